What follows belongs to an exercise in optimizing a design on an open flow for small area, a short achievable clock period and few clock cycles; a production flow would make more cautious choices.
Only simulation tests tie the RTL to the original design; equivalence was not proved.
Order is by start time. A run may have started before the one above it ended, and the first run may already hold edits.
The series may have gaps, and a smaller design here may also do less where the tests do not look.
Power and IR drop assume default switching activity.

--- flow/run.sh ---
#!/bin/bash
# synth_recipe.tcl (not shown) runs the flow's synth.tcl, then flattens the netlist and writes it again
# the make line also repeats each setting of config.mk as NAME=value (left out here)
make -C /OpenROAD-flow-scripts/flow DESIGN_CONFIG=/design/flow/config.mk WORK_HOME=/design/flow/orfs CLKGATE_MAP_FILE= SYNTH_SCRIPT=/design/flow/synth_recipe.tcl finish
--- flow/config.mk ---
export PLATFORM = sky130hd
export DESIGN_NAME = multi_cycle_cpu
export DESIGN_NICKNAME = multi_cycle_cpu
export VERILOG_FILES = /design/flow/design.v
export SDC_FILE = /design/flow/constraint.sdc
export NUM_CORES = 4
export LEC_CHECK = 0
export CAP_MARGIN = 20
export CORE_MARGIN = 2
export CORE_UTILIZATION = 40
export PLACE_DENSITY = 0.6
export SETUP_SLACK_MARGIN = 0.5
export SLEW_MARGIN = 20
--- flow/constraint.sdc ---
create_clock -name core_clock -period 11.0 [get_ports {clk}]
set_input_delay 2.2000 -clock core_clock [delete_from_list [all_inputs] [get_ports {clk}]]
set_output_delay 2.2000 -clock core_clock [all_outputs]
set_load 0.01 [all_outputs]
--- flow/design.v ---
`default_nettype none
module cpu_alu (
    input wire [31:0] src_a,
    input wire [31:0] src_b,
    input wire [ 3:0] control,
    output reg signed [31:0] result,
    output reg carry,
    output reg borrow,
    output wire zero,
    output reg overflow,
    output wire neg,
    output reg lt
);
  wire signed [31:0] src_a_signed = src_a;
  wire signed [31:0] src_b_signed = src_b;
  wire [4:0] shamt = src_b[4:0];
  always @(*) begin
    carry    = 0;
    borrow   = 0;
    overflow = 0;
    lt       = 0;
    casez (control)
      4'b0000: {carry, result} = {1'b0, src_a} + {1'b0, src_b};
      4'b1000: begin
        {carry, result} = {1'b1, src_a} - {1'b0, src_b};
        borrow = ~carry;
        overflow = (src_a[31] != src_b[31]) && (result[31] != src_a[31]);
        lt = (result[31] ^ overflow);
      end
      4'b0001: result = src_a << shamt;
      4'b0010: result = {31'b0, src_a_signed < src_b_signed};
      4'b0011: result = {31'b0, src_a < src_b};
      4'b0100: result = src_a ^ src_b;
      4'b0101: result = src_a >> shamt;
      4'b1101: result = src_a_signed >>> shamt;
      4'b0110: result = src_a | src_b;
      4'b0111: result = src_a & src_b;
      4'b1001: result = src_a;
      4'b1010: result = src_b;
      4'b1111: result = 32'b0;
      default: result = 32'b0;
    endcase
  end
  assign zero = (result == 0);
  assign neg  = result[31];
endmodule
`default_nettype none
module cpu_imm_extend (
    input  wire [24:0] data,
    input  wire [ 2:0] imm_src,
    output reg  [31:0] imm_ext
);
  wire [11:0] imm_i = data[24:13];
  wire [11:0] imm_s = {data[24:18], data[4:0]};
  wire [12:0] imm_b = {data[24], data[0], data[23:18], data[4:1], 1'b0};
  wire [31:0] imm_u = {data[24:5], {12{1'b0}}};
  wire [20:0] imm_j = {data[24], data[12:5], data[13], data[23:14], 1'b0};
  always @(*) begin
    case (imm_src)
      3'd0: imm_ext = {{20{imm_i[11]}}, imm_i};
      3'd1: imm_ext = {{20{imm_s[11]}}, imm_s};
      3'd2: imm_ext = {{19{imm_b[12]}}, imm_b};
      3'd3: imm_ext = imm_u;
      3'd4: imm_ext = {{11{imm_j[20]}}, imm_j};
      default: imm_ext = 32'b0;
    endcase
  end
endmodule
`default_nettype none
module cpu_register_file (
    input wire clk,
    input wire rst_n,
    input wire [4:0] a1,
    input wire [4:0] a2,
    input wire [4:0] a3,
    input wire [31:0] wd3,
    input wire we3,
    output wire [31:0] rd1,
    output wire [31:0] rd2
);
  localparam REGS_SIZE = 32;
  reg [31:0] regs[0:REGS_SIZE-1];
  integer i;
  always @(posedge clk or negedge rst_n) begin
    if (!rst_n) begin
      for (i = 0; i < REGS_SIZE; i = i + 1) begin
        regs[i] <= 0;
      end
    end else begin
      if (we3 && a3 != 0) begin
        regs[a3] <= wd3;
      end
    end
  end
  assign rd1 = (a1 == 0) ? 0 : regs[a1];
  assign rd2 = (a2 == 0) ? 0 : regs[a2];
  generate
    genvar idx;
    for (idx = 0; idx < 32; idx = idx + 1) begin : g_register
      wire [31:0] val = regs[idx];
    end
  endgenerate
endmodule
`default_nettype none
module cpu_data_extend (
    input  wire [31:0] data,
    input  wire [ 2:0] control,
    output reg  [31:0] data_ext
);
  always @(*) begin
    case (control)
      3'b000:  data_ext = {{24{data[7]}}, data[7:0]};
      3'b001:  data_ext = {{16{data[15]}}, data[15:0]};
      3'b010:  data_ext = data;
      3'b100:  data_ext = {{24{1'b0}}, data[7:0]};
      3'b101:  data_ext = {{16{1'b0}}, data[15:0]};
      default: data_ext = 32'b0;
    endcase
  end
endmodule
`default_nettype none
module mcc_control (
    input wire clk,
    input wire rst_n,
    input wire [6:0] op,
    input wire [2:0] funct3,
    input wire [6:0] funct7,
    output reg [1:0] branch_type,
    output reg adr_src,
    output reg [3:0] mem_write,
    output reg ir_write,
    output reg [1:0] result_src,
    output reg [3:0] alu_control,
    output reg [1:0] alu_src_a,
    output reg [1:0] alu_src_b,
    output reg [2:0] imm_src,
    output reg reg_write,
    output reg [2:0] data_ext_control
);
  localparam S_FETCH = 3'd0;
  localparam S_DECODE = 3'd1;
  localparam S_EXECUTE = 3'd2;
  localparam S_WRITE = 3'd3;
  localparam S_MEM_READ = 3'd4;
  localparam OP_LOAD = 7'b0000011;
  localparam OP_ALU_IMM = 7'b0010011;
  localparam OP_AUIPC = 7'b0010111;
  localparam OP_STORE = 7'b0100011;
  localparam OP_ALU_RD = 7'b0110011;
  localparam OP_LUI = 7'b0110111;
  localparam OP_BRANCH = 7'b1100011;
  localparam OP_JALR = 7'b1100111;
  localparam OP_JAL = 7'b1101111;
  reg [2:0] state, next_state;
  always @(*) begin
    branch_type = 2'd0;
    adr_src = 1'd0;
    mem_write = 4'b0000;
    ir_write = 0;
    result_src = 2'd0;
    alu_control = 4'b0000;
    alu_src_a = 2'd0;
    alu_src_b = 2'd0;
    imm_src = 3'd0;
    reg_write = 0;
    data_ext_control = 3'b000;
    case (state)
      S_FETCH: begin
        adr_src = 1'd0;
        branch_type = 2'd1;
        ir_write = 1;
        alu_src_a = 2'd0;
        alu_src_b = 2'd2;
        alu_control = 4'b0000;
        result_src = 2'd2;
        next_state = S_DECODE;
      end
      S_DECODE: begin
        if (op == OP_BRANCH) begin
          imm_src = 3'd2;
          alu_src_a = 2'd1;
          alu_src_b = 2'd1;
          alu_control = 4'b0000;
        end else if (op == OP_AUIPC) begin
          imm_src = 3'd3;
          alu_src_a = 2'd1;
          alu_src_b = 2'd1;
          alu_control = 4'b0000;
        end else if (op == OP_JAL) begin
          imm_src = 3'd4;
          alu_src_a = 2'd1;
          alu_src_b = 2'd1;
          alu_control = 4'b0000;
        end
        next_state = S_EXECUTE;
      end
      S_EXECUTE: begin
        case (op)
          OP_LOAD: begin
            imm_src = 3'd0;
            alu_src_a = 2'd2;
            alu_src_b = 2'd1;
            alu_control = 4'b0000;
            next_state = S_MEM_READ;
          end
          OP_ALU_IMM: begin
            imm_src = 3'd0;
            alu_src_a = 2'd2;
            alu_src_b = 2'd1;
            alu_control = {(funct3 == 3'b101) ? funct7[5] : 1'b0, funct3};
            next_state = S_WRITE;
          end
          OP_AUIPC: begin
            result_src = 2'd0;
            reg_write  = 1;
            next_state = S_FETCH;
          end
          OP_STORE: begin
            imm_src = 3'd1;
            alu_src_a = 2'd2;
            alu_src_b = 2'd1;
            alu_control = 4'b0000;
            next_state = S_WRITE;
          end
          OP_ALU_RD: begin
            alu_src_a   = 2'd2;
            alu_src_b   = 2'd0;
            alu_control = {funct7[5], funct3};
            next_state  = S_WRITE;
          end
          OP_LUI: begin
            imm_src = 3'd3;
            alu_src_b = 2'd1;
            alu_control = 4'b1010;
            next_state = S_WRITE;
          end
          OP_BRANCH: begin
            alu_src_a   = 2'd2;
            alu_src_b   = 2'd0;
            alu_control = 4'b1000;
            branch_type = 2'd2;
            result_src  = 2'd0;
            next_state  = S_FETCH;
          end
          OP_JALR: begin
            imm_src = 3'd0;
            alu_src_a = 2'd2;
            alu_src_b = 2'd1;
            alu_control = 4'b0000;
            branch_type = 2'd1;
            result_src = 2'd2;
            next_state = S_WRITE;
          end
          OP_JAL: begin
            branch_type = 2'd1;
            result_src  = 2'd0;
            next_state  = S_WRITE;
          end
          default: next_state = S_FETCH;
        endcase
      end
      S_MEM_READ: begin
        result_src = 2'd0;
        adr_src = 1'd1;
        next_state = S_WRITE;
      end
      S_WRITE: begin
        case (op)
          OP_LOAD: begin
            result_src = 2'd1;
            data_ext_control = funct3;
            reg_write = 1;
          end
          OP_ALU_IMM, OP_ALU_RD: begin
            result_src = 2'd0;
            reg_write  = 1;
          end
          OP_STORE: begin
            result_src = 2'd0;
            adr_src = 1'd1;
            case (funct3)
              3'b000:  mem_write = 4'b0001;
              3'b001:  mem_write = 4'b0011;
              3'b010:  mem_write = 4'b1111;
              default: mem_write = 4'b0000;
            endcase
          end
          OP_LUI: begin
            result_src = 2'd0;
            reg_write  = 1;
          end
          OP_JALR, OP_JAL: begin
            alu_src_a   = 2'd1;
            alu_src_b   = 2'd2;
            alu_control = 4'b0000;
            result_src  = 2'd2;
            reg_write   = 1;
          end
          default: begin
          end
        endcase
        next_state = S_FETCH;
      end
      default: next_state = S_FETCH;
    endcase
  end
  always @(posedge clk or negedge rst_n) begin
    if (!rst_n) begin
      state <= S_FETCH;
    end else begin
      state <= next_state;
    end
  end
endmodule
module mcc_branch_logic (
    input wire [1:0] branch_type,
    input wire [2:0] funct3,
    input wire alu_zero,
    input wire alu_lt,
    input wire alu_borrow,
    output reg pc_write
);
  always @(*) begin
    case (branch_type)
      2'd0: pc_write = 0;
      2'd1: pc_write = 1;
      2'd2: begin
        case (funct3)
          3'b000:  pc_write = alu_zero;   
          3'b001:  pc_write = !alu_zero;   
          3'b100:  pc_write = alu_lt;   
          3'b101:  pc_write = !alu_lt;   
          3'b110:  pc_write = alu_borrow;   
          3'b111:  pc_write = !alu_borrow;   
          default: pc_write = 0;
        endcase
      end
      default: pc_write = 0;
    endcase
  end
endmodule
module multi_cycle_cpu (
    input wire clk,
    input wire rst_n,
    output wire [31:0] mem_addr,
    output wire [31:0] mem_wdata,
    output wire [ 3:0] mem_wenable,
    input  wire [31:0] mem_rdata
);
  reg [31:0] pc;
  reg [31:0] old_pc;
  reg [31:0] instr;
  reg [31:0] data;
  wire [1:0] branch_type;
  wire adr_src;
  wire ir_write;
  wire [1:0] result_src;
  wire [3:0] alu_control;
  wire [1:0] alu_src_a;
  wire [1:0] alu_src_b;
  wire [2:0] imm_src;
  wire reg_write;
  wire [2:0] data_ext_control;
  wire [2:0] funct3 = instr[14:12];
  mcc_control control (
      .clk  (clk),
      .rst_n(rst_n),
      .op(instr[6:0]),
      .funct3(funct3),
      .funct7(instr[31:25]),
      .branch_type(branch_type),
      .adr_src(adr_src),
      .mem_write(mem_wenable),
      .ir_write(ir_write),
      .result_src(result_src),
      .alu_control(alu_control),
      .alu_src_a(alu_src_a),
      .alu_src_b(alu_src_b),
      .imm_src(imm_src),
      .reg_write(reg_write),
      .data_ext_control(data_ext_control)
  );
  wire alu_zero;
  wire alu_lt;
  wire alu_borrow;
  wire pc_write;
  mcc_branch_logic branch_logic (
      .branch_type(branch_type),
      .funct3(funct3),
      .alu_zero(alu_zero),
      .alu_lt(alu_lt),
      .alu_borrow(alu_borrow),
      .pc_write(pc_write)
  );
  wire [31:0] imm_ext;
  cpu_imm_extend imm_extend (
      .data(instr[31:7]),
      .imm_src(imm_src),
      .imm_ext(imm_ext)
  );
  wire [31:0] data_ext;
  cpu_data_extend data_extend (
      .data(data),
      .control(data_ext_control),
      .data_ext(data_ext)
  );
  wire [31:0] rd1;
  wire [31:0] rd2;
  cpu_register_file register_file (
      .clk  (clk),
      .rst_n(rst_n),
      .a1(instr[19:15]),
      .a2(instr[24:20]),
      .a3(instr[11:7]),
      .rd1(rd1),
      .rd2(rd2),
      .we3(reg_write),
      .wd3(result)
  );
  reg  [31:0] rd1_buf;
  reg  [31:0] rd2_buf;
  reg  [31:0] src_a;
  reg  [31:0] src_b;
  wire [31:0] alu_result;
  cpu_alu alu (
      .src_a  (src_a),
      .src_b  (src_b),
      .control(alu_control),
      .result(alu_result),
      .zero(alu_zero),
      .lt(alu_lt),
      .borrow(alu_borrow)
  );
  reg [31:0] alu_out;
  reg [31:0] result;
  always @(*) begin
    case (alu_src_a)
      2'd0:     src_a = pc;
      2'd1: src_a = old_pc;
      2'd2:    src_a = rd1_buf;
      default:           src_a = 32'b0;
    endcase
    case (alu_src_b)
      2'd0: src_b = rd2_buf;
      2'd1: src_b = imm_ext;
      2'd2:   src_b = 4;
      default:        src_b = 32'b0;
    endcase
    case (result_src)
      2'd0:    result = alu_out;
      2'd1:       result = data_ext;
      2'd2: result = alu_result;
      default:                result = 32'b0;
    endcase
  end
  wire [31:0] pc_next = result;
  always @(posedge clk or negedge rst_n) begin
    if (!rst_n) begin
      pc <= 0;
    end else begin
      if (pc_write) begin
        pc <= pc_next & ~1;
      end
      if (ir_write) begin
        old_pc <= pc;
        instr  <= mem_rdata;
      end
      rd1_buf <= rd1;
      rd2_buf <= rd2;
      data <= mem_rdata;
      alu_out <= alu_result;
    end
  end
  assign mem_addr  = adr_src == 1'd0 ? pc : result;
  assign mem_wdata = rd2_buf;
endmodule
==> results of run 1 <==
==> critical path: cells and delay by family, from the launching register on <==
family | cells | cell delay, ns
adders and majority gates | 2 | 0.65
buffers and inverters | 3 | 0.54
DFF | 1 | 0.42
AOI/OAI and AO/OA | 18 | 4.20
and+or+nand+nor | 9 | 1.80
==> layer usage <==
metal	track usage	routed length [um]	vias to the layer above
met3	0.167	52100	1966
met5	0.000575	471	-
met2	0.598	148000	5836
met1	0.504	126000	32500
met4	0.320	35600	38
li1	-	-	26900
==> cell usage in the layout (no fill, tap or decap), types with 120 or more instances in the layout <==
master,synthesis,layout
dfrtp_1,1026,1024
a21oi_1,836,827
nand2_1,796,785
nor2_1,776,699
o21ai_0,571,565
a22oi_1,334,334
buf_4,20,299
a221oi_1,301,292
a22o_1,256,256
edfxtp_1,191,191
nor3_1,172,153
nand4_1,150,150
inv_1,135,135
clkbuf_16,0,134
nand3_1,124,120
==> state kept, by name, summed over array words and instances (netlist names) <==
| name | flops |
|---|---|
| register_file.regs | 992 |
| alu_out | 32 |
| data | 32 |
| instr | 32 |
| rd1_buf | 32 |
| rd2_buf | 32 |
| old_pc | 31 |
| pc | 31 |
| control.state | 3 |
==> logic make-up after synthesis <==
family	count (synthesis)	synth area share
compound gates	2789	0.284
xor+xnor	13	0.00173
simple gates	2198	0.146
fa+ha+maj	106	0.0205
buf+inv	822	0.0508
flops	1217	0.478
mux	120	0.0189
==> worst max path at each step <==
stage          slack [ns]  depth (start not counted)                        from           end
3_5_place_dp          0.1                         30  control.state[0]$_DFF_PN0_  mem_addr[31]
6_report             0.38                         32          instr[5]$_DFFE_PP_  mem_addr[31]
5_1_grt              0.14                         32          instr[5]$_DFFE_PP_  mem_addr[31]
3_3_place_gp         0.17                         30  control.state[1]$_DFF_PN0_  mem_addr[31]
2_1_floorplan        0.89                         36          instr[5]$_DFFE_PP_  mem_addr[31]
4_1_cts              0.51                         23          instr[5]$_DFFE_PP_  mem_addr[22]
==> report_power, final <==
group | leakage [uW] | switching (uW) | total [uW] | internal [uW]
Sequential | 0.0161 | 260 | 5170 | 4910
Combinational | 0.0133 | 5960 | 8190 | 2220
Clock | 0.00212 | 1980 | 4550 | 2560
Total | 0.0316 | 8210 | 17900 | 9700
==> stage by stage <==
stage / instances / power [uW] / util / hold slack [ns] / cell area, um^2
2_1_floorplan: 7265 / 9220 / - / 0.447 / 65800
3_3_place_gp: 9152 / 12700 / 0.429 / 0.452 / 69900
3_5_place_dp: 9153 / 12700 / 0.429 / 0.461 / 69900
4_1_cts: 9404 / 17300 / 0.458 / 0.479 / 74700
5_1_grt: 9422 / 18300 / 0.462 / 0.482 / 75200
6_report: 9439 / 17900 / 0.462 / 0.479 / 75300
==> timing repair <==
action / CTS / global route
resized for setup: 57 / 67
pin swaps: 14 / 14
setup endpoints to repair: 10 / 20
buffers inserted: 18 / 15
==> final cells by class <==
class,count,area [um^2]
fillers,15600,87700
multi-input cells,5226,32500
flip-flops and latches,1217,31400
repair buffers,429,3710
clock buffers,177,3670
well taps,2175,2720
clock inverters,56,682
inverters,142,538
diodes,17,42.5
==> notes.md, run 1 <==
TritonCTS built the clock tree. The average detailed-routed wire length per instance is 38.4 um. The cell sitting at the root of the clock tree is a clkbuf_16. Before antenna repair, the detailed router went through 13 iterations. The slew at the pin closest to its max-slew limit came out at 1.25 ns.

The maximum clock path buffer count came out at 3. The number of DRC markers after the initial detailed-route iteration came out at 13200. After global routing the overflow that remains totals 0. In this run the core area contains 148 standard-cell rows.

After routing, the total negative slack on setup checks comes to 0 ns. The number of distinct library cells after synthesis is 106. The number of standard cells after synthesis is 7265. The number of cells on the worst reg-to-reg path is 25. Yosys mapped a number of flops with a built-in enable equal to 191.

In the synthesized netlist, the cells that appear most often are 1026 x dfrtp_1, 836 x a21oi_1, 796 x nand2_1. The die footprint came out at 168000 um^2. The number of cells on the worst hold path came out at 0. The via count of the first global-routing pass was 62900. From bottom edge to top edge, the die measures 409 um.

The worst-case clock skew came out at 0.0389 ns. The setup slack after layout came out at 0.384 ns. The worst hold path terminates at old_pc[21]$_DFFE_PP_. Synthesis produced a netlist with a net count of 7405. The flow ran to the end and the layout has no timing, DRC or antenna violations. The number of synthesis warnings came out at 8. The minimum clock period came out at 10.62 ns. The total via count after detailed routing came out at 67300. After legalization and detailed placement, the total HPWL measured 220000 um. The largest individual stage delay along the critical path comes from the cell a2111o_1.

The global-route total usage across every layer is 0.419. The quantity of hold-fixing buffers added after cts is 0. The cell taking the most area after synthesis is dfrtp_1. For this design the static power due to leakage is 0.0316 uW. The number of pins exceeding their max-slew limit in the final report came to 0. Setup repair after global routing could not meet its margin everywhere. The worst register-to-register path begins at instr[5]$_DFFE_PP_. For the worst setup path, the data arrival time is 8.42 ns.

The pin count of the biggest net entering global routing came out at 157. The number of DRC violations after detailed routing is 0. The final worst-path cycle share came out at 0.965. The cell area after synthesis is 65800 um^2.

The highest ir drop seen on vdd is 0.243 mV. The setup slack at placement is 0.0961 ns. In this run the most critical hold path is launched from pc[21]$_DFFE_PN0P_.

The first-pass GRT wire length came out at 498000 um. The register-to-register setup slack is 1.95 ns. The last weighted congestion value of the routability-driven placer came out at 1.09. The die is 409 um wide. The proportion of synthesized chip area in sequential cells is 0.478.

The critical path startpoint category is a flop. The maximum level of the CTS H-tree is 4. The most numerous cell type found on the critical path is a21oi_2.

The power density normalized to cell area came out at 238 nW/um^2. The number of antenna violations at the first check in global routing is 30. The synthesized area divided by synthesized cell count came out at 9.05 um^2.

Pin placement for this block handled 102 I/O pins. The number of endpoints with negative hold slack in the final report is 0. The fraction of synthesis flops using an asynchronous set or reset pin is 0.843. The total wire length after detailed routing came out at 362000 um. For the worst setup path, the data required time is 8.80 ns. The clock slew at the register clock pins of the worst setup and hold paths is 0.06 ns.

The fraction of layout cells with a size suffix above 1 came out at 0.111. The highest fanout seen on the critical path came out at 8. The insertion delay to the later sink of the worst-skew pair is 0.81 ns.

The number of vias per cell after detailed routing came out at 7.13. The number of nets in the layout came out at 7287. The most used flip-flop cell after synthesis is dfrtp_1.

The share of Yosys cell area claimed by the top area cell type is 0.390. The count of port buffers added during placement came out at 101. The initial core utilization came out at 0.403. The clock sink total is 1217. The total of max-cap violations came out at 0. The endpoint identified for the worst register-to-register timing path is pc[27]$_DFFE_PN0P_. The worst relative slew slack came out at 0.158.

The most common cell in the synthesized netlist is dfrtp_1. The path class of the lowest-slack min-delay path is reg -> reg. By startpoint and endpoint, the worst setup path is classified as reg -> out. In this run the remaining antenna-violating nets after routing total 0.

The type of element capturing the critical path is an output pin. The fmax came out at 0.0942 GHz. Counting the buffers created by CTS gives 131. After synthesis, the cell types taking the most area are dfrtp_1 39%, edfxtp_1 8.7%, a21oi_1 6.4%, nand2_1 4.5%, nor2_1 4.4%. The setup-violating endpoint count in the final report came out at 0.

For this run, the slowest stage of the critical path takes 0.55 ns. The area of the core came out at 163000 um^2. Compared with the post-synthesis result, the final layout area differs by 14.5%.

The synthesized flop and latch total came out at 1217.
Testbench counts, summed over its fixed seeds: cycles 1,746,720.
==> run 2, diff against run 1 <==
==> flow/design.v (replaced) <==
`default_nettype none
module cpu_alu (
    input wire [31:0] src_a,
    input wire [31:0] src_b,
    input wire sub,
    input wire [2:0] funct3,
    input wire alt,   
    output wire [31:0] sum,
    output reg  [31:0] result,
    output wire eq,
    output wire lt,
    output wire ltu
);
  wire [32:0] s = {1'b0, src_a} + {1'b0, src_b ^ {32{sub}}} + {32'b0, sub};
  assign sum = s[31:0];
  assign ltu = ~s[32];
  assign lt  = (src_a[31] ^ src_b[31]) ? src_a[31] : s[31];
  assign eq  = src_a == src_b;
  wire left = ~funct3[2];
  wire [4:0] shamt = src_b[4:0];
  reg [31:0] a_rev, sh_rev;
  integer k;
  always @(*) for (k = 0; k < 32; k = k + 1) a_rev[k] = src_a[31-k];
  wire [31:0] sh_in = left ? a_rev : src_a;
  wire fill = alt & src_a[31] & ~left;
  wire signed [32:0] sh_s = {fill, sh_in};
  wire [32:0] sh_w = sh_s >>> shamt;
  wire [31:0] sh = sh_w[31:0];
  always @(*) for (k = 0; k < 32; k = k + 1) sh_rev[k] = sh[31-k];
  always @(*) begin
    case (funct3)
      3'b000:  result = sum;
      3'b001:  result = sh_rev;
      3'b010:  result = {31'b0, lt};
      3'b011:  result = {31'b0, ltu};
      3'b100:  result = src_a ^ src_b;
      3'b101:  result = sh;
      3'b110:  result = src_a | src_b;
      default: result = src_a & src_b;
    endcase
  end
endmodule
`default_nettype none
module cpu_imm_extend (
    input  wire [24:0] data,
    input  wire [ 1:0] imm_src,
    output wire [31:0] imm_ext
);
  wire [11:0] imm_i = data[24:13];
  wire [11:0] imm_s = {data[24:18], data[4:0]};
  assign imm_ext = {{20{data[24]}}, (imm_src == 2'd1) ? imm_s : imm_i};
endmodule
`default_nettype none
module cpu_register_file (
    input wire clk,
    input wire rst_n,
    input wire [4:0] a1,
    input wire [4:0] a2,
    input wire [4:0] a3,
    input wire [31:0] wd3,
    input wire we3,
    output wire [31:0] rd1,
    output wire [31:0] rd2
);
  reg [31:0] regs[1:31];
  reg [31:1] valid;
  genvar i;
  generate
    for (i = 1; i < 32; i = i + 1) begin : g_reg
      always @(posedge clk) begin
        if (we3 && a3 == i) regs[i] <= wd3;
      end
    end
  endgenerate
  always @(posedge clk or negedge rst_n) begin
    if (!rst_n) valid <= 0;
    else if (we3 && a3 != 0) valid[a3] <= 1'b1;
  end
  wire [31:0] v = {valid, 1'b0};
  wire [31:0] r1 = (a1 == 0) ? 32'b0 : regs[a1];
  wire [31:0] r2 = (a2 == 0) ? 32'b0 : regs[a2];
  assign rd1 = v[a1] ? r1 : 32'b0;
  assign rd2 = v[a2] ? r2 : 32'b0;
endmodule
`default_nettype none
module cpu_data_extend (
    input  wire [31:0] data,
    input  wire [ 2:0] control,
    output wire [31:0] data_ext
);
  wire b = control[1:0] == 2'b00;
  wire h = control[1:0] == 2'b01;
  wire s = ~control[2] & (b ? data[7] : data[15]);
  assign data_ext[7:0]   = data[7:0];
  assign data_ext[15:8]  = b ? {8{s}} : data[15:8];
  assign data_ext[31:16] = (b | h) ? {16{s}} : data[31:16];
endmodule
`default_nettype none
module multi_cycle_cpu (
    input wire clk,
    input wire rst_n,
    output wire [31:0] mem_addr,
    output wire [31:0] mem_wdata,
    output wire [ 3:0] mem_wenable,
    input  wire [31:0] mem_rdata
);
  reg  [31:1] pc;      
  reg         v;       
  reg  [31:2] ir;      
  reg  [31:1] alt;     
  reg  [31:0] rs1v;    
  reg  [31:0] rs2v;
  wire [6:2] op = ir[6:2];
  wire [2:0] f3 = ir[14:12];
  wire [4:0] rd = ir[11:7];
  wire e_branch = op[6] & ~op[2];
  wire e_jalr   = op[6] & op[2] & ~op[3];
  wire e_jal    = op[6] & op[3];
  wire e_load   = ~op[6] & ~op[4] & ~op[5];
  wire e_store  = ~op[6] & ~op[4] & op[5];
  wire e_lui    = ~op[6] & op[4] & op[2] & op[5];
  wire e_auipc  = ~op[6] & op[4] & op[2] & ~op[5];
  wire e_reg    = ~op[6] & op[4] & ~op[2] & op[5];
  wire e_mem    = ~op[6] & ~op[4];
  wire [31:0] imm_ext;
  cpu_imm_extend imm_extend (
      .data(ir[31:7]),
      .imm_src(e_store ? 2'd1 : 2'd0),
      .imm_ext(imm_ext)
  );
  wire [31:0] src_b = (e_reg | e_branch) ? rs2v : imm_ext;
  wire sub = e_branch | (~op[6] & op[4] & ~op[2] & (f3[1] & ~f3[2] | (op[5] & ir[30] & f3 == 3'b000)));
  wire [31:0] sum, alu_result;
  wire eq, lt, ltu;
  cpu_alu alu (
      .src_a(rs1v),
      .src_b(src_b),
      .sub(sub),
      .funct3(f3),
      .alt(ir[30]),
      .sum(sum),
      .result(alu_result),
      .eq(eq),
      .lt(lt),
      .ltu(ltu)
  );
  wire cond = f3[0] ^ (f3[2] ? (f3[1] ? ltu : lt) : eq);
  wire redirect = v & ((e_branch & (cond ^ ir[31])) | e_jalr);
  wire fetch = ~(v & e_mem);
  wire [31:0] ld_ext;
  cpu_data_extend data_extend (
      .data(mem_rdata),
      .control(f3),
      .data_ext(ld_ext)
  );
  wire [31:0] ex_result = e_lui ? {ir[31:12], 12'b0} :
                          (op[6] | op[2]) ? {alt, 1'b0} : alu_result;
  wire [31:0] wb_data = e_load ? ld_ext : ex_result;
  wire wb_en = v & ~e_branch & ~e_store & (rd != 5'd0);
  wire [31:0] inst = mem_rdata;
  wire [4:0] rs1 = inst[19:15];
  wire [4:0] rs2 = inst[24:20];
  wire [31:0] rf1, rf2;
  cpu_register_file register_file (
      .clk(clk),
      .rst_n(rst_n),
      .a1(rs1),
      .a2(rs2),
      .a3(rd),
      .wd3(wb_data),
      .we3(wb_en),
      .rd1(rf1),
      .rd2(rf2)
  );
  wire byp1 = wb_en & (rd == rs1);
  wire byp2 = wb_en & (rd == rs2);
  wire f_branch = inst[6] & ~inst[2];
  wire f_jal    = inst[6] & inst[3];
  wire f_auipc  = ~inst[6] & inst[4] & inst[2] & ~inst[5];
  wire f_taken  = f_jal | (f_branch & inst[31]);
  wire [31:1] f_imm = f_branch ? {{20{inst[31]}}, inst[7], inst[30:25], inst[11:8]} :
                      f_jal    ? {{12{inst[31]}}, inst[19:12], inst[20], inst[30:21]} :
                                 {inst[31:12], 11'b0};
  wire [31:1] f_target = pc + f_imm;
  wire [31:1] pc4 = pc + 31'd2;
  wire [31:1] jalr_target = sum[31:1];
  always @(posedge clk or negedge rst_n) begin
    if (!rst_n) begin
      pc <= 31'b0;
      v  <= 1'b0;
    end else begin
      v <= fetch & ~redirect;
      if (redirect) pc <= e_jalr ? jalr_target : alt;
      else if (fetch) pc <= f_taken ? f_target : pc4;
    end
  end
  always @(posedge clk) begin
    ir   <= inst[31:2];
    alt  <= ((f_branch & ~inst[31]) | f_auipc) ? f_target : pc4;
    rs1v <= byp1 ? ex_result : rf1;
    rs2v <= byp2 ? ex_result : rf2;
  end
  assign mem_addr = (v & e_mem) ? sum : {pc, 1'b0};
  assign mem_wdata = rs2v;
  assign mem_wenable = (v & e_store) ? {f3[1], f3[1], f3[1] | f3[0], 1'b1} : 4'b0000;
endmodule
==> run 2 against run 1 <==
Against the previous run:
- combinational power down 54%
- global-route usage up 0.41 points
- sequential share of layout area up 7.6 points
- still clean
- synthesized area down 8.9%
- critical path type unchanged
- final cell count down 23%
- die area down 8.8%
- utilization down 0.18 points
- critical path depth down 15
==> notes.md, run 2 <==
The initial core utilization is 0.402. The number of post-CTS setup repair buffers is 0. The layout overhead on the synthesized area came out at 14.6%.

The fraction of layout cells with a size suffix above 1 came out at 0.124. The library cell used as clock root buffer is clkbuf_16. The highest ir drop seen on vdd is 0.140 mV. The number of nets produced by synthesis is 5276. The number of DRC violations after detailed routing came out at 0. Prior to clock tree synthesis, the placed netlist has a worst setup slack of 2.83 ns. The total of max-cap violations came out at 0.

The number of DRC markers after the initial detailed-route iteration came out at 12000. The worst relative slew slack is 0.163. The fmax is 0.111 GHz. The register with the most flip-flops in the layout has 992 of them.

The cell internal power dissipation is 9110 uW. Of the total power, the share spent switching nets is 0.353. The synthesized netlist contains 105 unique library cells.

The fraction of synthesis flops using an asynchronous set or reset pin is 0.0534. The number of gates given a new drive strength after cts came out at 0. The worst setup path is of the reg -> out kind. The first global-routing pass estimated 441000 um of wire. The number of antenna violations at the first check in global routing is 20. The synthesized flop and latch total came out at 1180.

The total wire length after detailed routing came out at 334000 um. The insertion delay to the later sink of the worst-skew pair came out at 0.81 ns. The dominant register cell in the synthesized netlist is edfxtp_1. The worst setup path is launched from a flop.

The slew at the pin closest to its max-slew limit came out at 1.25 ns. The number of pins exceeding their max-slew limit in the final report came to 0. The data required time of the critical path is 8.80 ns.

The arrival time reported for the critical path endpoint came out at 6.85 ns. Measured on the finished design, the core utilization comes to 0.460. The number of enable-type register cells in the synthesized netlist is 992. The tightest min-delay check is of the reg -> reg type. After routing, the total negative slack on setup checks comes to 0 ns. For this design the ratio of total power to cell area is 205 nW/um^2. By area the synthesized netlist is led by edfxtp_1 50%, a22oi_1 5.7%, dfxtp_1 4.2%, a22o_1 3.9%, a221oi_1 3.5%. The clock network power share is 0.312. The highest fanout seen on the critical path came out at 21. The average instance in the mapped netlist occupies 11.7 um^2. The maximum level of the CTS H-tree came out at 3. Measured along the x axis, the die boundary spans 391 um.

Leaving out fill and tap cells, the most frequent cells in the layout are 992 x edfxtp_1, 456 x a22oi_1, 375 x nand2_1. The proportion of synthesized chip area in sequential cells came out at 0.565. The via count of the first global-routing pass is 51100. The static leakage came out at 0.0231 uW.

The die span in y came out at 391 um. After legalization and detailed placement, the total HPWL measured 202000 um. The share of Yosys cell area claimed by the top area cell type is 0.497. The quantity of hold-fixing buffers added after cts came out at 0.

The setup-violating endpoint count in the final report is 0. The number of buffers created by CTS came out at 121. The count of port buffers added during placement came out at 101. The number of vias per cell after detailed routing came out at 7.64. The power consumption is 14100 uW. The portion of total power attributed to sequential cells is 0.420.

Dividing the final minimum period by the clock period gives 0.823. The worst-case clock skew came out at 0.0860 ns. The average detailed-routed wire length per instance came out at 46.2 um. The routed layout has 55200 vias. The global-route met3 utilization came out at 0.165. The most frequent cell after synthesis is edfxtp_1.

The global routing stage identified its most utilized layer as met2. Setup repair after global routing left no endpoint under its margin. The most common cell after layout, fill and taps aside is edfxtp_1. STA classifies the critical path endpoint as an output pin. The total global routing overflow is 0. The count of fill cells added during filler insertion is 13600. The register with the most flip-flops is register_file.regs. Yosys printed 36 warnings.

The switching power of the nets came out at 4980 uW. In the final layout, the registers with the most flip-flops are register_file.regs: 992 flops, rs1v: 32 flops, rs2v: 32 flops. The first TritonRoute pass finished after 12 iterations. The setup slack after layout is 1.95 ns.

The clock slew at the register clock pins of the worst setup and hold paths came out at 0.06 ns. Pin placement for this block handled 102 I/O pins. Entering global routing, the biggest net connects 64 pins. In this run the cell area of the synthesized design comes to 59900 um^2.

The total area of multi-input combinational cells is 25100 um^2. The number of standard cells after synthesis came out at 5102. The smallest clock period supported by the final layout is computed as 9.05 ns. The cell taking the most area after synthesis is edfxtp_1. The met2 layer usage reported by global route is 0.623. The clock sink total is 1180. TritonCTS built the clock tree.

The initialized floorplan defines 142 standard-cell rows. After synthesis, the most frequently instantiated cells are 992 x edfxtp_1, 456 x a22oi_1, 376 x nand2_1. In the global route stage, met1 resource usage came out at 0.500. The number of nets in the layout came out at 5333. The global-route total usage across every layer came out at 0.423. The area of the core is 149000 um^2.

The die footprint is 153000 um^2. The congestion estimate from routability-driven global placement came to 1.00. The maximum clock path buffer count came out at 3.

The run finished with no timing, DRC or antenna violations. The share of total power dissipated in combinational logic is 0.268. The number of endpoints with negative hold slack in the final report is 0. Summing all flip-flop and latch instances after layout gives 33900 um^2. The post-route antenna net violation count is 0.
[run 2: kinds of logic (layout without fill, tap and decap cells)]
| family | count (synthesis) | count (layout) | synth area share |
|---|---|---|---|
| AOI/OAI and AO/OA | 1870 | 1870 | 0.236 |
| xor gates and xnor gates | 131 | 131 | 0.0191 |
| adders and majority gates | 140 | 140 | 0.0295 |
| buffers and inverters | 486 | 650 | 0.0321 |
| DFF | 1180 | 1180 | 0.565 |
| muxes | 117 | 117 | 0.0254 |
| other | 0 | 15 | 0 |
| and+or+nand+nor | 1178 | 1178 | 0.0931 |
[run 2: power by group through the flow]
stage,registers (uW),logic (uW),clock network (uW)
final,5910,3780,4390
after global routing,5910,3900,4550
after CTS,5880,3630,4370
after detailed placement,5980,3610,0
after global placement,5980,3600,0
after floorplan,5740,1990,0
[run 2: routing by layer]
layer  up-vias  part of all wire
met5         -           0.00072
met4        24             0.095
met1     26800              0.34
met3      1737              0.15
met2      5873              0.42
li1      20800                 -
[run 2: layout make-up]
cell class | count | area share
Antenna cell | 15 | 0.000547
Clock buffer | 146 | 0.0469
Clock inverter | 84 | 0.0144
Inverter | 106 | 0.00579
Multi-Input combinational cell | 3436 | 0.365
Sequential cell | 1180 | 0.493
Tap cell | 1944 | 0.0354
Timing Repair Buffer | 314 | 0.0383
[run 2: per-stage QoR]
stage,instances,area [um^2],hold WS (ns)
global route,7210,68600,0.491
floorplan,5102,59900,0.439
global placement,6976,64400,0.450
detailed placement,6977,64400,0.465
finish,7225,68700,0.471
CTS,7207,68600,0.479
[run 2: worst paths after layout]
kind	slack [ns]	startpoint	cells past startpoint	to
setup / recovery	1.95	ir[6]$_DFF_P_	17	mem_addr[27]
hold / removal	0.47	register_file.valid[6]$_DFFE_PN0P_	1	register_file.valid[6]$_DFFE_PN0P_
setup reg to reg	3.31	ir[6]$_DFF_P_	16	pc[31]$_DFFE_PN0P_
hold reg to reg	0.47	register_file.valid[6]$_DFFE_PN0P_	1	register_file.valid[6]$_DFFE_PN0P_
max in group asynchronous	8.71	rst_n	2	pc[7]$_DFFE_PN0P_
min in group asynchronous	1.57	rst_n	2	pc[28]$_DFFE_PN0P_
[run 2: worst max-delay path: stages, from the launching register on]
cell and delay (ns):
dfxtp_1 0.49, a21oi_2 0.38, or2_2 0.48, and2_1 0.96, a21oi_1 0.21, xnor2_1 0.23, ha_1 0.46, nand2_1 0.11
o21ai_0 0.53, nand3_1 0.14, nand2_1 0.12, a31oi_1 0.13, a21oi_1 0.29, nor4_1 0.10, a311oi_1 0.64, nand2_1 0.13
nand2_1 0.10, clkdlybuf4s50_1 0.56
Testbench counts for the RTL of run 2, summed over its fixed seeds: cycles 511,671.
==> run 3, diff against run 2 <==
==> flow/design.v (replaced) <==
`default_nettype none
module cpu_alu (
    input wire [31:0] src_a,
    input wire [31:0] src_b,
    input wire sub,
    input wire [2:0] funct3,
    input wire alt,   
    output reg  [31:0] result,
    output wire eq,
    output wire lt,
    output wire ltu
);
  wire [32:0] s = {1'b0, src_a} + {1'b0, src_b ^ {32{sub}}} + {32'b0, sub};
  assign ltu = ~s[32];
  assign lt  = (src_a[31] ^ src_b[31]) ? src_a[31] : s[31];
  assign eq  = src_a == src_b;
  wire left = ~funct3[2];
  wire [4:0] shamt = src_b[4:0];
  reg [31:0] a_rev, sh_rev;
  integer k;
  always @(*) for (k = 0; k < 32; k = k + 1) a_rev[k] = src_a[31-k];
  wire [31:0] sh_in = left ? a_rev : src_a;
  wire fill = alt & src_a[31] & ~left;
  wire signed [32:0] sh_s = {fill, sh_in};
  wire [32:0] sh_w = sh_s >>> shamt;
  wire [31:0] sh = sh_w[31:0];
  always @(*) for (k = 0; k < 32; k = k + 1) sh_rev[k] = sh[31-k];
  always @(*) begin
    case (funct3)
      3'b000:  result = s[31:0];
      3'b001:  result = sh_rev;
      3'b010:  result = {31'b0, lt};
      3'b011:  result = {31'b0, ltu};
      3'b100:  result = src_a ^ src_b;
      3'b101:  result = sh;
      3'b110:  result = src_a | src_b;
      default: result = src_a & src_b;
    endcase
  end
endmodule
`default_nettype none
module cpu_imm_extend (
    input  wire [24:0] data,
    input  wire [ 1:0] imm_src,
    output wire [31:0] imm_ext
);
  wire [11:0] imm_i = data[24:13];
  wire [11:0] imm_s = {data[24:18], data[4:0]};
  assign imm_ext = {{20{data[24]}}, (imm_src == 2'd1) ? imm_s : imm_i};
endmodule
`default_nettype none
module cpu_register_file (
    input wire clk,
    input wire rst_n,
    input wire [4:0] a1,
    input wire [4:0] a2,
    input wire [4:0] a3,
    input wire [31:0] wd3,
    input wire we3,
    output wire [31:0] rd1,
    output wire [31:0] rd2
);
  reg [31:0] regs[1:31];
  reg [31:1] valid;
  genvar i;
  generate
    for (i = 1; i < 32; i = i + 1) begin : g_reg
      always @(posedge clk) begin
        if (we3 && a3 == i) regs[i] <= wd3;
      end
    end
  endgenerate
  always @(posedge clk or negedge rst_n) begin
    if (!rst_n) valid <= 0;
    else if (we3 && a3 != 0) valid[a3] <= 1'b1;
  end
  wire [31:0] v = {valid, 1'b0};
  wire [31:0] r1 = (a1 == 0) ? 32'b0 : regs[a1];
  wire [31:0] r2 = (a2 == 0) ? 32'b0 : regs[a2];
  assign rd1 = v[a1] ? r1 : 32'b0;
  assign rd2 = v[a2] ? r2 : 32'b0;
endmodule
`default_nettype none
module cpu_data_extend (
    input  wire [31:0] data,
    input  wire [ 2:0] control,
    output wire [31:0] data_ext
);
  wire b = control[1:0] == 2'b00;
  wire h = control[1:0] == 2'b01;
  wire s = ~control[2] & (b ? data[7] : data[15]);
  assign data_ext[7:0]   = data[7:0];
  assign data_ext[15:8]  = b ? {8{s}} : data[15:8];
  assign data_ext[31:16] = (b | h) ? {16{s}} : data[31:16];
endmodule
`default_nettype none
module multi_cycle_cpu (
    input wire clk,
    input wire rst_n,
    output wire [31:0] mem_addr,
    output wire [31:0] mem_wdata,
    output wire [ 3:0] mem_wenable,
    input  wire [31:0] mem_rdata
);
  reg  [31:1] pc;        
  reg         x_wb;      
  reg         x_mem;     
  reg         x_store;
  reg         x_branch;
  reg         x_jalr;
  reg         x_load;
  reg         x_link;    
  reg         x_sub;
  reg  [2:0]  x_f3;
  reg         x_f7;      
  reg         x_pred;    
  reg  [4:0]  x_rd;
  reg  [11:0] x_imm;     
  reg  [31:1] alt;       
  reg  [31:0] rs1v;
  reg  [31:0] opb;       
  wire [31:0] alu_result;
  wire eq, lt, ltu;
  cpu_alu alu (
      .src_a(rs1v),
      .src_b(opb),
      .sub(x_sub),
      .funct3(x_f3),
      .alt(x_f7),
      .result(alu_result),
      .eq(eq),
      .lt(lt),
      .ltu(ltu)
  );
  wire [31:0] addr = rs1v + {{20{x_imm[11]}}, x_imm};
  wire cond = x_f3[0] ^ (x_f3[2] ? (x_f3[1] ? ltu : lt) : eq);
  wire redirect = (x_branch & (cond ^ x_pred)) | x_jalr;
  wire fetch = ~x_mem;
  wire take = fetch & ~redirect;
  wire [31:0] ld_ext;
  cpu_data_extend data_extend (
      .data(mem_rdata),
      .control(x_f3),
      .data_ext(ld_ext)
  );
  wire [31:0] ex_result = x_link ? {alt, 1'b0} : alu_result;
  wire [31:0] wb_data = x_load ? ld_ext : ex_result;
  wire [31:0] inst = mem_rdata;
  wire [4:0] rs1 = inst[19:15];
  wire [4:0] rs2 = inst[24:20];
  wire [4:0] rd = inst[11:7];
  wire [2:0] f3 = inst[14:12];
  wire f_branch = inst[6] & ~inst[2];
  wire f_jalr   = inst[6] & inst[2] & ~inst[3];
  wire f_jal    = inst[6] & inst[3];
  wire f_mem    = ~inst[6] & ~inst[4];
  wire f_load   = f_mem & ~inst[5];
  wire f_store  = f_mem & inst[5];
  wire f_lui    = ~inst[6] & inst[4] & inst[2] & inst[5];
  wire f_auipc  = ~inst[6] & inst[4] & inst[2] & ~inst[5];
  wire f_alu    = ~inst[6] & inst[4] & ~inst[2];
  wire f_opimm  = f_alu & ~inst[5];
  wire f_wb     = ~f_branch & ~f_store & (rd != 5'd0);
  wire f_sub    = f_branch | (f_alu & ((f3[2:1] == 2'b01) | (inst[5] & inst[30] & f3 == 3'b000)));
  wire f_taken  = f_jal | (f_branch & inst[31]);
  wire [31:0] rf1, rf2;
  cpu_register_file register_file (
      .clk(clk),
      .rst_n(rst_n),
      .a1(rs1),
      .a2(rs2),
      .a3(x_rd),
      .wd3(wb_data),
      .we3(x_wb),
      .rd1(rf1),
      .rd2(rf2)
  );
  wire byp1 = x_wb & (x_rd == rs1);
  wire byp2 = x_wb & (x_rd == rs2);
  wire [31:0] imm_i;
  cpu_imm_extend imm_extend (
      .data(inst[31:7]),
      .imm_src(2'd0),
      .imm_ext(imm_i)
  );
  wire [31:1] f_imm = f_branch ? {{20{inst[31]}}, inst[7], inst[30:25], inst[11:8]} :
                      f_jal    ? {{12{inst[31]}}, inst[19:12], inst[20], inst[30:21]} :
                                 {inst[31:12], 11'b0};
  wire [31:1] f_target = pc + f_imm;
  wire [31:1] pc4 = pc + 31'd2;
  always @(posedge clk or negedge rst_n) begin
    if (!rst_n) begin
      pc       <= 31'b0;
      x_wb     <= 1'b0;
      x_mem    <= 1'b0;
      x_store  <= 1'b0;
      x_branch <= 1'b0;
      x_jalr   <= 1'b0;
    end else begin
      x_wb     <= take & f_wb;
      x_mem    <= take & f_mem;
      x_store  <= take & f_store;
      x_branch <= take & f_branch;
      x_jalr   <= take & f_jalr;
      if (redirect) pc <= x_jalr ? addr[31:1] : alt;
      else if (fetch) pc <= f_taken ? f_target : pc4;
    end
  end
  always @(posedge clk) begin
    x_load <= f_load;
    x_link <= (inst[6] & inst[2]) | f_auipc | f_lui;
    x_sub  <= f_sub;
    x_f3   <= f3;
    x_f7   <= inst[30];
    x_pred <= inst[31];
    x_rd   <= rd;
    x_imm  <= f_store ? {inst[31:25], inst[11:7]} : inst[31:20];
    alt    <= f_lui ? {inst[31:12], 11'b0} : ((f_branch & ~inst[31]) | f_auipc) ? f_target : pc4;
    rs1v   <= byp1 ? ex_result : rf1;
    opb    <= f_opimm ? imm_i : byp2 ? ex_result : rf2;
  end
  assign mem_addr = x_mem ? addr : {pc, 1'b0};
  assign mem_wdata = opb;
  assign mem_wenable = x_store ? {x_f3[1], x_f3[1], x_f3[1] | x_f3[0], 1'b1} : 4'b0000;
endmodule
--- a/flow/config.mk
+++ b/flow/config.mk
@@ -9,5 +9,5 @@
 export CORE_MARGIN = 2
 export CORE_UTILIZATION = 40
 export PLACE_DENSITY = 0.6
-export SETUP_SLACK_MARGIN = 0.5
+export SETUP_SLACK_MARGIN = 4
 export SLEW_MARGIN = 20
==> run 3 against run 2 <==
Against the previous run:
- sequential share of layout area down 0.90 points
- global-route usage down 5.1 points
- flip-flop and latch count down 3
- count of clock-buffer cells in the layout up 5
- via count down 0.42%
- critical path depth down 6
- critical path type unchanged
- largest power group unchanged
==> notes.md, run 3 <==
The run finished with no timing, DRC or antenna violations. Across all layers, the routed design uses 55000 vias. The number of endpoints with negative hold slack in the final report is 0. The critical path startpoint category is a flop. In the final layout, the registers with the most flip-flops are register_file.regs: 992 flops, opb: 32 flops, rs1v: 32 flops.

The via count of the first global-routing pass is 51000. For this run, the leading register cell type out of synthesis is edfxtp_1. The die span in y came out at 396 um.

The first global-routing pass estimated 409000 um of wire. The average detailed-routed wire length per instance is 41.3 um. The number of buffers created by CTS is 120. The path class of the tightest hold or removal check is reg -> reg.

The analysis attributes to cell leakage a power of 0.0241 uW. The cell area after synthesis is 61300 um^2. The insertion delay to the later sink of the worst-skew pair is 0.81 ns.

The top cell types in the final layout, fill and taps aside, are 992 x edfxtp_1, 318 x a22oi_1, 298 x nand2_1. The type of element capturing the critical path is an output pin. The number of DRC markers after the initial detailed-route iteration came out at 12700. Measured along the x axis, the die boundary spans 396 um. The number of enable-type register cells in the synthesized netlist came out at 992. The critical path starts at rs1v[16]$_DFF_P_. The number of DRC violations after detailed routing is 0.

The global-route total usage across every layer came out at 0.372. The highest fanout seen on the critical path came out at 7. The power consumption is 14000 uW. The share of the synthesized netlist area taken by xor and xnor gates came out at 0.0229.

The fraction of layout cells with a size suffix above 1 came out at 0.132. The routed wire length on met2 is 121000 um. Measured against the total synthesized area, the mux share comes to 0.0479. The clock slew at the register clock pins of the worst setup and hold paths came out at 0.06 ns.

At the pin with the least slew margin, the transition time is 1.31 ns. The library cell used as clock root buffer is clkbuf_16. The count of port buffers added during placement came out at 101. The uppermost layer routed is met5. Clock skew on the completed layout was measured at 0.0768 ns. The number of pins exceeding their max-slew limit in the final report is 0. Setup repair after global routing could not meet its margin everywhere. Among all stages on the critical path, the largest delay is contributed by dfxtp_1. TritonCTS built the clock tree.

Dividing the detail-routed via count by the number of cells gives 7.52. The number of nets in the layout came out at 5374. The tightest hold path in the finished design has a slack of 0.491 ns. The proportion of synthesized chip area in sequential cells came out at 0.552. The count of nets left with antenna violations once routing finished came out at 0. Entering global routing, the biggest net connects 69 pins. Relative to the synthesized area, the layout overhead comes to 14.0%. The number of post-CTS setup repair buffers came out at 0. The minimum clock period came out at 6.94 ns. After synthesis, the largest family of logic cells by area is compound AO/OA/AOI/OAI gates.

The worst relative slew slack came out at 0.118. The number of standard-cell rows in the floorplan is 143. The half-perimeter wire length after placement came out at 177000 um.

For this run, the share of the core covered by cells in the final layout is 0.459. The startpoint identified for the worst hold timing path is register_file.valid[6]$_DFFE_PN0P_. The highest ir drop seen on vdd came out at 0.144 mV.

The area fraction in compound gates after synthesis is 0.219. The maximum clock path buffer count is 3. edfxtp_1 is the most common cell in the netlist.

The number of nets produced by synthesis came out at 5341. Setup total negative slack on the finished layout was measured at 0 ns. After technology mapping, the gate count stands at 5135. The most common cell after layout, fill and taps aside is edfxtp_1. The critical path in this run is classified as reg -> out. Counting flops and latches in the post-synthesis netlist gives 1177. The total global routing overflow came out at 0. For this configuration, the core starts out at a cell density of 0.403.

After routing the design area is 69900 um^2. The total met3 wirelength after detailed routing is 51700 um. The final layout contains routed wiring with a total length of 302000 um. Counting instances in the post-synthesis netlist gives the leading cell types as 992 x edfxtp_1, 325 x clkbuf_1, 321 x nor2_1.

Of the total synthesized cell area, the portion taken by full adders, half adders and majority gates is 0.0355. The delay of the slowest cell on the worst path came out at 0.69 ns. The detailed-router iteration count before antenna repair is 11. The flip-flop count of the largest register, all copies and words added came out at 992.

The quantity of hold-fixing buffers added after cts is 0. STA puts the critical path data required time at 8.80 ns. The power density normalized to cell area is 201 nW/um^2. The setup-violating endpoint count in the final report is 0. The critical path goes through ha_1 -> a21o_1 -> a221o_1 -> a31o_2 -> a21boi_0 -> a21oi_1 -> o31ai_2 -> o21bai_1 -> xor2_1 -> mux2_2 -> clkdlybuf4s50_1. The fmax came out at 0.144 GHz. The cell taking the most area after synthesis is edfxtp_1. The wire length on met1 came out at 103000 um. The number of synthesis warnings is 36. The simple logic cell fraction of the synthesized area came out at 0.0903. The total area inside the core boundary comes to 152000 um^2. Of the post-synthesis cell area, the dominant cell type holds 0.486. The startpoint identified for the worst register-to-register timing path is x_sub$_DFF_P_.

The die footprint is 156000 um^2. After synthesis, the cell types taking the most area are edfxtp_1 49%, a22o_1 4.1%, a221oi_1 3.9%, a22oi_1 3.9%, dfxtp_1 3.9%. In this run the cell area measured after placement is 65700 um^2. The last weighted congestion value of the routability-driven placer is 1.01.

The number of different library cells used by synthesis comes to 92. The maximum level of the CTS H-tree came out at 3. The fraction of synthesis flops using an asynchronous set or reset pin came out at 0.0569. The arrival time reported for the critical path endpoint came out at 4.74 ns.

The total of max-cap violations came out at 0. The register with the most flip-flops is register_file.regs. The synthesized area divided by synthesized cell count is 11.9 um^2. 102 I/O pins were placed. In the finished design, the share of the clock period the worst path needs comes to 0.631. The number of antenna violations at the first check in global routing was 18.

The clock sink total came out at 1177.
==> run 3: kinds of logic after synthesis <==
| kind of cell | Yosys count |
|---|---|
| flip-flops | 1177 |
| buffers and inverters | 499 |
| adder cells (fa/ha/maj) | 172 |
| AND/OR/NAND/NOR | 1155 |
| XOR/XNOR | 160 |
| AO/OA/AOI/OAI | 1780 |
| multiplexers | 192 |
==> run 3: final timing paths <==
| kind | endpoint | slack [ns] | cells after the start |
|---|---|---|---|
| worst max-delay path | mem_addr[28] | 4.06 | 11 |
| worst min-delay path | register_file.valid[6]$_DFFE_PN0P_ | 0.49 | 1 |
| worst max register to register | pc[30]$_DFFE_PN0P_ | 5.57 | 14 |
| worst min register to register | register_file.valid[6]$_DFFE_PN0P_ | 0.49 | 1 |
| max in group asynchronous | x_mem$_DFF_PN0_ | 8.64 | 2 |
| min in group asynchronous | pc[13]$_DFFE_PN0P_ | 1.37 | 1 |
==> run 3: stage by stage <==
step / worst slack [ns] / instances
floorplan: 4.84 / 5135
global placement: 3.91 / 7076
detailed placement: 3.90 / 7076
CTS: 4.01 / 7301
global route: 3.94 / 7303
finish: 4.06 / 7311
==> run 3: final cells by class <==
type / count / area [um^2]
Timing Repair Buffer: 298 / 2480
Tap cell: 2030 / 2540
Multi-Input combinational cell: 3459 / 26500
Sequential cell: 1177 / 33800
Clock buffer: 151 / 3170
Fill cell: 13700 / 82200
Clock inverter: 74 / 936
Antenna cell: 10 / 25.0
Inverter: 112 / 420
==> run 3: power breakdown <==
group	leakage, uW	internal (uW)	total [uW]	switching (uW)
Sequential	0.0108	5320	5790	477
Clock	0.00200	2470	4340	1870
Combinational	0.0112	1450	3910	2460
==> run 3: worst max-delay path: cells and delay by family (launching register included) <==
kind / cells / cell delay (ns)
compound gates: 7 / 1.73
flops: 1 / 0.69
buf+inv: 1 / 0.55
fa+ha+maj: 1 / 0.39
xor+xnor: 1 / 0.32
mux: 1 / 0.31
==> run 3: metal layers <==
metal,global-route usage,vias to the layer above
li1,-,20900
met1,0.456,26600
met2,0.522,5870
met3,0.172,1640
met4,0.239,29
met5,0.0139,-
==> run 3: timing repair <==
action                                  CTS  global route
pin swaps                                 0             0
endpoints found under the setup margin    9             8
gates resized for setup                   5             6
Testbench counts for the RTL of run 3, summed over its fixed seeds: cycles 511,671.
==> run 4, diff against run 3 <==
--- a/flow/config.mk
+++ b/flow/config.mk
@@ -9,5 +9,5 @@
 export CORE_MARGIN = 2
 export CORE_UTILIZATION = 40
 export PLACE_DENSITY = 0.6
-export SETUP_SLACK_MARGIN = 4
+export SETUP_SLACK_MARGIN = 5
 export SLEW_MARGIN = 20
==> run 4 against run 3 <==
Against the previous run:
- still clean
- global-route usage up 0.10 points
- combinational power up 6.1%
- sequential power about the same
- setup slack better by 0.87 ns
- register-to-register slack worse by 0.05 ns
- synthesized area unchanged
- first-iteration DRC count down 1.1%
- count of clock-buffer cells in the layout down 7
- design area up 1.4%
- final cell count up 0.71%
- via count up 0.44%
- critical path type unchanged
- critical endpoint is now mem_addr[26]
==> notes.md, run 4 <==
During I/O placement, the number of pins put on the boundary was 102. The minimum clock period came out at 6.06 ns. The portion of total power attributed to sequential cells is 0.407.

In the routed design, unresolved DRC markers number 0. The worst relative slew slack is 0.142. In this run the deepest clock path goes through 3 buffers.

Summed over all failing endpoints, the final setup total negative slack is 0 ns. Counting flops with an async set or reset pin after synthesis yields a share of 0.0569. The congestion estimate from routability-driven global placement came to 1.02. The cell internal power dissipation came out at 9300 uW. The synthesized area divided by synthesized cell count is 11.9 um^2.

The number of buffers created by CTS is 120. The fraction of layout cells with a size suffix above 1 came out at 0.154. The number of antenna violations at the first check in global routing was 19. The most frequent cell after synthesis is edfxtp_1. The total of max-cap violations is 0. In this run the clock root is driven by a clkbuf_16. Global routing finished with a remaining overflow of 0. The worst setup path category is reg -> out.

STA classifies the critical path startpoint as a flop. The count of port buffers added during placement came out at 101. The proportion of synthesized chip area in sequential cells is 0.552. The slew at the pin closest to its max-slew limit came out at 1.28 ns. The setup slack after layout is 4.94 ns.

Prior to clock tree synthesis, the placed netlist has a worst setup slack of 3.91 ns. The number of pins exceeding their max-slew limit in the final report came out at 0. After filler insertion, the fill cell instance count of the layout stands at 13600. The netlist uses 92 different library cells. The pin count of the biggest net entering global routing is 69.

The worst setup path is captured at an output pin. Setup repair after global routing could not meet its margin everywhere. The layout overhead on the synthesized area is 15.6%. In this run, the number of DRC markers left after iteration 0 of detailed routing was 12500. The static leakage came out at 0.0245 uW. In the finished design, the share of the clock period the worst path needs comes to 0.551. The register with the most flip-flops is register_file.regs. The register with the most flip-flops in the layout has 992 of them. The synthesized flop and latch total came out at 1177. The number of standard cells after synthesis came out at 5135. The switching share of total power is 0.346. TritonCTS built the clock tree. The commonest cells after synthesis are 992 x edfxtp_1, 325 x clkbuf_1, 321 x nor2_1. At the later pin of the worst-skew pair, clock insertion delay measures 0.84 ns. The global-route total usage across every layer came out at 0.373. The horizontal die dimension is 396 um. Setup violations remaining at the end of the flow were counted as 0. The largest total area in the synthesized netlist belongs to edfxtp_1.

IR analysis of the VDD net gives a maximum drop of 0.159 mV. The detailed-router iteration count before antenna repair came out at 11. The half-perimeter wire length after placement came out at 178000 um. Summed over all layers, the routed wires come to 304000 um. Dividing the detail-routed wire length by the instance count gives 41.2 um. The detail route stage leaves a number of antenna-violating nets equal to 0. The via count of the first global-routing pass came out at 50700. The clock sink total came out at 1177. The clock slew at the register clock pins of the worst setup and hold paths is 0.06 ns.

Hold repair after CTS inserted 0 buffers. The worst-case clock skew came out at 0.109 ns. The H-tree was split into 3 levels. The cell area after synthesis is 61300 um^2. The largest registers in the layout are register_file.regs: 992 flops, opb: 32 flops, rs1v: 32 flops. The highest fanout seen on the critical path is 3. The synthesized design contains 992 enable-type register cells. The number of standard-cell rows in the floorplan is 143. The die footprint is 156000 um^2. The flow ran to the end and the layout has no timing, DRC or antenna violations.

The clock network power share came out at 0.301. For this run, the leading register cell type out of synthesis is edfxtp_1. Synthesis produced a netlist with a net count of 5341. The net count of the finished layout is 5425. The path class of the lowest-slack min-delay path is reg -> reg.

The most common cell after layout, fill and taps aside is edfxtp_1. For this run, the top clock speed supported by timing is 0.165 GHz. Yosys printed 36 warnings.

Sorting the synthesized cells by area gives the leading types as edfxtp_1 49%, a22o_1 4.1%, a221oi_1 3.9%, a22oi_1 3.9%, dfxtp_1 3.9%. The share of Yosys cell area claimed by the top area cell type came out at 0.486. The number of endpoints with negative hold slack in the final report came out at 0. In the layout the commonest cells are 992 x edfxtp_1, 318 x a22oi_1, 297 x nand2_1. The analysis attributes to net switching a power of 4930 uW. The worst register-to-register path has a setup slack of 5.52 ns. The die span in y is 396 um. The initial core utilization came out at 0.403. The total area inside the core boundary comes to 152000 um^2. At the worst endpoint, the arrival time is 3.86 ns. The logic gate share of total power came out at 0.292. The total via count after detailed routing is 55200. The data required time of the critical path came out at 8.80 ns. The first global-routing pass estimated 410000 um of wire. Using the TritonRoute via totals, the vias-per-cell ratio works out to 7.50. Dividing total power by cell area gives a power density of 201 nW/um^2.
==> run 4: through the flow <==
| step | power [uW] | area [um^2] | std cells | hold slack [ns] | utilization |
|---|---|---|---|---|---|
| after floorplan | 8010 | 61300 | 5135 | 0.455 | - |
| after global placement | 9620 | 65700 | 7075 | 0.470 | 0.432 |
| after detailed placement | 9650 | 65700 | 7075 | 0.480 | 0.432 |
| after CTS | 14000 | 70400 | 7323 | 0.496 | 0.463 |
| after global routing | 14600 | 70900 | 7350 | 0.508 | 0.466 |
| final | 14200 | 70900 | 7363 | 0.494 | 0.466 |
==> run 4: layout make-up <==
type | count | area (um^2) | share of cell area
antenna | 13 | 32.5 | 0.000459
clock inverter | 79 | 896 | 0.0126
clock buffer | 144 | 3150 | 0.0445
sequential | 1177 | 33900 | 0.478
timing repair buffer | 349 | 2950 | 0.0416
tap | 2030 | 2540 | 0.0358
multi-input combinational | 3459 | 27000 | 0.381
inverter | 112 | 428 | 0.00604
==> run 4: power groups by stage <==
stage	Combinational [uW]	Sequential, uW	Clock (uW)
3_5_place_dp	3790	5860	0
5_1_grt	4360	5790	4430
3_3_place_gp	3770	5860	0
6_report	4150	5790	4290
4_1_cts	3940	5770	4260
2_1_floorplan	2390	5620	0
==> run 4: timing repair <==
| action | in CTS | in global routing |
|---|---|---|
| endpoints found under the setup margin | 26 | 25 |
| buffers inserted | 25 | 26 |
| resized for setup | 117 | 54 |
| pin swaps | 27 | 20 |
==> run 4: worst paths after layout <==
check,startpoint,end,cells past startpoint
worst max-delay path,rs1v[0]$_DFF_P_,mem_addr[26],17
worst min-delay path,register_file.valid[13]$_DFFE_PN0P_,register_file.valid[13]$_DFFE_PN0P_,1
worst max register to register,opb[0]$_DFF_P_,pc[30]$_DFFE_PN0P_,15
worst min register to register,register_file.valid[13]$_DFFE_PN0P_,register_file.valid[13]$_DFFE_PN0P_,1
max in group asynchronous,rst_n,x_jalr$_DFF_PN0_,1
min in group asynchronous,rst_n,pc[21]$_DFFE_PN0P_,1
==> run 4: layer usage <==
layer | GRT usage | vias to the layer above | wire length (um)
li1 | - | 21000 | -
met1 | 0.458 | 26700 | 103000
met2 | 0.534 | 5897 | 124000
met3 | 0.156 | 1663 | 49400
met4 | 0.244 | 20 | 26800
met5 | 0.000308 | - | 371
==> run 4: cell families (layout without fill, tap and decap cells) <==
| logic type | after synthesis | after routing | share of synthesized area |
|---|---|---|---|
| AOI/OAI and AO/OA | 1780 | 1780 | 0.219 |
| muxes | 192 | 192 | 0.0479 |
| and+or+nand+nor | 1155 | 1155 | 0.0903 |
| xor gates and xnor gates | 160 | 160 | 0.0229 |
| buffers and inverters | 499 | 684 | 0.0323 |
| other | 0 | 13 | 0 |
| adders and majority gates | 172 | 172 | 0.0355 |
| DFF | 1177 | 1177 | 0.552 |
==> run 4: worst max-delay path, stage by stage (launching register included) <==
cell and delay, ns:
dfxtp_2 0.32, buf_6 0.13, ha_4 0.17, inv_2 0.06
fa_2 0.23, nor2b_4 0.06, o31ai_4 0.34, a21oi_4 0.13
o211ai_1 0.23, buf_4 0.19, a21oi_4 0.07, o31ai_4 0.30
buf_6 0.16, buf_12 0.10, buf_12 0.09, xnor2_4 0.09
mux2_4 0.31, buf_6 0.13
==> run 5, diff against run 4 <==
--- a/flow/design.v
+++ b/flow/design.v
@@ -5,12 +5,14 @@
     input wire sub,
     input wire [2:0] funct3,
     input wire alt,   
+    output wire [31:0] sum,
     output reg  [31:0] result,
     output wire eq,
     output wire lt,
     output wire ltu
 );
   wire [32:0] s = {1'b0, src_a} + {1'b0, src_b ^ {32{sub}}} + {32'b0, sub};
+  assign sum = s[31:0];
   assign ltu = ~s[32];
   assign lt  = (src_a[31] ^ src_b[31]) ? src_a[31] : s[31];
   assign eq  = src_a == src_b;
@@ -107,9 +109,10 @@
   reg         x_mem;     
   reg         x_store;
   reg         x_branch;
-  reg         x_jalr;
+  reg         x_jump;    
   reg         x_load;
   reg         x_link;    
+  reg         x_pcrel;   
   reg         x_sub;
   reg  [2:0]  x_f3;
   reg         x_f7;      
@@ -119,7 +122,7 @@
   reg  [31:1] alt;       
   reg  [31:0] rs1v;
   reg  [31:0] opb;       
-  wire [31:0] alu_result;
+  wire [31:0] alu_sum, alu_result;
   wire eq, lt, ltu;
   cpu_alu alu (
       .src_a(rs1v),
@@ -127,6 +130,7 @@
       .sub(x_sub),
       .funct3(x_f3),
       .alt(x_f7),
+      .sum(alu_sum),
       .result(alu_result),
       .eq(eq),
       .lt(lt),
@@ -134,7 +138,7 @@
   );
   wire [31:0] addr = rs1v + {{20{x_imm[11]}}, x_imm};
   wire cond = x_f3[0] ^ (x_f3[2] ? (x_f3[1] ? ltu : lt) : eq);
-  wire redirect = (x_branch & (cond ^ x_pred)) | x_jalr;
+  wire redirect = (x_branch & (cond ^ x_pred)) | x_jump;
   wire fetch = ~x_mem;
   wire take = fetch & ~redirect;
   wire [31:0] ld_ext;
@@ -162,7 +166,7 @@
   wire f_opimm  = f_alu & ~inst[5];
   wire f_wb     = ~f_branch & ~f_store & (rd != 5'd0);
   wire f_sub    = f_branch | (f_alu & ((f3[2:1] == 2'b01) | (inst[5] & inst[30] & f3 == 3'b000)));
-  wire f_taken  = f_jal | (f_branch & inst[31]);
+  wire f_taken  = f_branch & inst[31];
   wire [31:0] rf1, rf2;
   cpu_register_file register_file (
       .clk(clk),
@@ -183,11 +187,13 @@
       .imm_src(2'd0),
       .imm_ext(imm_i)
   );
-  wire [31:1] f_imm = f_branch ? {{20{inst[31]}}, inst[7], inst[30:25], inst[11:8]} :
-                      f_jal    ? {{12{inst[31]}}, inst[19:12], inst[20], inst[30:21]} :
-                                 {inst[31:12], 11'b0};
-  wire [31:1] f_target = pc + f_imm;
+  wire [31:1] f_target = pc + {{20{inst[31]}}, inst[7], inst[30:25], inst[11:8]};
   wire [31:1] pc4 = pc + 31'd2;
+  wire f_pcrel = f_jal | f_auipc;
+  wire f_u     = f_lui | f_auipc;
+  wire [31:0] f_immb = f_opimm ? imm_i :
+                       f_u     ? {inst[31:12], 12'b0} :
+                                 {{12{inst[31]}}, inst[19:12], inst[20], inst[30:21], 1'b0};
   always @(posedge clk or negedge rst_n) begin
     if (!rst_n) begin
       pc       <= 31'b0;
@@ -195,29 +201,30 @@
       x_mem    <= 1'b0;
       x_store  <= 1'b0;
       x_branch <= 1'b0;
-      x_jalr   <= 1'b0;
+      x_jump   <= 1'b0;
     end else begin
       x_wb     <= take & f_wb;
       x_mem    <= take & f_mem;
       x_store  <= take & f_store;
       x_branch <= take & f_branch;
-      x_jalr   <= take & f_jalr;
-      if (redirect) pc <= x_jalr ? addr[31:1] : alt;
+      x_jump   <= take & (f_jal | f_jalr);
+      if (redirect) pc <= x_jump ? (x_pcrel ? alu_sum[31:1] : addr[31:1]) : alt;
       else if (fetch) pc <= f_taken ? f_target : pc4;
     end
   end
   always @(posedge clk) begin
-    x_load <= f_load;
-    x_link <= (inst[6] & inst[2]) | f_auipc | f_lui;
-    x_sub  <= f_sub;
-    x_f3   <= f3;
-    x_f7   <= inst[30];
-    x_pred <= inst[31];
-    x_rd   <= rd;
-    x_imm  <= f_store ? {inst[31:25], inst[11:7]} : inst[31:20];
-    alt    <= f_lui ? {inst[31:12], 11'b0} : ((f_branch & ~inst[31]) | f_auipc) ? f_target : pc4;
-    rs1v   <= byp1 ? ex_result : rf1;
-    opb    <= f_opimm ? imm_i : byp2 ? ex_result : rf2;
+    x_load  <= f_load;
+    x_link  <= inst[6] & inst[2];
+    x_pcrel <= f_pcrel;
+    x_sub   <= f_sub;
+    x_f3    <= f_u | f_jal ? 3'b000 : f3;
+    x_f7    <= inst[30];
+    x_pred  <= inst[31];
+    x_rd    <= rd;
+    x_imm   <= f_store ? {inst[31:25], inst[11:7]} : inst[31:20];
+    alt     <= (f_branch & ~inst[31]) ? f_target : pc4;
+    rs1v    <= f_pcrel ? {pc, 1'b0} : f_lui ? 32'b0 : byp1 ? ex_result : rf1;
+    opb     <= (f_opimm | f_u | f_jal) ? f_immb : byp2 ? ex_result : rf2;
   end
   assign mem_addr = x_mem ? addr : {pc, 1'b0};
   assign mem_wdata = opb;
--- a/flow/config.mk
+++ b/flow/config.mk
@@ -8,6 +8,6 @@
 export CAP_MARGIN = 20
 export CORE_MARGIN = 2
 export CORE_UTILIZATION = 40
-export PLACE_DENSITY = 0.6
+export PLACE_DENSITY = 0.45
 export SETUP_SLACK_MARGIN = 5
 export SLEW_MARGIN = 20
==> run 5 against run 4 <==
Against the previous run:
- still clean
- wire length is 14% higher
- synthesized area hardly changed
- sequential share of layout area hardly changed
- largest power group unchanged
==> notes.md, run 5 <==
Of the total power, the clock network draws 0.298. The register area came out at 33900 um^2. Summing all placed instances gives a cell area of 65900 um^2. Timing would allow up to 0.161 GHz. The number of endpoints with negative hold slack in the final report came to 0. The total wire length after detailed routing came out at 347000 um. The number of DRC violations after detailed routing is 0. The layout overhead on the synthesized area is 15.8%.

The pin count of the biggest net entering global routing is 85. The first-pass GRT wire length came out at 461000 um. The HPWL after detailed placement is 216000 um.

In the layout the commonest cells are 992 x edfxtp_1, 322 x nand2_1, 316 x a221oi_1. The register-to-register setup slack is 4.97 ns. The analysis attributes to net switching a power of 5570 uW. The minimum clock period is 6.21 ns.

The number of pins exceeding their max-slew limit in the final report came out at 0. The horizontal die dimension came out at 396 um. The register with the most flip-flops is register_file.regs. STA classifies the critical path startpoint as an input pin. The setup-violating endpoint count in the final report is 0. The register with the most flip-flops in the layout has 992 of them. The number of cells on the worst reg-to-reg path is 14. The endpoint identified for the worst register-to-register timing path is register_file.regs[6][26]$_DFFE_PP_. The clock sink total came out at 1178. The total of max-cap violations is 0. The number of nets produced by synthesis came out at 5437. The number of antenna violations at the first check in global routing is 15. The power consumption came out at 15100 uW. The total global routing overflow is 0. Headroom to the max-slew limit came out at 0.112.

The start of the worst register-to-register path is opb[0]$_DFF_P_. For this run, the leading register cell type out of synthesis is edfxtp_1. The clock tree from TritonCTS is built. The most frequent cell after synthesis is edfxtp_1. Setup repair after global routing could not meet its margin everywhere. The initial core utilization came out at 0.403. The critical path is of the in -> reg type.

During I/O placement, the number of pins put on the boundary was 102. The cell internal power dissipation came out at 9490 uW. In the synthesized netlist, the cells that appear most often are 992 x edfxtp_1, 368 x nor2_1, 323 x nand2_1. The count of fill cells added during filler insertion came out at 13800. The biggest area contributor in the post-synthesis netlist is edfxtp_1. The synthesized flop and latch total came out at 1178.

The run finished with no timing, DRC or antenna violations. In this run the number of H-tree levels came out at 4. The total via count after detailed routing is 55700.

The root buffer cell chosen for the clock tree is clkbuf_16. The largest registers in the layout are register_file.regs: 992 flops, opb: 32 flops, rs1v: 32 flops. The number of enable-type register cells in the synthesized netlist is 992. For the worst setup path, the data required time is 11.71 ns. After clock tree synthesis, the clock-pin slew on the worst setup and hold paths is 0.06 ns.

For this run, the detailed router's first-pass iteration total came to 10. Dividing the synthesized area by the synthesized cell count gives 11.7 um^2. The quantity of hold-fixing buffers added after cts came out at 0. The later pin in the worst-skew pair is clocked with a latency of 0.79 ns. Along the worst path, the maximum fanout reaches 18. Sorting the synthesized cells by area gives the leading types as edfxtp_1 49%, a221oi_1 4.5%, a22o_1 4.2%, dfxtp_1 3.9%, ha_1 3.4%.

At the end of routability-driven placement, the weighted congestion stood at 1.01. Of the post-synthesis cell area, the dominant cell type holds 0.486. The number of buffers created by CTS is 133. In this run the static leakage power is 0.0246 uW.

The final worst-path cycle share came out at 0.564. Across every metal layer, demand over resource in global routing totals 0.432. The setup total negative slack is 0 ns. The number of standard-cell rows in the floorplan is 143. The total area of multi-input combinational cells came out at 26800 um^2. Synthesis produced 5231 cells. For the worst setup path, the data arrival time is 6.92 ns.

The die footprint came out at 156000 um^2. The cell area that synthesis handed to floorplanning was 61300 um^2. The maximum clock path buffer count came out at 3. The proportion of synthesized chip area in sequential cells came out at 0.552. After floorplanning, the core was sized to cover 152000 um^2.

The number of distinct library cells after synthesis is 89. The portion of total power attributed to sequential cells is 0.404. The fraction of layout cells with a size suffix above 1 came out at 0.151.

Power spread over the standard cell area amounts to 212 nW/um^2. The start point of the critical path is mem_rdata[20]. In this run the worst hold path is classified as reg -> reg.

The number of nets in the layout came out at 5539. The average detailed-routed wire length per instance is 46.5 um. The count of port buffers added during placement is 101. The highest ir drop seen on vdd came out at 0.165 mV.

After the first detailed-routing iteration, the DRC count stood at 10500. The worst setup path is captured at a flop. The switching share of total power is 0.370. The number of vias per cell after detailed routing came out at 7.46.

Across all hold checks on the routed design, the worst slack comes to 0.480 ns. The worst-case clock skew is 0.0283 ns. The count of nets left with antenna violations once routing finished came out at 0. During synthesis, Yosys emitted a total of 36 warnings. The logic gate share of total power is 0.298. With fillers left out, the area of the finished cells amounts to 71000 um^2.

The via count of the first global-routing pass is 52500. The library cell used most frequently in the layout, excluding fill and tap cells, is edfxtp_1. The most critical setup path has its endpoint at opb[11]$_DFF_P_. At the pin with the least slew margin, the transition time is 1.32 ns. The core utilization of the finished layout came out at 0.467. The die is 396 um tall. The fraction of synthesis flops using an asynchronous set or reset pin came out at 0.0569.
## run 5: changes by cell type after synthesis, sizes merged, moves of 25 or more
cell	previous run	this run
o21bai	48	21
a22oi	318	276
nor2	321	368
nand2	298	323
nor3	66	128
a221oi	276	317
## run 5: timing repair
action                                  4_1_cts  5_1_grt
hold endpoints to repair                      0        0
endpoints found under the setup margin       88       51
pin swaps                                    23       23
gates resized for setup                      98       54
setup buffers                                21       12
## run 5: power groups by stage
| stage | clock network (uW) | logic [uW] | registers [uW] |
|---|---|---|---|
| floorplan | 0 | 2500 | 5710 |
| global placement | 0 | 4200 | 6150 |
| detailed placement | 0 | 4210 | 6140 |
| CTS | 4510 | 4300 | 6050 |
| global route | 4680 | 4690 | 6070 |
| finish | 4480 | 4490 | 6090 |
## run 5: how the worst min path moves through the flow
stage / start / to / slack (ns) / cells past startpoint
floorplan: register_file.valid[3]$_DFFE_PN0P_ / register_file.valid[3]$_DFFE_PN0P_ / 0.44 / 1
global placement: register_file.valid[30]$_DFFE_PN0P_ / register_file.valid[30]$_DFFE_PN0P_ / 0.46 / 1
detailed placement: register_file.valid[22]$_DFFE_PN0P_ / register_file.valid[22]$_DFFE_PN0P_ / 0.46 / 1
CTS: register_file.valid[14]$_DFFE_PN0P_ / register_file.valid[14]$_DFFE_PN0P_ / 0.48 / 1
global route: register_file.valid[15]$_DFFE_PN0P_ / register_file.valid[15]$_DFFE_PN0P_ / 0.50 / 1
finish: register_file.valid[14]$_DFFE_PN0P_ / register_file.valid[14]$_DFFE_PN0P_ / 0.48 / 1
## run 5: stage by stage
stage,setup WS (ns),cells
6_report,4.79,7472
3_3_place_gp,4.05,7190
2_1_floorplan,5.90,5231
4_1_cts,4.82,7449
5_1_grt,4.80,7464
3_5_place_dp,4.34,7192
## run 5: critical path: stages
cell and delay [ns]:
clkdlybuf4s50_1 1.00, nand2b_1 0.62, nor2_4 1.08, buf_4 0.64, a22o_1 0.24, a221oi_1 0.05, nand4_1 0.18, o221ai_1 0.46
nand2_1 0.23, a21oi_1 0.06, nor2_1 0.13
## run 5: layout make-up
class	count	share of cell area
flip-flops and latches	1178	0.478
multi-input cells	3546	0.377
clock buffers	163	0.0496
repair buffers	354	0.0421
well taps	2030	0.0358
clock inverters	73	0.0109
inverters	120	0.00640
diodes	8	0.000282
## run 5: kinds of logic (layout without fill, tap and decap cells)
| kind of cell | count (synthesis) | after routing | share of synthesized area |
|---|---|---|---|
| adders and majority gates | 172 | 172 | 0.0355 |
| DFF | 1178 | 1178 | 0.552 |
| buffers and inverters | 507 | 710 | 0.0320 |
| other | 0 | 8 | 0 |
| and+or+nand+nor | 1271 | 1271 | 0.0982 |
| xor gates and xnor gates | 163 | 163 | 0.0233 |
| muxes | 169 | 169 | 0.0416 |
| AOI/OAI and AO/OA | 1771 | 1771 | 0.218 |
## run 5: metal layers
| metal | track usage | wire length, um | part of all wire | vias up |
|---|---|---|---|---|
| met5 | 0.00123 | 182 | 0.00052 | - |
| met4 | 0.306 | 31000 | 0.089 | 10 |
| met3 | 0.141 | 44600 | 0.13 | 1540 |
| met2 | 0.648 | 149000 | 0.43 | 5140 |
| met1 | 0.523 | 122000 | 0.35 | 27700 |
| li1 | - | - | - | 21300 |
Testbench counts for the RTL of run 5, summed over its fixed seeds: cycles 513,540.
==> run 6, diff against run 5 <==
==> flow/flow/run.sh (new file) <==
#!/bin/bash
set -euo pipefail
bash standard.sh SETUP_SLACK_MARGIN=6.5 "BUFFER_PORTS_ARGS=-buffer_cell sky130_fd_sc_hd__buf_4" finish > standard.log 2>&1
==> flow/standard.sh (new file) <==
#!/bin/bash
# synth_recipe.tcl (not shown) runs the flow's synth.tcl, then flattens the netlist and writes it again
# the make line also repeats each setting of config.mk as NAME=value (left out here)
make -C /OpenROAD-flow-scripts/flow DESIGN_CONFIG=/design/flow/config.mk WORK_HOME=/design/flow/orfs CLKGATE_MAP_FILE= SYNTH_SCRIPT=/design/flow/synth_recipe.tcl "${@:-finish}"
--- a/flow/config.mk
+++ b/flow/config.mk
@@ -11,3 +11,4 @@
 export PLACE_DENSITY = 0.45
 export SETUP_SLACK_MARGIN = 5
 export SLEW_MARGIN = 20
+export TNS_END_PERCENT = 20
removed: flow/run.sh
==> run 6 against run 5 <==
Against the previous run:
- wire length rose by 1.5%
- largest cell class unchanged
- still clean
- via count rose by 0.76%
- clock power rose by 4.9%
- highest routed layer unchanged
==> notes.md, run 6 <==
The flow ran to the end and the layout has no timing, DRC or antenna violations. The critical path ends at mem_addr[29]. The total of max-cap violations is 0.

The static leakage came out at 0.0256 uW. The post-route antenna net violation count is 0. In the synthesized netlist, the cells that appear most often are 992 x edfxtp_1, 368 x nor2_1, 323 x nand2_1. The insertion delay to the later sink of the worst-skew pair came out at 0.82 ns. Detailed routing placed a total of 44400 um of wire on met3. The routed layout has 56200 vias. VDD sags by at most 0.152 mV. The number of cells on the worst reg-to-reg path is 7. The number of standard-cell rows in the floorplan is 143. Relative to the synthesized area, the layout overhead comes to 19.2%. Sorting the synthesized cells by area gives the leading types as edfxtp_1 49%, a221oi_1 4.5%, a22o_1 4.2%, dfxtp_1 3.9%, ha_1 3.4%. The initial utilization of the core area, before any placement, comes to 0.403. Setup violations remaining at the end of the flow were counted as 0.

The largest delay contributor family on the critical path is compound AO/OA/AOI/OAI gates. In this run the critical register-to-register path is launched from rs1v[31]$_DFF_P_. Leaving out fill and tap cells, the most frequent cell in the layout is edfxtp_1.

The flip-flop count of the largest register, all copies and words added came out at 992. After clock tree synthesis, the clock-pin slew on the worst setup and hold paths is 0.07 ns. The worst relative slew slack came out at 0.0517. Setup repair after global routing could not meet its margin everywhere.

The most used flip-flop cell after synthesis is edfxtp_1. The last weighted congestion value of the routability-driven placer is 0.988. Synthesis inferred 1178 register bits. For this run, the total global-route usage over all layers was measured as 0.436.

The setup path with the least slack is of type reg -> out. The final instance area is 73100 um^2. In this run the number of H-tree levels came out at 4.

The die span in y is 396 um. The number of nets produced by synthesis came out at 5437. The slew at the pin closest to its max-slew limit came out at 1.42 ns. The number of antenna violations at the first check in global routing is 11. In the final layout, the share of cells above drive strength 1 is 0.203. The tree is rooted in a clkbuf_16. The Yosys step of the flow raised 36 warnings. The core utilization of the finished layout is 0.481. The number of DRC violations after detailed routing came out at 0.

In the finished design, the share of the clock period the worst path needs comes to 0.525. The data required time of the critical path is 8.80 ns. In this run the count of I/O pins placed on the die edge is 102. The number of endpoints with negative hold slack in the final report is 0. Derived from the worst setup path, the maximum achievable clock frequency is 0.173 GHz. Entering global routing, the biggest net connects 66 pins.

The number of nets in the layout came out at 5622. Power spread over the standard cell area amounts to 214 nW/um^2. The delay of the slowest cell on the worst path came out at 0.41 ns. The critical path runs through a total of 11 cells. The via count of the first global-routing pass came out at 52300. Measured along the x axis, the die boundary spans 396 um. The uppermost layer routed is met5. The highest fanout seen on the critical path is 8. The design draws 15600 uW. The register with the most flip-flops is register_file.regs. The first-pass GRT wire length is 464000 um.

The arrival time reported for the critical path endpoint came out at 3.58 ns. After synthesis the cells add up to 61300 um^2. The fraction of synthesis flops using an asynchronous set or reset pin came out at 0.0569.

The number of buffers created by CTS came out at 134. Of the post-synthesis cell area, the dominant cell type holds 0.486. The clock net in this run drives a total of 1178 sinks. The biggest area contributor in the post-synthesis netlist is edfxtp_1. The setup check on the worst reg-to-reg path leaves a slack of 5.95 ns. STA classifies the critical path endpoint as an output pin. Walking the worst path, the cells encountered are buf_12 -> ha_4 -> a211oi_2 -> o21bai_1 -> a211oi_2 -> o31ai_2 -> a211o_1 -> a41oi_2 -> xnor2_2 -> mux2_2 -> buf_4. The worst register-to-register path ends at register_file.regs[1][4]$_DFFE_PP_. The critical path starts at x_pred$_DFF_P_. The most frequent cell after synthesis is edfxtp_1. The minimum clock period came out at 5.78 ns. The count of port buffers added during placement came out at 101. In this run the worst hold path is classified as reg -> reg. The average detailed-routed wire length per instance came out at 46.6 um. Once placement finished, the instance area stood at 65500 um^2. The cell type of the slowest stage on the worst timing path is dfxtp_4. The quantity of hold-fixing buffers added after cts is 0.

The wire length on met1 came out at 125000 um. STA classifies the critical path startpoint as a flop. TritonCTS built the clock tree. The critical path contains buffers and inverters numbering 2 combined. The number of pins exceeding their max-slew limit in the final report came out at 0. Yosys mapped the design onto 89 distinct sky130hd cell types. The number of standard cells after synthesis is 5231.

The area of the core is 152000 um^2. The largest registers in the layout are register_file.regs: 992 flops, opb: 32 flops, rs1v: 32 flops. The routed wire length on met2 is 150000 um. The most numerous cell type found on the critical path is a211oi_2. The synthesized area divided by synthesized cell count is 11.7 um^2. The proportion of synthesized chip area in sequential cells is 0.552. The floorplan step defined a die boundary enclosing 156000 um^2. After routing, the total negative slack on setup checks comes to 0 ns.

The total wire length after detailed routing came out at 353000 um. The number of enable-type register cells in the synthesized netlist is 992. The worst-case clock skew came out at 0.0604 ns. The half-perimeter wire length after placement is 209000 um. The detailed-router iteration count before antenna repair is 12. Leaving out fill and tap cells, the most frequent cells in the layout are 992 x edfxtp_1, 343 x buf_4, 314 x a221oi_1. The worst hold margin came out at 0.491 ns. The number of vias per cell after detailed routing came out at 7.43. The number of DRC markers after the initial detailed-route iteration is 10700. Global routing finished with a remaining overflow of 0.

The maximum clock path buffer count came out at 3.
run 6: changes by cell type in the layout (fill, tap and decap cells not counted), moves of 11 or more:
cell,delta
a21oi_1,-17
mux2_2,-12
buf_12,+13
buf_4,+99
a21oi_2,+14
clkdlybuf4s50_1,-86
buf_6,+55
ha_4,+11
mux2_4,+12
run 6: how the worst min path moves through the flow:
stage | start | endpoint | slack, ns | cells after the start
floorplan | register_file.valid[3]$_DFFE_PN0P_ | register_file.valid[3]$_DFFE_PN0P_ | 0.44 | 1
CTS | register_file.valid[14]$_DFFE_PN0P_ | register_file.valid[14]$_DFFE_PN0P_ | 0.49 | 1
detailed placement | register_file.valid[14]$_DFFE_PN0P_ | register_file.valid[14]$_DFFE_PN0P_ | 0.46 | 1
global placement | register_file.valid[14]$_DFFE_PN0P_ | register_file.valid[14]$_DFFE_PN0P_ | 0.47 | 1
finish | register_file.valid[14]$_DFFE_PN0P_ | register_file.valid[14]$_DFFE_PN0P_ | 0.49 | 1
global route | register_file.valid[14]$_DFFE_PN0P_ | register_file.valid[14]$_DFFE_PN0P_ | 0.51 | 1
run 6: final cells by class:
cell class | instances | area [um^2]
Timing Repair Buffer | 428 | 3720
Multi-Input combinational cell | 3554 | 27800
Tap cell | 2030 | 2540
Sequential cell | 1178 | 33900
Clock inverter | 80 | 1030
Fill cell | 13700 | 79000
Inverter | 120 | 455
Clock buffer | 165 | 3590
Antenna cell | 8 | 20.0
run 6: power by group:
| group | internal (uW) | switching (uW) |
|---|---|---|
| logic | 1760 | 3170 |
| registers | 5420 | 600 |
| clock network | 2670 | 2020 |
| total | 9850 | 5790 |
run 6: kinds of logic (layout without fill, tap and decap cells):
kind of cell / after synthesis / count (layout) / share of synthesized area
AOI/OAI and AO/OA: 1771 / 1778 / 0.218
and+or+nand+nor: 1271 / 1272 / 0.0982
DFF: 1178 / 1178 / 0.552
buffers and inverters: 507 / 793 / 0.0320
adders and majority gates: 172 / 172 / 0.0355
muxes: 169 / 169 / 0.0416
xor gates and xnor gates: 163 / 163 / 0.0233
other: 0 / 8 / 0
run 6: per-stage QoR:
step	setup slack, ns	std cells
2_1_floorplan	6.30	5231
3_3_place_gp	5.02	7163
3_5_place_dp	5.06	7167
4_1_cts	5.25	7477
5_1_grt	5.13	7556
6_report	5.22	7563
run 6: layer usage:
metal | global-route usage | vias up
met2 | 0.648 | 5181
met1 | 0.534 | 27900
met5 | 0.00185 | -
li1 | - | 21500
met3 | 0.138 | 1532
met4 | 0.315 | 10
run 6: timing repair:
action | CTS | global route
gates resized for setup | 177 | 173
endpoints found under the setup margin | 1064 | 894
pin swaps | 53 | 68
gates cloned | 5 | 3
setup buffers | 60 | 75
==> run 7, diff against run 6 <==
--- a/flow/design.v
+++ b/flow/design.v
@@ -15,7 +15,7 @@
   assign sum = s[31:0];
   assign ltu = ~s[32];
   assign lt  = (src_a[31] ^ src_b[31]) ? src_a[31] : s[31];
-  assign eq  = src_a == src_b;
+  assign eq  = ~|s[31:0];   
   wire left = ~funct3[2];
   wire [4:0] shamt = src_b[4:0];
   reg [31:0] a_rev, sh_rev;
--- a/flow/config.mk
+++ b/flow/config.mk
@@ -8,7 +8,9 @@
 export CAP_MARGIN = 20
 export CORE_MARGIN = 2
 export CORE_UTILIZATION = 40
+export CTS_CLUSTER_DIAMETER = 60
+export CTS_CLUSTER_SIZE = 20
 export PLACE_DENSITY = 0.45
 export SETUP_SLACK_MARGIN = 5
 export SLEW_MARGIN = 20
-export TNS_END_PERCENT = 20
+export TNS_END_PERCENT = 5
==> run 7 against run 6 <==
Against the previous run:
- global-route usage shrank 0.064 points
- total power shrank 3.4%
- utilization is 0.63 points lower
- clock power is 11% lower
- non-clock buffer count increased by 4
==> notes.md, run 7 <==
The fraction of layout cells with a size suffix above 1 came out at 0.200. The setup slack after layout came out at 4.74 ns. CTS built an H-tree with a depth of 3. The type of element capturing the critical path is an output pin.

The worst-case clock skew is 0.0868 ns. The synthesized flop and latch total came out at 1178. The count of port buffers added during placement came out at 101. Dividing the detail-routed via count by the number of cells gives 7.42. No sink is reached through more buffers than the 3 on the longest clock path. The fmax came out at 0.160 GHz. The layout overhead on the synthesized area is 17.8%. Of all cell types, the one taking the most synthesized area is edfxtp_1. The clock tree from TritonCTS is built.

After clock tree synthesis, the flow added hold-fix buffers numbering 0. The first-pass GRT wire length is 464000 um. The number of antenna violations at the first check in global routing came out at 19.

The clock slew at the register clock pins of the worst setup and hold paths came out at 0.07 ns. The area fraction in compound gates after synthesis came to 0.222. The multiplexer share of the synthesized area came out at 0.0419. In the final layout, the registers with the most flip-flops are register_file.regs: 992 flops, opb: 32 flops, rs1v: 32 flops. The number of pins exceeding their max-slew limit in the final report is 0. Summed over all layers, the global routing overflow is 0. Routability-driven placement finished with a final weighted congestion of 1.00. The average detailed-routed wire length per instance came out at 46.6 um. After synthesis, the largest family of logic cells by area is compound AO/OA/AOI/OAI gates.

The worst setup path is of the reg -> out kind. In the global route stage, overall resource usage came out at 0.435. For this run, the leading register cell type out of synthesis is edfxtp_1.

The total of max-cap violations is 0. The number of synthesis warnings came out at 36. Among cell families on the critical path, the largest total delay comes from compound AO/OA/AOI/OAI gates. The number of standard cells after synthesis came out at 5221. The worst setup path is launched from a flop. The flip-flop count of the largest register, all copies and words added is 992. The total wire length after detailed routing is 351000 um. The fraction of the mapped netlist area in adder cells came out at 0.0355. The number of standard-cell rows in the floorplan came out at 143.

The library cell used most frequently in the layout, excluding fill and tap cells, is edfxtp_1. The minimum clock period is 6.26 ns. The count of fill cells added during filler insertion came out at 13700. The signal on the critical path passes through ha_4 -> inv_2 -> fa_2 -> nor2b_2 -> o21a_1 -> o21ai_2 -> a211oi_2 -> o31ai_2 -> a21oi_2 -> buf_4 -> o221a_4 -> o41ai_4 -> buf_4 -> xnor2_2 -> nand2_1 -> o21ai_1 -> buf_4. The most common cell in the synthesized netlist is edfxtp_1.

Data on the critical path is required at its endpoint by 8.80 ns. The post-route antenna net violation count is 0. The library cells used most frequently in the layout, excluding fill and tap cells, are 992 x edfxtp_1, 345 x buf_4, 342 x a221oi_1. The delay of the slowest cell on the worst path came out at 0.39 ns.

The simple logic cell fraction of the synthesized area came out at 0.0933. Of the synthesized area, sequential elements account for 0.553. Setup violations remaining at the end of the flow were counted as 0. Each instance of the synthesized netlist takes up on average 11.7 um^2. In this run the clock root is driven by a clkbuf_16. The clock reaches the later pin of the worst-skew pair after 0.80 ns. The highest fanout seen on the critical path came out at 2.

In the routed design, unresolved DRC markers number 0. The die is 395 um wide. The path class of the tightest hold or removal check is reg -> reg. The flow ran to the end and the layout has no timing, DRC or antenna violations. Sorting the synthesized cells by how often they occur yields 992 x edfxtp_1, 369 x nor2_1, 342 x a221oi_1. The number of nets produced by synthesis came out at 5427.

Setup repair after global routing could not meet its margin everywhere. The worst relative slew slack is 0.147. For this run, the post-layout net count is 5580.

The highest ir drop seen on vdd is 0.155 mV. For this configuration, the core starts out at a cell density of 0.403. The final worst-path cycle share is 0.569. The number of endpoints with negative hold slack in the final report came out at 0.

The die footprint is 156000 um^2. The fraction of synthesis flops using an asynchronous set or reset pin came out at 0.0569. The number of buffers and inverters on the critical path came out at 4.

The half-perimeter wire length after placement is 212000 um. The number of distinct library cells after synthesis came out at 88. The number of buffers created by CTS came out at 108. The area of the core is 152000 um^2. The cell type of the slowest stage on the worst timing path is dfxtp_4. The via count of the first global-routing pass is 51900. Of the post-synthesis cell area, the dominant cell type holds 0.487.

The number of enable-type register cells in the synthesized netlist is 992. The power density normalized to cell area came out at 210 nW/um^2. The slew at the pin closest to its max-slew limit is 1.27 ns. Ranked by flip-flop count, first place goes to register_file.regs. Counting stages on the worst path, the most repeated cell is buf_4. The detailed-router iteration count before antenna repair came out at 13. The die is 395 um tall.

The clock sink total is 1178. Entering global routing, the biggest net connects 66 pins. The I/O pin total is 102. Data on the critical path arrives at its endpoint at 4.06 ns. The share of the synthesized netlist area taken by xor and xnor gates came out at 0.0225. Sorting the synthesized cells by area gives the leading types as edfxtp_1 49%, a221oi_1 4.9%, a22o_1 4.4%, dfxtp_1 3.9%, ha_1 3.5%. The setup total negative slack came out at 0 ns. The setup slack at placement came out at 4.39 ns. The number of DRC markers after the initial detailed-route iteration came out at 10300.

The static leakage is 0.0250 uW. The final route contains 55800 vias. The cell area after synthesis is 61200 um^2.
## run 7: final timing paths
check | start | endpoint | slack (ns) | depth (start not counted)
worst min-delay path | register_file.valid[26]$_DFFE_PN0P_ | register_file.valid[26]$_DFFE_PN0P_ | 0.47 | 1
max in group asynchronous | rst_n | x_mem$_DFF_PN0_ | 8.66 | 2
worst max register to register | opb[4]$_DFF_P_ | register_file.regs[18][27]$_DFFE_PP_ | 5.74 | 16
worst min register to register | register_file.valid[26]$_DFFE_PN0P_ | register_file.valid[26]$_DFFE_PN0P_ | 0.47 | 1
min in group asynchronous | rst_n | register_file.valid[17]$_DFFE_PN0P_ | 1.36 | 1
worst max-delay path | rs1v[0]$_SDFF_PP0_ | mem_addr[28] | 4.74 | 17
## run 7: cell type report
class	instances	area (um^2)	area share
antenna	17	42.5	0.000590
clock buffer	116	2750	0.0382
clock inverter	89	1150	0.0159
inverter	121	454	0.00630
multi-input combinational	3533	27400	0.380
sequential	1178	33900	0.471
tap	2030	2540	0.0352
timing repair buffer	432	3790	0.0526
## run 7: logic make-up (layout without fill, tap and decap cells)
group,after synthesis,in the layout
AOI/OAI and AO/OA,1807,1808
and+or+nand+nor,1217,1217
DFF,1178,1178
buffers and inverters,511,758
muxes,179,179
adders and majority gates,172,172
xor gates and xnor gates,157,157
other,0,17
## run 7: per-layer routing
metal	up-vias	GRT usage	part of all wire
met5	-	0	0.00080
li1	21400	-	-
met3	1406	0.129	0.13
met1	27900	0.548	0.36
met4	19	0.302	0.090
met2	5063	0.642	0.42
## run 7: what timing repair did
item / CTS / global route
pin swaps: 54 / 63
endpoints found under the setup margin: 1067 / 1141
cloned: 4 / 1
resized for setup: 198 / 146
buffers inserted: 66 / 54
## run 7: worst reg2reg max path: stages (launching register included)
cell,delay (ns)
dfxtp_2,0.33
buf_8,0.27
xor2_1,0.14
ha_1,0.43
nand2_1,0.18
o22ai_4,0.28
o22ai_4,0.16
nor4_4,0.44
o21a_1,0.21
nor3b_1,0.07
xnor2_1,0.81
a21o_1,0.23
a21oi_1,0.14
o31ai_1,0.76
nor2_1,0.11
a21oi_2,0.14
buf_4,0.34
## run 7: per-stage QoR
stage          total power (uW)  cells  hold WS [ns]  cell area [um^2]  utilization
2_1_floorplan              8300   5221         0.439             61500            -
3_3_place_gp              10400   7166         0.455             65600        0.432
3_5_place_dp              10400   7167         0.463             65600        0.432
4_1_cts                   14800   7442         0.477             71000        0.467
5_1_grt                   15500   7504         0.491             72000        0.474
6_report                  15100   7516         0.474             72100        0.475
## run 7: power breakdown
part / internal [uW] / switching (uW)
sequential: 5430 / 575
clock: 2120 / 2050
combinational: 1750 / 3200
Testbench counts for the RTL of run 7, summed over its fixed seeds: cycles 513,540.
==> run 8, diff against run 7 <==
--- a/flow/config.mk
+++ b/flow/config.mk
@@ -8,8 +8,8 @@
 export CAP_MARGIN = 20
 export CORE_MARGIN = 2
 export CORE_UTILIZATION = 40
-export CTS_CLUSTER_DIAMETER = 60
-export CTS_CLUSTER_SIZE = 20
+export CTS_CLUSTER_DIAMETER = 50
+export CTS_CLUSTER_SIZE = 16
 export PLACE_DENSITY = 0.45
 export SETUP_SLACK_MARGIN = 5
 export SLEW_MARGIN = 20
==> run 8 against run 7 <==
Against the previous run:
- critical path depth fell by 2
- fmax shrank 0.18%
- final cell count grew 0.24%
- sequential power about the same
- first-iteration DRC count rose by 2.2%
- synthesized area unchanged
- design area is 0.65% higher
- synthesized cell count stayed put
- largest power group unchanged
==> notes.md, run 8 <==
The flow ran to the end and the layout has no timing, DRC or antenna violations. Sorting the synthesized cells by area gives the leading types as edfxtp_1 49%, a221oi_1 4.9%, a22o_1 4.4%, dfxtp_1 3.9%, ha_1 3.5%. The via count of the first global-routing pass came out at 52400. The synthesized flop and latch total is 1178. The total placed cells including tap cells is 7167. The first routing iteration left 10500 violations. The die span in y came out at 395 um. Dividing the final minimum period by the clock period gives 0.570. Along the worst path, the maximum fanout reaches 8.

The post-route antenna net violation count came out at 0. The worst setup path is of the reg -> out kind. The arrival time reported for the critical path endpoint came out at 4.07 ns. The number of antenna violations at the first check in global routing came out at 20. The total overflow left after global routing is 0. The core utilization of the finished layout came out at 0.478. The area of the core is 152000 um^2. The minimum clock period came out at 6.27 ns. The number of synthesis warnings is 36. At the worst endpoint, the required time is 8.80 ns.

The root buffer cell chosen for the clock tree is clkbuf_16. The I/O pin total is 102. The first global-routing pass estimated 466000 um of wire.

The quantity of hold-fixing buffers added after cts came out at 0. The layout overhead on the synthesized area is 18.6%. The cell taking the most area after synthesis is edfxtp_1.

The worst relative slew slack came out at 0.168. Setup violations remaining at the end of the flow were counted as 0. The clock slew at the register clock pins of the worst setup and hold paths is 0.06 ns. The number of endpoints with negative hold slack in the final report is 0. The average detailed-routed wire length per instance came out at 46.7 um. The share of Yosys cell area claimed by the top area cell type came out at 0.487.

The cell area reported after detailed placement is 65600 um^2. Leaving out fill and tap cells, the most frequent cells in the layout are 992 x edfxtp_1, 355 x buf_4, 342 x a221oi_1. In the routed layout, each cell is associated on average with a via count of 7.46. In this run the number of H-tree levels came out at 4. Power spread over the standard cell area amounts to 217 nW/um^2.

In the global route stage, overall resource usage came out at 0.437. The insertion delay to the later sink of the worst-skew pair came out at 0.81 ns. The worst register-to-register path begins at opb[15]$_DFF_P_. The largest registers in the layout are register_file.regs: 992 flops, opb: 32 flops, rs1v: 32 flops. Counting flops per register, the top entry is register_file.regs.

In this run the critical register-to-register path is captured at register_file.regs[20][27]$_DFFE_PP_. The number of DRC violations after detailed routing is 0. The horizontal die dimension came out at 395 um. The first detailed-routing pass took 9 iterations. The synthesized area divided by synthesized cell count came out at 11.7 um^2.

The number of pins exceeding their max-slew limit in the final report is 0. The clock sink total came out at 1178. The number of standard cells after synthesis came out at 5221.

The cell area after synthesis came out at 61200 um^2. The number of nets produced by synthesis is 5427. The number of enable-type register cells in the synthesized netlist came out at 992.

In this run the worst hold path is classified as reg -> reg. Counting instances in the post-synthesis netlist gives the leading cell types as 992 x edfxtp_1, 369 x nor2_1, 342 x a221oi_1. The synthesized netlist contains 88 unique library cells. The fmax is 0.160 GHz. The static leakage came out at 0.0252 uW. For this run, the register share of the synthesized area comes to 0.553. The pin count of the biggest net entering global routing came out at 66. The most critical setup path has its endpoint at mem_addr[28]. In the synthesized netlist the dominant register cell turns out to be edfxtp_1. After routing the design area is 72500 um^2. The slew at the pin closest to its max-slew limit came out at 1.24 ns. The number of standard-cell rows in the floorplan is 143. Across all register-to-register paths, the minimum setup slack is 5.78 ns. Routability-driven placement finished with a final weighted congestion of 1.00. The fraction of layout cells with a size suffix above 1 is 0.197. The most frequent cell after synthesis is edfxtp_1. The most critical setup path has its startpoint at rs1v[5]$_DFF_P_. The setup total negative slack came out at 0 ns. The number of cells on the worst reg-to-reg path came out at 16. Across all layers, the routed design uses 56200 vias. The initial core utilization came out at 0.403.

TritonCTS built the clock tree. The flip-flop count of the largest register, all copies and words added came out at 992. The most common cell after layout, fill and taps aside is edfxtp_1. The total wire length after detailed routing came out at 352000 um. The non-filler instance count after layout came out at 7534.

The die footprint is 156000 um^2. Of all flip-flops after synthesis, the portion carrying an async set or reset was 0.0569. The count of port buffers added during placement came out at 101. The half-perimeter wire length after placement is 212000 um. The worst setup path is launched from a flop.

Setup repair after global routing could not meet its margin everywhere. The maximum clock path buffer count came out at 3. The type of element capturing the critical path is an output pin.

The total of max-cap violations is 0. The number of buffers created by CTS is 134. The net count of the finished layout is 5579. The worst-case IR drop observed on VDD is 0.166 mV.

The worst-case clock skew is 0.0706 ns.
==> run 8: metal layers <==
layer / track usage / wire length (um) / up-vias
met5: 0 / 92 / -
met4: 0.294 / 28900 / 14
met3: 0.133 / 45500 / 1342
met2: 0.644 / 150000 / 5186
met1: 0.551 / 128000 / 28200
li1: - / - / 21400
==> run 8: worst max-delay path, cell delays in order (launching register included) <==
cell and delay, ns:
dfxtp_4 0.41, ha_2 0.44, o21a_1 0.15, o21ai_0 0.09
or3_1 0.41, a211oi_2 0.28, o31ai_2 0.13, a21oi_2 0.23
buf_4 0.15, o221a_4 0.20, o41ai_4 0.07, buf_4 0.15
xnor2_2 0.23, nand2_1 0.10, o21ai_1 0.12, buf_4 0.14
==> run 8: final cells by class <==
class | count | area, um^2
fillers | 13700 | 79400
flip-flops and latches | 1178 | 33900
multi-input cells | 3535 | 27400
repair buffers | 403 | 3500
clock buffers | 149 | 3480
well taps | 2030 | 2540
clock inverters | 98 | 1220
inverters | 121 | 454
diodes | 20 | 50.0
==> run 8: what timing repair did <==
item                       in CTS  in global routing
buffers inserted               72                 15
setup endpoints to repair    1066               1138
pin swaps                      57                 33
gates resized for setup       211                 64
gates cloned                    7                  4
hold endpoints to repair        0                  0
==> run 8: cells by family (layout without fill, tap and decap cells) <==
| group | Yosys count | after routing | share of synthesized area |
|---|---|---|---|
| multiplexers | 179 | 181 | 0.0419 |
| other | 0 | 20 | 0 |
| AND/OR/NAND/NOR | 1217 | 1217 | 0.0933 |
| XOR/XNOR | 157 | 157 | 0.0225 |
| AO/OA/AOI/OAI | 1807 | 1808 | 0.222 |
| flip-flops | 1178 | 1178 | 0.553 |
| adder cells (fa/ha/maj) | 172 | 172 | 0.0355 |
| buffers and inverters | 511 | 771 | 0.0319 |
==> run 8: where the power goes <==
part / internal [uW] / total (uW) / leakage [uW] / switching (uW)
clock network: 2670 / 4790 / 0.00225 / 2120
registers: 5430 / 6010 / 0.0109 / 574
logic: 1730 / 4940 / 0.0121 / 3210
total: 9830 / 15700 / 0.0252 / 5910
==> run 8: worst min path at each step <==
stage                     slack [ns]                             endpoint  depth (start not counted)                                 from
final                           0.47  register_file.valid[26]$_DFFE_PN0P_                          1  register_file.valid[26]$_DFFE_PN0P_
after global placement          0.45  register_file.valid[14]$_DFFE_PN0P_                          1  register_file.valid[14]$_DFFE_PN0P_
after floorplan                 0.44  register_file.valid[10]$_DFFE_PN0P_                          1  register_file.valid[10]$_DFFE_PN0P_
after CTS                       0.48  register_file.valid[26]$_DFFE_PN0P_                          1  register_file.valid[26]$_DFFE_PN0P_
after detailed placement        0.46  register_file.valid[14]$_DFFE_PN0P_                          1  register_file.valid[14]$_DFFE_PN0P_
after global routing            0.49  register_file.valid[26]$_DFFE_PN0P_                          1  register_file.valid[26]$_DFFE_PN0P_
==> run 8: metrics by stage <==
stage	total power (uW)	hold slack [ns]	setup WS, ns
3_5_place_dp	10400	0.463	4.39
4_1_cts	15400	0.475	4.75
6_report	15700	0.474	4.73
3_3_place_gp	10400	0.455	4.27
2_1_floorplan	8300	0.439	6.06
5_1_grt	16100	0.488	4.70
==> run 9, diff against run 8 <==
--- a/flow/design.v
+++ b/flow/design.v
@@ -15,7 +15,7 @@
   assign sum = s[31:0];
   assign ltu = ~s[32];
   assign lt  = (src_a[31] ^ src_b[31]) ? src_a[31] : s[31];
-  assign eq  = ~|s[31:0];   
+  assign eq  = src_a == src_b;
   wire left = ~funct3[2];
   wire [4:0] shamt = src_b[4:0];
   reg [31:0] a_rev, sh_rev;
--- a/flow/config.mk
+++ b/flow/config.mk
@@ -8,8 +8,8 @@
 export CAP_MARGIN = 20
 export CORE_MARGIN = 2
 export CORE_UTILIZATION = 40
-export CTS_CLUSTER_DIAMETER = 50
-export CTS_CLUSTER_SIZE = 16
+export CTS_CLUSTER_DIAMETER = 60
+export CTS_CLUSTER_SIZE = 20
 export PLACE_DENSITY = 0.45
 export SETUP_SLACK_MARGIN = 5
 export SLEW_MARGIN = 20
==> run 9 against run 8 <==
Against the previous run:
- synthesized area up 0.25%
- die area is 0.24% higher
- global-route usage decreased by 1.0 points
- design area shrank 2.3%
- first-iteration DRC count is 2.9% higher
- sequential share of layout area increased by 1.1 points
- total power shrank 5.4%
- fmax up 9.0%
- setup slack improved by 0.52 ns
- still clean
- critical path depth is 2 lower
- synthesized cell count grew 0.19%
- final cell count down 1.3%
==> notes.md, run 9 <==
The number of antenna violations at the first check in global routing is 18. TritonCTS built the clock tree. Together, buffers and inverters on the worst path number 2. The last weighted congestion value of the routability-driven placer came out at 0.973.

The initial utilization of the core area, before any placement, comes to 0.403. The floorplan has 143 rows. met2 is the most crowded layer. The number of cells on the worst hold path came out at 1. The area of the core is 152000 um^2. The worst-case IR drop observed on VDD is 0.135 mV. The floorplan step set the die width to 396 um.

The synthesized flop and latch total is 1178. The fraction of layout cells with a size suffix above 1 came out at 0.178. The I/O pin total came out at 102. The arrival time reported for the critical path endpoint is 3.55 ns.

The flip-flop count of the largest register, all copies and words added came out at 992. The proportion of synthesized chip area in sequential cells is 0.552. The maximum level of the CTS H-tree is 3.

After synthesis the cells add up to 61300 um^2. The setup slack after layout is 5.25 ns. Among all stages on the critical path, the largest delay is contributed by dfxtp_4. The largest total area in the synthesized netlist belongs to edfxtp_1. The die footprint is 156000 um^2.

The die span in y came out at 396 um. From synthesis to final layout, the design area changed by 15.5%. The number of distinct library cells after synthesis is 89. The critical path in this run is classified as reg -> out. Clock skew on the completed layout was measured at 0.0863 ns.

Data on the critical path is required at its endpoint by 8.80 ns. OpenSTA, run right after detailed placement, puts the worst setup slack at 5.07 ns. The number of nets in the layout is 5517. The global-route total usage across every layer is 0.427.

Entering global routing, the biggest net connects 72 pins. The number of nets produced by synthesis is 5437. The startpoint identified for the worst hold timing path is register_file.valid[31]$_DFFE_PN0P_. The cell internal power dissipation is 9150 uW. The number of endpoints with negative hold slack in the final report is 0. For this run, the number of Yosys warnings is 36. The setup total negative slack came out at 0 ns. The slew at the pin closest to its max-slew limit is 1.17 ns.

Ranked by instance count, the synthesized netlist is headed by 992 x edfxtp_1, 368 x nor2_1, 323 x nand2_1. The number of vias per cell after detailed routing is 7.43. The share of Yosys cell area claimed by the top area cell type is 0.486. STA classifies the critical path startpoint as a flop. The register with the most flip-flops is register_file.regs. The number of pins exceeding their max-slew limit in the final report is 0. The half-perimeter wire length after placement came out at 209000 um. For the worst-skew pair, the clock arrives at the later sink with an insertion delay of 0.80 ns. The clock network power share is 0.286. The run finished with no timing, DRC or antenna violations.

After detailed routing, the total wire length is 344000 um. The total via count after detailed routing is 55300. In this run the static leakage power is 0.0246 uW. The number of standard cells after synthesis is 5231. Setup repair after global routing could not meet its margin everywhere. The post-route antenna net violation count is 0. Sorting the synthesized cells by area gives the leading types as edfxtp_1 49%, a221oi_1 4.5%, a22o_1 4.2%, dfxtp_1 3.9%, ha_1 3.4%. Setup violations remaining at the end of the flow were counted as 0. The minimum clock period came out at 5.75 ns. The delay of the slowest cell on the worst path came out at 0.39 ns. The number of cells on the worst reg-to-reg path is 11. The synthesized design contains 992 enable-type register cells. The number of DRC violations after detailed routing came out at 0. Of the total power, combinational logic draws 0.309.

The clock sink total came out at 1178. The cell sitting at the root of the clock tree is a clkbuf_16. Walking the worst path, the cells encountered are ha_4 -> inv_2 -> fa_2 -> nor2b_2 -> o31a_1 -> o2111ai_4 -> a211oi_4 -> o21bai_2 -> nand2_2 -> a311oi_2 -> xnor2_1 -> mux2_4 -> buf_6. The worst register-to-register path ends at register_file.regs[29][27]$_DFFE_PP_. The path class of the lowest-slack min-delay path is reg -> reg. The power density normalized to cell area came out at 210 nW/um^2.

The via count of the first global-routing pass came out at 51700. The most frequent cell after synthesis is edfxtp_1. The first-pass GRT wire length is 456000 um. After global routing the overflow that remains totals 0. The total of max-cap violations came out at 0. The dominant register cell in the synthesized netlist is edfxtp_1.

The highest fanout seen on the critical path is 4. The final worst-path cycle share is 0.523. The met2 layer usage reported by global route is 0.642.

The worst relative slew slack came out at 0.215. The detailed-router iteration count before antenna repair is 10. The quantity of hold-fixing buffers added after cts came out at 0. The switching power of the nets came out at 5740 uW. The number of buffers created by CTS came out at 110.

The maximum clock path buffer count came out at 3. The met1 layer usage reported by global route is 0.519. The switching share of total power is 0.385. The worst register-to-register path has a setup slack of 5.96 ns. For this run, the top clock speed supported by timing is 0.174 GHz. The average detailed-routed wire length per instance is 46.3 um. The clock slew at the register clock pins of the worst setup and hold paths came out at 0.07 ns. At the end of the flow the core is filled with cells to 0.466.

The type of element capturing the critical path is an output pin. After synthesis, the mean cell area works out to 11.7 um^2. The largest delay contributor family on the critical path is compound AO/OA/AOI/OAI gates. The library cells used most frequently in the layout, excluding fill and tap cells, are 992 x edfxtp_1, 323 x buf_4, 317 x nand2_1. The fraction of synthesis flops using an asynchronous set or reset pin is 0.0569. The endpoint of the worst hold path is register_file.valid[31]$_DFFE_PN0P_. The start of the worst register-to-register path is x_sub$_DFF_P_. The number of DRC markers after the initial detailed-route iteration is 10800. The global-route met3 utilization came out at 0.133. In the final layout, the registers with the most flip-flops are register_file.regs: 992 flops, opb: 32 flops, rs1v: 32 flops. The most common cell after layout, fill and taps aside is edfxtp_1.

The count of port buffers added during placement came out at 101. The share of total power dissipated in sequential elements is 0.405.
==> run 9: power by group through the flow <==
stage	clock network [uW]	logic (uW)	registers [uW]
finish	4250	4610	6030
floorplan	0	2510	5710
global placement	0	4230	6100
CTS	4270	4400	5990
global route	4430	4820	6010
detailed placement	0	4230	6090
==> run 9: repair_timing <==
action	4_1_cts	5_1_grt
gates cloned	2	1
resized for setup	98	75
setup buffers	26	40
pin swaps	32	42
setup endpoints to repair	1089	1071
==> run 9: stage by stage <==
| step | hold WS (ns) | power, uW | std cells | area [um^2] |
|---|---|---|---|---|
| 3_5_place_dp | 0.464 | 10300 | 7158 | 65400 |
| 5_1_grt | 0.493 | 15300 | 7434 | 70800 |
| 6_report | 0.476 | 14900 | 7438 | 70800 |
| 3_3_place_gp | 0.450 | 10300 | 7157 | 65400 |
| 4_1_cts | 0.478 | 14700 | 7390 | 70100 |
| 2_1_floorplan | 0.438 | 8220 | 5231 | 61400 |
==> run 9: worst max path at each step <==
stage	startpoint	end	slack [ns]	depth (start not counted)
after global placement	mem_rdata[20]	opb[16]$_DFF_P_	5.10	11
after CTS	rs1v[0]$_SDFF_PP0_	mem_addr[30]	5.24	13
after global routing	x_pred$_DFF_P_	mem_addr[30]	5.16	12
after detailed placement	mem_rdata[20]	opb[31]$_DFF_P_	5.07	9
final	rs1v[0]$_SDFF_PP0_	mem_addr[30]	5.25	13
after floorplan	mem_rdata[30]	pc[22]$_DFFE_PN0P_	6.30	12
==> run 9: logic make-up after synthesis <==
group           Yosys count  synth area share
xor+xnor                163            0.0233
compound gates         1771             0.218
simple gates           1271            0.0982
fa+ha+maj               172            0.0355
buf+inv                 507            0.0320
flops                  1178             0.552
mux                     169            0.0416
==> run 9: worst reg2reg max path: cells and delay by family (launching register included) <==
kind                     cells  cell delay (ns)
adder cells (fa/ha/maj)      1             0.37
flip-flops                   1             0.74
AND/OR/NAND/NOR              2             0.86
AO/OA/AOI/OAI                6             1.98
XOR/XNOR                     2             0.77
==> run 9: cell type report <==
| class | instances | area (um^2) |
|---|---|---|
| tap | 2030 | 2540 |
| inverter | 120 | 454 |
| timing repair buffer | 353 | 2850 |
| sequential | 1178 | 33900 |
| multi-input combinational | 3548 | 27100 |
| fill | 13900 | 81200 |
| antenna | 5 | 12.5 |
| clock inverter | 91 | 1220 |
| clock buffer | 113 | 2790 |
==> run 9: routing by layer <==
| layer | wire [um] | up-vias |
|---|---|---|
| li1 | - | 21300 |
| met1 | 121000 | 27400 |
| met2 | 148000 | 4961 |
| met3 | 43600 | 1570 |
| met4 | 30900 | 18 |
| met5 | 155 | - |
Testbench counts for the RTL of run 9, summed over its fixed seeds: cycles 513,540.

## port drivers added, routing unchanged
The flow's constraints put no driver on any port. The routed layouts listed below were extracted and timed again, unchanged, in two steps.
Step 1, drivers: a clkbuf_16 drives clk and a buf_2 each remaining input, both assumed.
Step 2 adds t to the input delays and takes it off the output delays; t is the mean of the earliest and latest rising clock arrival at the registers after step 1. Input paths then give back, and output paths get back, about the clock's delay inside the block.
Slacks: ideal / step 1 / step 2; pairs: ideal / step 1.
run	shift t [ns]	setup WS [ns]	clock arrival spread, ns
run 1	0.869	0.384 / 0.304 / 1.174	0.039 / 0.039
run 2	0.848	1.952 / 1.874 / 2.721	0.089 / 0.089
run 3	0.851	4.064 / 3.983 / 3.759	0.077 / 0.077
run 4	0.871	4.937 / 4.848 / 4.197	0.109 / 0.109
run 5	0.869	4.793 / 4.858 / 3.990	0.032 / 0.033
run 6	0.871	5.221 / 5.140 / 5.315	0.063 / 0.063
run 7	0.845	4.743 / 4.654 / 4.504	0.091 / 0.091
run 8	0.869	4.731 / 4.641 / 4.444	0.070 / 0.071
run 9	0.846	5.251 / 5.162 / 4.744	0.086 / 0.086
After both steps every run listed still meets setup and hold. For run 5, which loses most, drivers alone change the setup slack by +0.065 ns; drivers and shift together by -0.803 ns.
